This design comes from an exercise in tuning for small area on the open sky130 flow, not from production work.
Where RTL was checked, it was by simulation tests only, not by an equivalence proof against the original.
The runs stand in the order in which they began. Some may have run side by side, so a run need not build on the results above it, and the first need not be the original design.
The series may have gaps, and a smaller design here may also do less where the tests do not look.
No functional check of the RTL was part of runs 1 to 4.
The flow treats the clock pin as an ideal source. Dropping or thinning the clock tree relies on that and would not hold on a real chip.

==> design.v <==
module uart_tx #(
    parameter BAUD_DIV = 434
) (
    input logic clk,
    input logic rst_n,
    input logic tx_start,
    input logic [7:0] data_in,
    output logic tx_busy,
    output logic tx
);
    logic [9:0] tx_shift;   
    logic [3:0] bit_count;
    logic [11:0] baud_counter;
    logic tx_active;
    always_ff @(posedge clk or negedge rst_n) begin
        if (!rst_n) begin
            tx_active <= 0;
            baud_counter <= 0;
            tx_busy <= 0;
            tx <= 1;   
        end else begin
            if (tx_start && !tx_active) begin
                tx_active <= 1;
                tx_shift <= {1'b1, data_in, 1'b0};   
                baud_counter <= BAUD_DIV;
                bit_count <= 0;
                tx_busy <= 1;
            end else if (tx_active) begin
                if (baud_counter == 0) begin
                    baud_counter <= BAUD_DIV;
                    tx <= tx_shift[0];   
                    tx_shift <= {1'b1, tx_shift[9:1]};   
                    bit_count <= bit_count + 1;
                    if (bit_count == 9) begin   
                        tx_active <= 0;
                        tx_busy <= 0;
                    end
                end else begin
                    baud_counter <= baud_counter - 1;
                end
            end
        end
    end
endmodule
module uart_rx #(
    parameter BAUD_DIV = 434   
) (
    input logic clk,
    input logic rst_n,
    input logic rx,
    output logic [7:0] data_out,
    output logic data_valid,
	 	output logic [7:0] leds
);
    logic [11:0] baud_counter;
    logic [3:0] bit_count;
    logic [7:0] rx_shift;
    logic rx_active;
    always_ff @(posedge clk or negedge rst_n) begin
        if (!rst_n) begin
            baud_counter <= 0;
            bit_count <= 0;
            rx_active <= 0;
            data_valid <= 0;
            rx_shift <= 8'b0;   
        end else begin
            if (!rx_active && !rx) begin
                rx_active <= 1;
                baud_counter <= BAUD_DIV / 2;
                bit_count <= 0;
                rx_shift <= 8'b0;   
            end else if (rx_active) begin
                if (baud_counter == 0) begin
                    baud_counter <= BAUD_DIV;
                    if (bit_count < 9) begin
                        rx_shift <= {rx, rx_shift[7:1]};   
                        bit_count <= bit_count + 1;
                    end else begin
                        rx_active <= 0;
                        data_out <= rx_shift;  
								leds <= rx_shift;
                        data_valid <= 1;
                    end
                end else begin
                    baud_counter <= baud_counter - 1;
                end
            end else begin
                data_valid <= 0;
            end
        end
    end
endmodule
module uart_edge_detection (
    input logic clk,           
    input logic rst_n,         
    input logic uart_rx,       
    output logic uart_tx,      
    output logic led_rx,       
    output logic led_tx,       
    output logic data_ready    
);
    parameter CLOCK_FREQ = 50000000;    
    parameter BAUD_RATE  = 115200;
    parameter BAUD_DIV   = CLOCK_FREQ / BAUD_RATE;
    parameter THRESHOLD  = 4;           
    logic [7:0] rx_data;
    logic rx_done;
    logic [7:0] processed_data;
    logic tx_start;
    logic tx_busy;
    logic [7:0] image_data [0:63];     
    logic [7:0] conv_result [0:35];    
    logic [5:0] rx_counter;            
    logic [5:0] tx_counter;            
    typedef enum logic [1:0] {IDLE, RECEIVE, PROCESS, SEND} state_t;
    state_t state, next_state;
    uart_rx #(
        .BAUD_DIV(BAUD_DIV)
    ) uart_receiver (
        .clk(clk),
        .rst_n(rst_n),
        .rx(uart_rx),
        .data_out(rx_data),
        .data_valid(rx_done)
    );
    uart_tx #(
        .BAUD_DIV(BAUD_DIV)
    ) uart_transmitter (
        .clk(clk),
        .rst_n(rst_n),
        .tx_start(tx_start),
        .data_in(processed_data),
        .tx_busy(tx_busy),
        .tx(uart_tx)
    );
    always_ff @(posedge clk or negedge rst_n) begin
        if (!rst_n)
            state <= IDLE;
        else
            state <= next_state;
    end
    always_comb begin
        case (state)
            IDLE:      next_state = (rx_done) ? RECEIVE : IDLE;
            RECEIVE:   next_state = (rx_counter == 6'd63 && rx_done) ? PROCESS : RECEIVE;
            PROCESS:   next_state = SEND;
            SEND:      next_state = (tx_counter == 6'd36 && !tx_busy) ? IDLE : SEND;
            default:   next_state = IDLE;
        endcase
    end
    always_ff @(posedge clk or negedge rst_n) begin
        if (!rst_n) begin
            rx_counter <= 6'd0;
        end else if ((state == IDLE || state == RECEIVE) && rx_done) begin
            image_data[rx_counter] <= rx_data;
            rx_counter <= rx_counter + 1;
        end else if (state == IDLE) begin
            rx_counter <= 6'd0;
        end
    end
    integer i, j, k, l;
    reg [3:0] sum;
    always_ff @(posedge clk or negedge rst_n) begin
        if (!rst_n) begin
            for (i = 0; i < 36; i = i + 1)
                conv_result[i] <= 8'd0;
        end else if (state == PROCESS) begin
            for (i = 0; i < 6; i = i + 1) begin
                for (j = 0; j < 6; j = j + 1) begin
                    sum = 0;
                    for (k = 0; k < 3; k = k + 1) begin
                        for (l = 0; l < 3; l = l + 1) begin
                            sum = sum + image_data[(i + k) * 8 + (j + l)][0];
                        end
                    end
                    conv_result[i * 6 + j] <= (sum >= THRESHOLD) ? 8'b1 : 8'b0;
                end
            end
        end
    end
    always_ff @(posedge clk or negedge rst_n) begin
        if (!rst_n) begin
            tx_counter <= 6'd0;
            tx_start <= 1'b0;
            processed_data <= 8'd0;
        end else if (state == SEND) begin
            if (!tx_busy && !tx_start) begin
                tx_start <= 1'b1;
                processed_data <= conv_result[tx_counter];
                tx_counter <= tx_counter + 1;
            end else if (tx_start && tx_busy) begin
                tx_start <= 1'b0;
            end
        end else begin
            tx_counter <= 6'd0;
            tx_start <= 1'b0;
        end
    end
    always_ff @(posedge clk or negedge rst_n) begin
        if (!rst_n) begin
            led_rx <= 1'b0;
            led_tx <= 1'b0;
            data_ready <= 1'b0;
        end else begin
            led_rx <= (state == RECEIVE) ? rx_done : 1'b0;
            led_tx <= (state == SEND) ? ~tx_busy : 1'b0;
            data_ready <= (state == SEND);  
        end
    end
endmodule
==> run.sh <==
#!/bin/bash
# synth_recipe.tcl (not shown) runs the flow's synth.tcl, then flattens the netlist and writes it again
# the make line also repeats each setting of config.mk as NAME=value (left out here)
make -C /OpenROAD-flow-scripts/flow DESIGN_CONFIG=/design/flow/config.mk WORK_HOME=/design/flow/orfs CLKGATE_MAP_FILE= SYNTH_SCRIPT=/design/flow/synth_recipe.tcl finish
==> config.mk <==
export PLATFORM = sky130hd
export DESIGN_NAME = uart_edge_detection
export DESIGN_NICKNAME = uart_edge_detection
export VERILOG_FILES = /design/flow/design.v
export SDC_FILE = /design/flow/constraint.sdc
export NUM_CORES = 4
export LEC_CHECK = 0
export CAP_MARGIN = 20
export CORE_MARGIN = 2
export CORE_UTILIZATION = 40
export SLEW_MARGIN = 20
==> constraint.sdc <==
create_clock -name core_clock -period 20.0 [get_ports {clk}]
set_input_delay 4.0000 -clock core_clock [delete_from_list [all_inputs] [get_ports {clk}]]
set_output_delay 4.0000 -clock core_clock [all_outputs]
set_load 0.01 [all_outputs]
==> summary.md, run 1 <==
| Metric | Value |
|---|---|
| Syn Area/Cell | 10.4 µm² |
| Vias in the first global route | 8278 |
| Port bufs | 6 |
| Synth warn | 5 |
| Iteration-0 DRC Markers | 533 |
| Status | complete, no violations |
| Netlist Area Pre-Place | 0.0125 mm² |
| Final Hold Fails | 0 |
| Yosys top cell area share | 19.1% |
| Final net count | 1422 |
| Critical Path End Type | register |
| Max_slew headroom | 45.3% |
| Min cycle time layout | 5800 ps |
| Ys flop type | dfrtp_1 |
| Remaining global-route overflow | 0 |
| Routed length per instance | 16.9 µm |
| Inserted Diodes | 0 |
| Worst Path Max Fanout | 65 |
| Vias per std cell | 5.09 |
| Final period util | 29.0% |
| Post-CTS resize count | 0 |
| Sequential-to-total area share from yosys stat | 38.1% |
| GRT Overall Usage | 17.7% |
| Setup TNS | 0 ps |
| TritonCTS clock tree | done |
| Syn nets | 1430 |
| Critical path class | input pin to register |
| Clock Skews | 13.8 ps |
| Die Ht | 181 µm |
| CTS Buffer Depth | 2 |
| Crit path DAT | 5860 ps |
| Netlist cell types | 61 |
| Via Count | 8116 |
| Die ar. | 0.0326 mm² |
| Area contributors post-synth | dfrtp_1 19%, edfxtp_1 19%, fa_1 17% |
| Flop2flop setup slack | 16280 ps |
| Initial antenna violation count | 4 |
| Synth Register Bits | 174 |
| Largest net degree at the start of global routing | 73 |
| First-pass GRT wire length | 45100 µm |
| Tightest Hold Check Type | register to register |
| Final setup vio count | 0 |
| RSZ-0062 raised after global routing | false |
| P&R area growth vs syn | 7.96% |
| Post-synth EDFFs | 78 |
| Total wire length | 27000 µm |
| Worst endpoint required time | 20070 ps |
| Die width | 181 µm |
| Yosys top cell by area | dfrtp_1 |
| Worst Tran Pin Value | 820 ps |
| Max Cap Violations | 0 |
| Root buffer cell | clkbuf_16 |
| Worst-path clk slew | 60 ps |
| 1st-pass router iterations | 5 |
| Row count | 64 |
| Hold bufs inserted after CTS | 0 |
| Core Region | 0.0307 mm² |
| H-tree levels | 4 |
| Initial Utilization | 40.6% |
| Asr flop ratio synth | 55.2% |
| Post-CTS Setup Inserts | 0 |
| F_max | 173 MHz |
| Ratio of cells with drive above 1 in the final layout | 4.17% |
| Post-route ant nets | 0 |
| Crit path launch type | input pin |
| GPL Wtd Cong | 0.798 |
| Syn Inst Count | 1194 |
| Drt drc | 0 |
| I/O pin total | 7 |
| Skew-Pair Late Insertion Delay | 440 ps |
| Dpl hpwl | 20400 µm |
| Sink Count | 174 |
| CTS buffer count | 17 |
| Slew Limit Fails | 0 |
synthesized netlist by cell type, types with 3 or more instances:
| cell type | instances |
|---|---|
| inv_1 | 231 |
| ha_1 | 125 |
| nor2_1 | 112 |
| fa_1 | 108 |
| dfrtp_1 | 95 |
| nand2_1 | 86 |
| edfxtp_1 | 78 |
| o21ai_0 | 59 |
| a21o_1 | 39 |
| a211oi_1 | 37 |
| clkbuf_1 | 31 |
| nor3_1 | 13 |
| mux2i_1 | 11 |
| nand2b_1 | 11 |
| xnor2_1 | 11 |
| nand3_1 | 10 |
| a21oi_1 | 9 |
| and2_1 | 9 |
| nor2b_1 | 9 |
| a32o_1 | 8 |
| nand4_1 | 8 |
| nor4_1 | 6 |
| xor2_1 | 6 |
| o22ai_1 | 5 |
| or3_1 | 5 |
| or4_1 | 5 |
| a22oi_1 | 4 |
| a31oi_1 | 4 |
| and3_1 | 4 |
| buf_1 | 4 |
| a2111oi_0 | 3 |
| nand4b_1 | 3 |
| nor3b_1 | 3 |
| nor4b_1 | 3 |
| o21a_1 | 3 |
| or2_2 | 3 |
worst paths after layout:
| kind | startpoint | endpoint | cells after the start |
|---|---|---|---|
| hold reg to reg | uart_receiver.rx_shift[0] | uart_receiver.data_out[0] | 0 |
| setup reg to reg | image_data[27] | conv_result[20][0] | 9 |
| min in group asynchronous | rst_n | uart_receiver.rx_shift[6] | 1 |
| max in group asynchronous | rst_n | conv_result[1][0] | 2 |
| setup / recovery | rst_n | uart_transmitter.tx_shift[0] | 3 |
| hold / removal | uart_receiver.rx_shift[0] | uart_receiver.data_out[0] | 0 |
logic make-up (layout without fill, tap and decap cells):
group / Yosys count / after routing / synth area share (%)
AOI/OAI and AO/OA: 194 / 194 / 10.7
xor gates and xnor gates: 17 / 17 / 1.19
adders and majority gates: 233 / 233 / 29.9
buffers and inverters: 268 / 273 / 8.14
DFF: 174 / 174 / 38.1
muxes: 13 / 13 / 1.06
and+or+nand+nor: 295 / 295 / 10.9
layer usage:
metal	GRT usage, %	up-vias	share of wire (%)
met2	28.1	128	47
met4	4.65	0	1.8
met1	24.9	4028	47
met5	0	-	0
li1	-	3929	-
met3	3.25	31	3.9
per-stage QoR:
| step | std cells | setup slack, ps | area (µm²) | hold slack [ps] | utilization [%] |
|---|---|---|---|---|---|
| floorplan | 1194 | 14890 | 12500 | 415 | - |
| global placement | 1563 | 13420 | 12900 | 437 | 42.1 |
| detailed placement | 1563 | 13340 | 12900 | 448 | 42.1 |
| CTS | 1595 | 13820 | 13500 | 463 | 43.9 |
| global route | 1595 | 13940 | 13500 | 468 | 43.9 |
| finish | 1595 | 14200 | 13500 | 461 | 43.9 |
state kept, by name, indices dropped and copies added (netlist names), 2 cells and up:
register and flops:
uart_transmitter.bit_count 4, uart_transmitter.tx_shift 9, uart_receiver.baud_counter 12, state 2, tx_counter 6, conv_result 36
uart_receiver.bit_count 4, uart_transmitter.baud_counter 12, image_data 64, rx_counter 6, uart_receiver.rx_shift 8
layout make-up:
type | count | area, µm²
Inverter | 231 | 867
Clock buffer | 21 | 473
Timing Repair Buffer | 10 | 87.6
Fill cell | 2926 | 17200
Sequential cell | 174 | 4750
Clock inverter | 11 | 78.8
Tap cell | 396 | 495
Multi-Input combinational cell | 752 | 6710
critical path: stages:
cell	delay, ps
buf_4	390
buf_4	720
nor2b_2	690
cell usage in the layout (no fill, tap or decap), types with 8 or more instances in the layout:
cell type  netlist  layout
nor2_1         112     112
clkbuf_16        0      18
fa_1           108     108
a211oi_1        37      37
inv_1          231     231
nand2b_1        11      10
o21ai_0         59      59
nor2b_1          9       8
nor3_1          13      13
a21o_1          39      39
xnor2_1         11      11
edfxtp_1        78      78
ha_1           125     125
a21oi_1          9       9
and2_1           9       9
nand4_1          8       8
nand2_1         86      86
dfrtp_1         95      95
a32o_1           8       8
nand3_1         10      10
mux2i_1         11      11
Power of run 1 is not shown: the default activity estimate is doubtful for this run.
==> inputs of run 2 (changes only) <==
==> design.v (replaced) <==
module uart_tx (
    input  logic clk,
    input  logic rst_n,
    input  logic tx_start,
    input  logic data_in,
    output logic tx_busy,
    output logic tx
);
    localparam logic [8:0] BAUD_TICK = 9'b001101000;
    localparam logic [8:0] BAUD_FULL = 9'b011010001;
    logic [8:0] baud;
    logic [3:0] bit_count;
    wire        tick = baud == BAUD_TICK;
    always_ff @(posedge clk or negedge rst_n) begin
        if (!rst_n)
            tx_busy <= 1'b0;
        else if (tx_start && !tx_busy)
            tx_busy <= 1'b1;
        else if (tx_busy && tick && bit_count == 4'd9)
            tx_busy <= 1'b0;
    end
    always_ff @(posedge clk) begin
        if (!tx_busy) begin
            baud      <= BAUD_FULL;
            bit_count <= 4'd0;
        end else begin
            baud <= {baud[7:0], baud[8] ^ baud[4] ^ tick};
            if (tick)
                bit_count <= bit_count + 4'd1;
        end
    end
    assign tx = !tx_busy || bit_count == 4'd0 || (bit_count == 4'd2 && data_in);
endmodule
module uart_rx (
    input  logic clk,
    input  logic rst_n,
    input  logic rx,
    output logic data_out,
    output logic data_valid
);
    localparam logic [8:0] BAUD_TICK = 9'b001101000;
    localparam logic [8:0] BAUD_HALF = 9'b110010100;
    logic [8:0] baud;
    logic [3:0] bit_count;
    logic       rx_active;
    logic       bit0;
    wire        tick = baud == BAUD_TICK;
    always_ff @(posedge clk or negedge rst_n) begin
        if (!rst_n) begin
            rx_active  <= 1'b0;
            data_valid <= 1'b0;
        end else begin
            if (!rx_active && !rx) begin
                rx_active <= 1'b1;
            end else if (rx_active) begin
                if (tick && bit_count == 4'd9) begin
                    rx_active  <= 1'b0;
                    data_valid <= 1'b1;
                end
            end else begin
                data_valid <= 1'b0;
            end
        end
    end
    always_ff @(posedge clk) begin
        if (!rx_active) begin
            baud      <= BAUD_HALF;
            bit_count <= 4'd0;
        end else begin
            baud <= {baud[7:0], baud[8] ^ baud[4] ^ tick};
            if (tick) begin
                bit_count <= bit_count + 4'd1;
                if (bit_count == 4'd1)
                    bit0 <= rx;
                if (bit_count == 4'd9)
                    data_out <= bit0;
            end
        end
    end
endmodule
module uart_edge_detection (
    input logic clk,           
    input logic rst_n,         
    input logic uart_rx,       
    output logic uart_tx,      
    output logic led_rx,       
    output logic led_tx,       
    output logic data_ready    
);
    parameter CLOCK_FREQ = 50000000;    
    parameter BAUD_RATE  = 115200;
    parameter BAUD_DIV   = CLOCK_FREQ / BAUD_RATE;
    parameter THRESHOLD  = 4;           
    logic rx_data;             
    logic rx_done;
    logic tx_start;
    logic tx_busy;
    logic tx_data;             
    logic [17:0] line_buf;     
    logic [35:0] results;
    logic [5:0]  counter;      
    localparam logic [1:0] IDLE = 2'd0, RECEIVE = 2'd1, PROCESS = 2'd2, SEND = 2'd3;
    logic [1:0] state, next_state;
    uart_rx uart_receiver (
        .clk(clk),
        .rst_n(rst_n),
        .rx(uart_rx),
        .data_out(rx_data),
        .data_valid(rx_done)
    );
    uart_tx uart_transmitter (
        .clk(clk),
        .rst_n(rst_n),
        .tx_start(tx_start),
        .data_in(tx_data),
        .tx_busy(tx_busy),
        .tx(uart_tx)
    );
    always_ff @(posedge clk or negedge rst_n) begin
        if (!rst_n)
            state <= IDLE;
        else
            state <= next_state;
    end
    always_comb begin
        case (state)
            IDLE:      next_state = (rx_done) ? RECEIVE : IDLE;
            RECEIVE:   next_state = (counter == 6'd63 && rx_done) ? PROCESS : RECEIVE;
            PROCESS:   next_state = SEND;
            SEND:      next_state = (counter == 6'd36 && !tx_busy) ? IDLE : SEND;
            default:   next_state = IDLE;
        endcase
    end
    wire take_pixel = (state == IDLE || state == RECEIVE) && rx_done;
    wire load_byte  = (state == SEND) && !tx_busy && !tx_start;
    logic [2:0] s, c;
    assign {c[0], s[0]} = rx_data + line_buf[0] + line_buf[1];
    assign {c[1], s[1]} = line_buf[7] + line_buf[8] + line_buf[9];
    assign {c[2], s[2]} = line_buf[15] + line_buf[16] + line_buf[17];
    wire window_set = (c[0] & c[1]) | (c[0] & c[2]) | (c[1] & c[2])
                    | ((c[0] | c[1] | c[2]) & ((s[0] & s[1]) | (s[0] & s[2]) | (s[1] & s[2])));
    wire window_done = (state == RECEIVE) && rx_done && counter[2:1] != 2'b00;
    always_ff @(posedge clk) begin
        if (state == IDLE)
            counter <= {5'd0, rx_done};
        else if ((state == RECEIVE && rx_done) || load_byte)
            counter <= counter + 6'd1;
    end
    always_ff @(posedge clk) begin
        if (take_pixel)
            line_buf <= {line_buf[16:0], rx_data};
        if (window_done || load_byte)
            results <= {results[34:0], window_set};
        if (load_byte)
            tx_data <= results[35];
    end
    always_ff @(posedge clk or negedge rst_n) begin
        if (!rst_n)
            tx_start <= 1'b0;
        else
            tx_start <= load_byte || (tx_start && !tx_busy);
    end
    assign led_tx = tx_start;
    always_ff @(posedge clk or negedge rst_n) begin
        if (!rst_n) begin
            led_rx <= 1'b0;
            data_ready <= 1'b0;
        end else begin
            led_rx <= (state == RECEIVE) ? rx_done : 1'b0;
            data_ready <= (state == SEND);
        end
    end
endmodule
--- a/config.mk
+++ b/config.mk
@@ -8,4 +8,6 @@
 export CAP_MARGIN = 20
 export CORE_MARGIN = 2
 export CORE_UTILIZATION = 40
+export CTS_CLUSTER_DIAMETER = 200
+export CTS_CLUSTER_SIZE = 40
 export SLEW_MARGIN = 20
==> summary.md, run 2 <==
| Metric | Value |
|---|---|
| Skew-Pair Late Insertion Delay | 350 ps |
| Crit path DAT | 1810 ps |
| Final net count | 262 |
| Asr flop ratio synth | 8.25% |
| Vias per std cell | 4.89 |
| Setup TNS | 0 ps |
| Final worst slack | 14190 ps |
| Crit-path slowest cell | clkdlybuf4s50_1 |
| Post-route ant nets | 0 |
| F_max | 172 MHz |
| Top cells by count, synth | 58 x edfxtp_1, 31 x dfxtp_1, 16 x nand2_1, 12 x nand2b_1, 12 x nor2_1 |
| Worst endpoint required time | 16000 ps |
| Clock Skews | 7.48 ps |
| Initial Utilization | 41.2% |
| Commonest non-fill, non-tap cell in the layout | edfxtp_1 |
| Synth Register Bits | 97 |
| Crit path max-delay family | buffers and inverters |
| Remaining global-route overflow | 0 |
| Most frequent cells in the layout | 58 x edfxtp_1, 31 x dfxtp_1, 16 x nand2_1, 12 x nor2_1, 12 x nand2b_1 |
| Initial antenna violation count | 0 |
| P&R area growth vs syn | 9.99% |
| CTS Buffer Depth | 2 |
| Ratio of cells with drive above 1 in the final layout | 10.7% |
| Post-CTS Setup Inserts | 0 |
| GRT Overall Usage | 11.0% |
| Post-CTS resize count | 0 |
| Synth warn | 3 |
| Area contributors post-synth | edfxtp_1 48%, dfxtp_1 17%, dfrtp_1 5.6% |
| Sink Count | 97 |
| Netlist Area Pre-Place | 0.00359 mm² |
| Hold bufs inserted after CTS | 0 |
| Die ar. | 0.00976 mm² |
| Syn nets | 252 |
| Port bufs | 6 |
| Worst path max stage delay | 570 ps |
| Final setup vio count | 0 |
| Final Util | 45.3% |
| Largest reg by FF count | results |
| Sequential-to-total area share from yosys stat | 71.3% |
| Core Region | 0.00872 mm² |
| Crit path buf inv count | 2 |
| Via Count | 1764 |
| Syn Inst Count | 238 |
| Inserted Diodes | 0 |
| Die Ht | 98.8 µm |
| Finished Layout Cells | 361 |
| H-tree levels | 3 |
| Max Cap Violations | 0 |
| Drt drc | 0 |
| First-pass GRT wire length | 8370 µm |
| I/O pin total | 7 |
| Worst-path clk slew | 90 ps |
| Crit path launch type | register |
| Iteration-0 DRC Markers | 68 |
| Min cycle time layout | 5810 ps |
| CP cell instances | inv_1, ha_1, a21oi_1, o31ai_1, clkdlybuf4s50_1 |
| Vias in the first global route | 1770 |
| Largest net degree at the start of global routing | 37 |
| Max reg flops | 36 |
| Status | complete, no violations |
| Worst Tran Pin Value | 762 ps |
| Worst Path Max Fanout | 5 |
| Worst slack, placed | 14570 ps |
| Syn Area/Cell | 15.1 µm² |
| Max_slew headroom | 49.2% |
| Final period util | 29.1% |
| Placed instance count | 344 |
| Routed length per instance | 13.2 µm |
| Final Hold Fails | 0 |
| Yosys top cell by area | edfxtp_1 |
| Critical Path End Type | output port |
| Top flop regs | results (36), line_buf (18) |
| CTS buffer count | 9 |
| GPL Wtd Cong | 0.731 |
| Total wire length | 4770 µm |
| Post-synth EDFFs | 58 |
| Ys flop type | edfxtp_1 |
| Count leader, synth | edfxtp_1 |
| Root buffer cell | clkbuf_8 |
| Slew Limit Fails | 0 |
| Yosys top cell area share | 48.5% |
| Tightest Hold Check Type | register to register |
| TritonCTS clock tree | done |
| Die width | 98.8 µm |
| RSZ-0062 raised after global routing | false |
| Critical path class | register to output port |
| Row count | 34 |
| Dpl hpwl | 2870 µm |
| Netlist cell types | 46 |
| 1st-pass router iterations | 4 |
[run 2: cell count changes after synthesis, moves of 55 or more]
cell / change
inv_1: -223
o21ai_0: -55
fa_1: -105
dfrtp_1: -87
ha_1: -117
nor2_1: -100
nand2_1: -70
[run 2: metrics by stage]
step	cell area (µm²)	hold WS, ps
6_report	3950	424
5_1_grt	3950	438
4_1_cts	3930	427
3_5_place_dp	3750	405
3_3_place_gp	3750	404
2_1_floorplan	3590	400
[run 2: final timing paths]
check                                              startpoint                  endpoint  slack (ps)  depth (start not counted)
worst max register to register                       state[1]               results[17]       17370                          4
worst min-delay path                              results[21]               results[22]         420                          0
max in group asynchronous                               rst_n                  state[0]       15780                          1
worst max-delay path            uart_transmitter.bit_count[0]                   uart_tx       14190                          5
min in group asynchronous                               rst_n  uart_transmitter.tx_busy        3930                          1
worst min register to register                    results[21]               results[22]         420                          0
[run 2: worst reg2reg max path, cell delays in order, from the launching register on]
cell	delay [ps]
dfrtp_1	480
and2b_1	730
o21ai_0	330
a21boi_4	560
buf_16	230
[run 2: final cells by class]
type	instances	area (µm²)
Inverter	8	30.0
Tap cell	108	135
Clock buffer	11	141
Multi-Input combinational cell	125	965
Fill cell	764	4770
Timing Repair Buffer	7	87.6
Clock inverter	5	31.3
Sequential cell	97	2560
[run 2: metal layers]
layer  track usage (%)  vias up  part of all wire (%)
li1                  -      876                     -
met1              15.7      857                    53
met2              15.2       23                    42
met3              3.90        8                   3.6
met4              4.74        0                   1.6
met5                 0        -                     0
[run 2: kinds of logic (layout without fill, tap and decap cells)]
| family | after synthesis | in the layout | share of synthesized area (%) |
|---|---|---|---|
| muxes | 11 | 11 | 3.06 |
| and+or+nand+nor | 80 | 80 | 14.3 |
| DFF | 97 | 97 | 71.3 |
| adders and majority gates | 13 | 13 | 5.01 |
| AOI/OAI and AO/OA | 21 | 21 | 4.14 |
| buffers and inverters | 16 | 31 | 2.16 |
Power of run 2 is not shown: the default activity estimate is doubtful for this run.
==> inputs of run 3 (changes only) <==
--- a/config.mk
+++ b/config.mk
@@ -8,6 +8,7 @@
 export CAP_MARGIN = 20
 export CORE_MARGIN = 2
 export CORE_UTILIZATION = 40
-export CTS_CLUSTER_DIAMETER = 200
-export CTS_CLUSTER_SIZE = 40
+export CTS_BUF_LIST = sky130_fd_sc_hd__clkbuf_16
+export CTS_CLUSTER_DIAMETER = 300
+export CTS_CLUSTER_SIZE = 50
 export SLEW_MARGIN = 20
==> summary.md, run 3 <==
| Metric | Value |
|---|---|
| P&R area growth vs syn | 12.5% |
| Row count | 34 |
| Commonest non-fill, non-tap cell in the layout | edfxtp_1 |
| Post-route ant nets | 0 |
| TritonCTS clock tree | done |
| Worst Path Max Fanout | 5 |
| Crit path buf inv count | 2 |
| Die width | 98.8 µm |
| Skew-Pair Late Insertion Delay | 330 ps |
| Routed length per instance | 13.1 µm |
| Die ar. | 0.00976 mm² |
| Max_slew headroom | 50.0% |
| Largest reg by FF count | results |
| GPL Wtd Cong | 0.731 |
| Crit path DAT | 1780 ps |
| Worst-path clk slew | 60 ps |
| Crit path max-delay family | buffers and inverters |
| Vias in the first global route | 1796 |
| Initial Utilization | 41.2% |
| Post-CTS resize count | 0 |
| Syn Inst Count | 238 |
| Area contributors post-synth | edfxtp_1 48%, dfxtp_1 17%, dfrtp_1 5.6% |
| Total wire length | 4740 µm |
| Sink Count | 97 |
| Dpl hpwl | 2870 µm |
| Most frequent cells in the layout | 58 x edfxtp_1, 31 x dfxtp_1, 16 x nand2_1, 12 x nor2_1, 12 x nand2b_1 |
| F_max | 173 MHz |
| Setup TNS | 0 ps |
| Crit path launch type | register |
| Final net count | 262 |
| Netlist cell types | 46 |
| Post-CTS Setup Inserts | 0 |
| I/O pin total | 7 |
| Syn nets | 252 |
| Core Region | 0.00872 mm² |
| Asr flop ratio synth | 8.25% |
| Netlist Area Pre-Place | 0.00359 mm² |
| Critical Path End Type | output port |
| Inserted Diodes | 0 |
| GRT Overall Usage | 11.0% |
| Max Cap Violations | 0 |
| Top cells by count, synth | 58 x edfxtp_1, 31 x dfxtp_1, 16 x nand2_1, 12 x nand2b_1, 12 x nor2_1 |
| Count leader, synth | edfxtp_1 |
| Final period util | 28.9% |
| Root buffer cell | clkbuf_16 |
| Synth Register Bits | 97 |
| Ratio of cells with drive above 1 in the final layout | 10.3% |
| Worst path max stage delay | 570 ps |
| Tightest Hold Check Type | register to register |
| Crit-path slowest cell | clkdlybuf4s50_1 |
| 1st-pass router iterations | 4 |
| Worst Tran Pin Value | 750 ps |
| Slew Limit Fails | 0 |
| Min cycle time layout | 5780 ps |
| RSZ-0062 raised after global routing | false |
| Iteration-0 DRC Markers | 71 |
| H-tree levels | 3 |
| CP cell instances | inv_1, ha_1, a21oi_1, o31ai_1, clkdlybuf4s50_1 |
| Max reg flops | 36 |
| Yosys top cell by area | edfxtp_1 |
| CTS Buffer Depth | 2 |
| Drt drc | 0 |
| Critical path class | register to output port |
| Final Hold Fails | 0 |
| Worst endpoint required time | 16000 ps |
| Initial antenna violation count | 0 |
| Status | complete, no violations |
| Hold bufs inserted after CTS | 0 |
| First-pass GRT wire length | 8420 µm |
| Remaining global-route overflow | 0 |
| Sequential-to-total area share from yosys stat | 71.3% |
| Synth warn | 3 |
| Yosys top cell area share | 48.5% |
| Clock Skews | 7.72 ps |
| Top flop regs | results (36), line_buf (18) |
| CTS buffer count | 9 |
| Largest net degree at the start of global routing | 37 |
| Final setup vio count | 0 |
| Post-synth EDFFs | 58 |
| Ys flop type | edfxtp_1 |
| Port bufs | 6 |
| Via Count | 1757 |
| Syn Area/Cell | 15.1 µm² |
| Vias per std cell | 4.87 |
| Fillcell total | 750 |
| Die Ht | 98.8 µm |
==> run 3: cell count changes in the layout (fill, tap and decap cells not counted) <==
cell / change
clkbuf_8: -10
clkbuf_16: +9
clkinv_1: +1
clkbuf_1: -1
inv_1: +1
==> run 3: logic make-up (layout without fill, tap and decap cells) <==
family	after synthesis	count (layout)	share of synthesized area, %
and+or+nand+nor	80	80	14.3
AOI/OAI and AO/OA	21	21	4.14
muxes	11	11	3.06
buffers and inverters	16	31	2.16
DFF	97	97	71.3
adders and majority gates	13	13	5.01
==> run 3: area by class of cell <==
cell class	instances	area, µm²	share of cell area, %
clock buffer	9	225	5.57
clock inverter	7	38.8	0.959
inverter	8	30.0	0.743
multi-input combinational	125	965	23.9
sequential	97	2560	63.4
tap	108	135	3.34
timing repair buffer	7	87.6	2.17
==> run 3: layer usage <==
metal	wire length, µm	GRT usage, %	up-vias	part of all wire, %
met2	2000	14.9	24	42
met3	186	4.33	4	3.9
li1	-	-	876	-
met4	34	4.85	0	0.72
met5	0	0	-	0
met1	2530	15.6	853	53
==> run 3: per-stage QoR <==
stage	hold WS [ps]	utilization, %	instance area (µm²)	setup slack (ps)	cells
floorplan	400	-	3590	15060	238
global placement	404	43.0	3750	14610	344
detailed placement	405	43.0	3750	14570	344
CTS	421	46.1	4020	14200	360
global route	426	46.4	4040	14090	361
finish	420	46.4	4040	14220	361
==> run 3: final timing paths <==
check	from	endpoint	slack, ps	cells past startpoint
worst max-delay path	uart_transmitter.bit_count[0]	uart_tx	14220	5
worst min-delay path	line_buf[10]	line_buf[11]	420	0
worst max register to register	state[1]	results[19]	17380	4
worst min register to register	line_buf[10]	line_buf[11]	420	0
max in group asynchronous	rst_n	state[1]	15750	1
min in group asynchronous	rst_n	uart_receiver.data_valid	3960	1
Power of run 3 is not shown: the default activity estimate is doubtful for this run.
==> inputs of run 4 (changes only) <==
--- a/config.mk
+++ b/config.mk
@@ -8,7 +8,5 @@
 export CAP_MARGIN = 20
 export CORE_MARGIN = 2
 export CORE_UTILIZATION = 40
-export CTS_BUF_LIST = sky130_fd_sc_hd__clkbuf_16
-export CTS_CLUSTER_DIAMETER = 300
-export CTS_CLUSTER_SIZE = 50
+export CTS_BUF_LIST = sky130_fd_sc_hd__clkbuf_4 sky130_fd_sc_hd__clkbuf_8
 export SLEW_MARGIN = 20
==> summary.md, run 4 <==
| Metric | Value |
|---|---|
| Status | complete, no violations |
| GRT Overall Usage | 11.0% |
| RSZ-0062 raised after global routing | false |
| Worst Path Max Fanout | 5 |
| F_max | 172 MHz |
| Hold bufs inserted after CTS | 0 |
| Worst-path clk slew | 90 ps |
| Port bufs | 6 |
| Initial antenna violation count | 0 |
| Count leader, synth | edfxtp_1 |
| Crit-path slowest cell | clkdlybuf4s50_1 |
| CTS Buffer Depth | 2 |
| P&R area growth vs syn | 10.1% |
| First-pass GRT wire length | 8370 µm |
| Crit path launch type | register |
| Remaining global-route overflow | 0 |
| Crit path buf inv count | 2 |
| Cells on worst reg2reg path | 4 |
| FF-to-FF End | results[17] |
| Sink Count | 97 |
| WP depth | 5 |
| I/O pin total | 7 |
| Top cells by count, synth | 58 x edfxtp_1, 31 x dfxtp_1, 16 x nand2_1, 12 x nand2b_1, 12 x nor2_1 |
| Ratio of cells with drive above 1 in the final layout | 11.1% |
| Max_slew headroom | 49.2% |
| Max reg flops | 36 |
| Syn Area/Cell | 15.1 µm² |
| Final setup vio count | 0 |
| Met1 Usage GRT | 15.7% |
| H-tree levels | 3 |
| Inserted Diodes | 0 |
| Crit path DAT | 1810 ps |
| Min cycle time layout | 5810 ps |
| Post-synth EDFFs | 58 |
| Vias per std cell | 4.89 |
| CTS buffer count | 9 |
| Largest reg by FF count | results |
| GR met3 Demand/Resource | 3.90% |
| GPL Wtd Cong | 0.731 |
| Top flop regs | results (36), line_buf (18) |
| Netlist Area Pre-Place | 0.00359 mm² |
| Sequential-to-total area share from yosys stat | 71.3% |
| Area contributors post-synth | edfxtp_1 48%, dfxtp_1 17%, dfrtp_1 5.6% |
| Drt drc | 0 |
| Initial Utilization | 41.2% |
| Routed length per instance | 13.2 µm |
| Footprint of the multi-input gates | 965 µm² |
| TritonCTS clock tree | done |
| Synth Register Bits | 97 |
| Syn nets | 252 |
| Flop2flop setup slack | 17370 ps |
| Worst setup path end | uart_tx |
| Critical Path End Type | output port |
| Row count | 34 |
| Root buffer cell | clkbuf_8 |
| R2R Path Start | state[1] |
| Worst path max stage delay | 570 ps |
| Setup TNS | 0 ps |
| GRT busiest layer | met1 |
| Asr flop ratio synth | 8.25% |
| Netlist cell types | 46 |
| Syn Inst Count | 238 |
| Ys flop type | edfxtp_1 |
| CP cell instances | inv_1, ha_1, a21oi_1, o31ai_1, clkdlybuf4s50_1 |
| Slew Limit Fails | 0 |
| Final period util | 29.1% |
| Post-CTS Setup Inserts | 0 |
| Die Ht | 98.8 µm |
| Synth warn | 3 |
| Fillcell total | 764 |
| Total wire length | 4770 µm |
| Post-route ant nets | 0 |
| Met2 usage | 15.2% |
| Commonest non-fill, non-tap cell in the layout | edfxtp_1 |
| Die ar. | 0.00976 mm² |
| Worst endpoint required time | 16000 ps |
| Final net count | 262 |
| CP startpoint | uart_transmitter.bit_count[0] |
| 1st-pass router iterations | 4 |
| Max Cap Violations | 0 |
| Yosys top cell area share | 48.5% |
| Tightest Hold Check Type | register to register |
| Clock Skews | 7.48 ps |
| Final Hold Fails | 0 |
| Largest net degree at the start of global routing | 37 |
| Via Count | 1764 |
| Worst Tran Pin Value | 762 ps |
| Crit path max-delay family | buffers and inverters |
| Most frequent cells in the layout | 58 x edfxtp_1, 31 x dfxtp_1, 16 x nand2_1, 12 x nor2_1, 12 x nand2b_1 |
| Yosys top cell by area | edfxtp_1 |
| Iteration-0 DRC Markers | 68 |
| Die width | 98.8 µm |
| Dpl hpwl | 2870 µm |
| Critical path class | register to output port |
| Vias in the first global route | 1770 |
| Core Region | 0.00872 mm² |
| Skew-Pair Late Insertion Delay | 350 ps |
| Reg area | 0.00256 mm² |
| Post-CTS resize count | 0 |
## run 4: cell counts after synthesis
No cell type changed its count.
## run 4: stage by stage
| step | utilization, % | instance area, µm² | hold WS, ps | setup WS [ps] | std cells |
|---|---|---|---|---|---|
| 6_report | 45.4 | 3960 | 424 | 14190 | 361 |
| 5_1_grt | 45.4 | 3960 | 438 | 14050 | 361 |
| 4_1_cts | 45.1 | 3930 | 427 | 14160 | 360 |
| 3_5_place_dp | 43.0 | 3750 | 405 | 14570 | 344 |
| 3_3_place_gp | 43.0 | 3750 | 404 | 14610 | 344 |
| 2_1_floorplan | - | 3590 | 400 | 15060 | 238 |
## run 4: kinds of logic (layout without fill, tap and decap cells)
logic type | after synthesis | count (layout) | synth area share [%]
compound gates | 21 | 21 | 4.14
fa+ha+maj | 13 | 13 | 5.01
buf+inv | 16 | 31 | 2.16
flops | 97 | 97 | 71.3
mux | 11 | 11 | 3.06
simple gates | 80 | 80 | 14.3
## run 4: metal layers
| layer | vias up | part of all wire [%] |
|---|---|---|
| met5 | - | 0 |
| met4 | 0 | 1.6 |
| met3 | 8 | 3.6 |
| met2 | 23 | 42 |
| met1 | 857 | 53 |
| li1 | 876 | - |
## run 4: worst min-delay path by stage
stage | from | end | slack [ps] | depth (start not counted)
detailed placement | uart_receiver.bit0 | uart_receiver.data_out | 410 | 0
global placement | results[25] | results[26] | 400 | 0
floorplan | line_buf[10] | line_buf[11] | 400 | 0
finish | results[21] | results[22] | 420 | 0
CTS | line_buf[14] | line_buf[15] | 430 | 0
global route | results[25] | results[26] | 440 | 0
## run 4: final cells by class
type	instances	share of cell area, %
clock buffers	11	3.67
clock inverters	5	0.791
inverters	8	0.759
multi-input cells	125	24.4
flip-flops and latches	97	64.8
well taps	108	3.42
repair buffers	7	2.21
## run 4: worst reg2reg max path: stages, from the launching register on
cell and delay [ps]:
dfrtp_1 480, and2b_1 730, o21ai_0 330, a21boi_4 560
buf_16 230
Power of run 4 is not shown: the default activity estimate is doubtful for this run.
==> inputs of run 5 (changes only) <==
--- a/design.v
+++ b/design.v
@@ -12,12 +12,16 @@
     logic [3:0] bit_count;
     wire        tick = baud == BAUD_TICK;
     always_ff @(posedge clk or negedge rst_n) begin
-        if (!rst_n)
+        if (!rst_n) begin
             tx_busy <= 1'b0;
-        else if (tx_start && !tx_busy)
+            tx      <= 1'b1;
+        end else if (tx_start && !tx_busy) begin
             tx_busy <= 1'b1;
-        else if (tx_busy && tick && bit_count == 4'd9)
-            tx_busy <= 1'b0;
+        end else if (tx_busy && tick) begin
+            tx <= (bit_count == 4'd1 && data_in) || bit_count == 4'd9;
+            if (bit_count == 4'd9)
+                tx_busy <= 1'b0;
+        end
     end
     always_ff @(posedge clk) begin
         if (!tx_busy) begin
@@ -29,7 +33,6 @@
                 bit_count <= bit_count + 4'd1;
         end
     end
-    assign tx = !tx_busy || bit_count == 4'd0 || (bit_count == 4'd2 && data_in);
 endmodule
 module uart_rx (
     input  logic clk,
--- a/config.mk
+++ b/config.mk
@@ -8,5 +8,4 @@
 export CAP_MARGIN = 20
 export CORE_MARGIN = 2
 export CORE_UTILIZATION = 40
-export CTS_BUF_LIST = sky130_fd_sc_hd__clkbuf_4 sky130_fd_sc_hd__clkbuf_8
 export SLEW_MARGIN = 20
==> summary.md, run 5 <==
| Metric | Value |
|---|---|
| Largest reg by FF count | results |
| Worst Tran Pin Value | 563 ps |
| I/O pin total | 7 |
| Vias in the first global route | 1769 |
| Remaining global-route overflow | 0 |
| H-tree levels | 3 |
| Syn Inst Count | 254 |
| Slew Limit Fails | 0 |
| Post-CTS resize count | 0 |
| Crit path max-delay family | flip-flops |
| Initial Utilization | 40.6% |
| Largest net degree at the start of global routing | 37 |
| Post-synth EDFFs | 58 |
| Top cells by count, synth | 58 x edfxtp_1, 31 x dfxtp_1, 16 x nand2_1, 15 x nand2b_1, 11 x and2_1 |
| Post-CTS Setup Inserts | 0 |
| Netlist Area Pre-Place | 0.00370 mm² |
| Sink Count | 98 |
| Synth Register Bits | 98 |
| Asr flop ratio synth | 9.18% |
| Skew-Pair Late Insertion Delay | 350 ps |
| Drt drc | 0 |
| Die Ht | 100 µm |
| Yosys top cell by area | edfxtp_1 |
| Adder-Cell Fraction of Synth Area | 4.20% |
| Tightest Hold Check Type | register to register |
| CTS Buffer Depth | 2 |
| Commonest non-fill, non-tap cell in the layout | edfxtp_1 |
| Routed length per instance | 14.0 µm |
| CP cell instances | clkdlybuf4s50_1 |
| Hold bufs inserted after CTS | 0 |
| Sequential-to-total area share from yosys stat | 70.0% |
| Synth Area in Compound Gates | 5.48% |
| Cells on worst reg2reg path | 3 |
| GPL Wtd Cong | 0.740 |
| Most frequent cells in the layout | 58 x edfxtp_1, 31 x dfxtp_1, 16 x nand2_1, 15 x nand2b_1, 11 x and2_1 |
| 1st-pass router iterations | 4 |
| Max Used Layer | met4 |
| Final period util | 27.1% |
| Setup TNS | 0 ps |
| WL met1 | 2730 µm |
| Dpl hpwl | 3340 µm |
| Post-synthesis share of cell area spent on xor and xnor gates | 0% |
| Worst Path Max Fanout | 2 |
| Core Region | 0.00911 mm² |
| Worst-path clk slew | 100 ps |
| Max_slew headroom | 62.5% |
| P&R area growth vs syn | 10.5% |
| Root buffer cell | clkbuf_8 |
| Crit path DAT | 1420 ps |
| Syn nets | 266 |
| Critical path class | register to output port |
| Vias per std cell | 5.00 |
| Crit path launch type | register |
| Proportion of synthesized area in mux cells | 2.44% |
| Count leader, synth | edfxtp_1 |
| Final setup vio count | 0 |
| TritonCTS clock tree | done |
| Max Cap Violations | 0 |
| Hold depth | 0 |
| Final Hold Fails | 0 |
| Syn Area/Cell | 14.6 µm² |
| F_max | 184 MHz |
| Total wire length | 5320 µm |
| Inserted Diodes | 0 |
| Min cycle time layout | 5420 ps |
| Status | complete, no violations |
| Row count | 35 |
| GRT Overall Usage | 11.9% |
| Ys flop type | edfxtp_1 |
| Top flop regs | results (36), line_buf (18) |
| Netlist cell types | 55 |
| RSZ-0062 raised after global routing | false |
| Crit path buf inv count | 1 |
| Largest family of logic cells by synthesized area | simple AND/OR/NAND/NOR gates |
| Critical Path End Type | output port |
| Worst endpoint required time | 16000 ps |
| First-pass GRT wire length | 9110 µm |
| Worst path max stage delay | 540 ps |
| Max reg flops | 36 |
| Area contributors post-synth | edfxtp_1 47%, dfxtp_1 17%, dfrtp_1 5.4% |
| Final net count | 276 |
| Synth Area in Simple Gates | 15.7% |
| Port bufs | 6 |
| Via Count | 1901 |
| Crit-path slowest cell | dfstp_2 |
| Yosys top cell area share | 47.1% |
| Iteration-0 DRC Markers | 173 |
| CTS buffer count | 9 |
| WP depth | 1 |
| Clock Skews | 8.56 ps |
| Post-route ant nets | 0 |
| Die ar. | 0.0100 mm² |
| Met2 wire len | 2360 µm |
| Met3 wire len | 168 µm |
| Die width | 100 µm |
| Initial antenna violation count | 0 |
| Ratio of cells with drive above 1 in the final layout | 10.4% |
| Synth warn | 3 |
## run 5: worst paths after layout
check / from / to / slack [ps]
min in group asynchronous: rst_n / uart_transmitter.tx_busy / 3950
setup / recovery: uart_transmitter.tx / uart_tx / 14580
hold reg to reg: results[1] / results[2] / 420
setup reg to reg: uart_transmitter.tx_busy / results[1] / 17930
max in group asynchronous: rst_n / uart_transmitter.tx / 15700
hold / removal: results[1] / results[2] / 420
## run 5: cell type report
type,count,area (µm²)
Fill cell,845,5020
Tap cell,111,139
Sequential cell,98,2590
Timing Repair Buffer,8,95.1
Multi-Input combinational cell,137,1040
Inverter,10,37.5
Clock buffer,9,124
Clock inverter,7,60.1
## run 5: kinds of logic (layout without fill, tap and decap cells)
kind of cell    after synthesis  after routing
mux                           9              9
flops                        98             98
fa+ha+maj                    11             11
simple gates                 89             89
compound gates               28             28
buf+inv                      19             34
## run 5: stage by stage
| stage | util, % | cells | setup WS [ps] | hold slack, ps | instance area, µm² |
|---|---|---|---|---|---|
| final | 44.8 | 380 | 14580 | 422 | 4080 |
| after global routing | 44.8 | 380 | 14520 | 427 | 4080 |
| after CTS | 44.5 | 379 | 14540 | 428 | 4060 |
| after detailed placement | 42.5 | 363 | 14960 | 405 | 3870 |
| after global placement | 42.5 | 363 | 14970 | 402 | 3870 |
| after floorplan | - | 254 | 15040 | 400 | 3700 |
## run 5: metal layers
metal | global-route usage (%) | up-vias
li1 | - | 945
met1 | 17.4 | 923
met2 | 16.4 | 27
met3 | 3.76 | 6
met4 | 4.74 | 0
met5 | 0 | -
Power of run 5 is not shown: the default activity estimate is doubtful for this run.
==> inputs of run 6 (changes only) <==
--- a/config.mk
+++ b/config.mk
@@ -8,4 +8,6 @@
 export CAP_MARGIN = 20
 export CORE_MARGIN = 2
 export CORE_UTILIZATION = 40
+export CTS_CLUSTER_DIAMETER = 200
+export CTS_CLUSTER_SIZE = 40
 export SLEW_MARGIN = 20
==> summary.md, run 6 <==
| Metric | Value |
|---|---|
| Max Cap Violations | 0 |
| Post-synth EDFFs | 58 |
| I/O pin total | 7 |
| Count leader, synth | edfxtp_1 |
| Post-synthesis share of cell area spent on xor and xnor gates | 0% |
| Footprint of the multi-input gates | 0.00104 mm² |
| Commonest non-fill, non-tap cell in the layout | edfxtp_1 |
| Initial Utilization | 40.6% |
| Sequential-to-total area share from yosys stat | 70.0% |
| H-tree levels | 3 |
| Synth Register Bits | 98 |
| Largest reg by FF count | results |
| Via Count | 1901 |
| CTS Buffer Depth | 2 |
| Syn Inst Count | 254 |
| Worst-path clk slew | 100 ps |
| Post-route ant nets | 0 |
| Initial antenna violation count | 0 |
| Final period util | 27.1% |
| Root buffer cell | clkbuf_8 |
| Final setup vio count | 0 |
| Yosys top cell by area | edfxtp_1 |
| CP cell instances | clkdlybuf4s50_1 |
| Largest net degree at the start of global routing | 37 |
| Vias in the first global route | 1769 |
| Crit path max-delay family | flip-flops |
| Area contributors post-synth | edfxtp_1 47%, dfxtp_1 17%, dfrtp_1 5.4% |
| Hold depth | 0 |
| Post-CTS resize count | 0 |
| Vias per std cell | 5.00 |
| Port bufs | 6 |
| First-pass GRT wire length | 9110 µm |
| Inserted Diodes | 0 |
| Die Ht | 100 µm |
| Drt drc | 0 |
| Hold bufs inserted after CTS | 0 |
| 1st-pass router iterations | 4 |
| Yosys top cell area share | 47.1% |
| Iteration-0 DRC Markers | 173 |
| Die ar. | 0.0100 mm² |
| Proportion of synthesized area in mux cells | 2.44% |
| Netlist Area Pre-Place | 0.00370 mm² |
| Die width | 100 µm |
| Routed length per instance | 14.0 µm |
| Cells on worst reg2reg path | 3 |
| Adder-Cell Fraction of Synth Area | 4.20% |
| Synth Area in Compound Gates | 5.48% |
| GRT Overall Usage | 11.9% |
| Max_slew headroom | 62.5% |
| Most frequent cells in the layout | 58 x edfxtp_1, 31 x dfxtp_1, 16 x nand2_1, 15 x nand2b_1, 11 x and2_1 |
| Worst endpoint required time | 16000 ps |
| Worst Tran Pin Value | 563 ps |
| Crit path buf inv count | 1 |
| Synth warn | 3 |
| Finished Layout Cells | 380 |
| RSZ-0062 raised after global routing | false |
| Largest family of logic cells by synthesized area | simple AND/OR/NAND/NOR gates |
| Top cells by count, synth | 58 x edfxtp_1, 31 x dfxtp_1, 16 x nand2_1, 15 x nand2b_1, 11 x and2_1 |
| Min cycle time layout | 5420 ps |
| Post-CTS Setup Inserts | 0 |
| Worst path max stage delay | 540 ps |
| Skew-Pair Late Insertion Delay | 350 ps |
| Row count | 35 |
| Max reg flops | 36 |
| Remaining global-route overflow | 0 |
| GPL Wtd Cong | 0.740 |
| Ys flop type | edfxtp_1 |
| Clock Skews | 8.56 ps |
| Asr flop ratio synth | 9.18% |
| Crit path launch type | register |
| Worst Path Max Fanout | 2 |
| Sink Count | 98 |
| Dpl hpwl | 3340 µm |
| TritonCTS clock tree | done |
| CTS buffer count | 9 |
| Total wire length | 5320 µm |
| F_max | 184 MHz |
| Top flop regs | results (36), line_buf (18) |
| Setup TNS | 0 ps |
| Tightest Hold Check Type | register to register |
| Synth Area in Simple Gates | 15.7% |
| Crit-path slowest cell | dfstp_2 |
| Core Region | 0.00911 mm² |
| Critical path class | register to output port |
| Final Hold Fails | 0 |
| Syn nets | 266 |
| Final net count | 276 |
| Fillcell total | 845 |
| P&R area growth vs syn | 10.5% |
| Syn Area/Cell | 14.6 µm² |
| Critical Path End Type | output port |
| Netlist cell types | 55 |
| Reg area | 0.00259 mm² |
| Status | complete, no violations |
| Slew Limit Fails | 0 |
| Ratio of cells with drive above 1 in the final layout | 10.4% |
| Crit path DAT | 1420 ps |
| WP depth | 1 |
| Placed instance count | 363 |
run 6: per-stage QoR:
stage	hold WS, ps	utilization [%]	worst slack [ps]	area (µm²)
global route	427	44.8	14520	4080
CTS	428	44.5	14540	4060
global placement	402	42.5	14970	3870
finish	422	44.8	14580	4080
floorplan	400	-	15040	3700
detailed placement	405	42.5	14960	3870
run 6: metal layers:
metal	up-vias	GRT usage, %	part of all wire [%]
met3	6	3.76	3.2
met5	-	0	0
met1	923	17.4	51
met4	0	4.74	1.2
li1	945	-	-
met2	27	16.4	44
run 6: logic make-up (layout without fill, tap and decap cells):
group	after synthesis	count (layout)
DFF	98	98
AOI/OAI and AO/OA	28	28
buffers and inverters	19	34
adders and majority gates	11	11
and+or+nand+nor	89	89
muxes	9	9
run 6: worst paths after layout:
| kind | startpoint | endpoint | slack (ps) |
|---|---|---|---|
| max | uart_transmitter.tx | uart_tx | 14580 |
| max reg2reg | uart_transmitter.tx_busy | results[1] | 17930 |
| min | results[1] | results[2] | 420 |
| max in group asynchronous | rst_n | uart_transmitter.tx | 15700 |
| min in group asynchronous | rst_n | uart_transmitter.tx_busy | 3950 |
| min reg2reg | results[1] | results[2] | 420 |
run 6: cell type report:
| type | count | share of cell area, % |
|---|---|---|
| inverter | 10 | 0.919 |
| sequential | 98 | 63.4 |
| timing repair buffer | 8 | 2.33 |
| multi-input combinational | 137 | 25.5 |
| tap | 111 | 3.40 |
| clock buffer | 9 | 3.03 |
| clock inverter | 7 | 1.47 |
Power of run 6 is not shown: the default activity estimate is doubtful for this run.
==> inputs of run 7 (changes only) <==
==> flow/run.sh (new file) <==
#!/bin/bash
# Layout flow: standard.sh (standard synthesis unchanged), with
#  - the combinational logic of that synthesis re-mapped by ABC's area
#    mapper (flow/reopt.tcl); flip-flops are kept as synthesis made them;
#  - port buffers of buf_1 instead of the resizer's default pick;
#  - clock tree synthesis without dummy loads.
# Each tool's output goes to a log file here: synth_make.log, reopt_yosys.log,
# flow_make.log (ORFS also keeps per-step logs under orfs/logs).
set -euo pipefail
RES=orfs/results/$FLOW_PLATFORM/uart_edge_detection/base

bash standard.sh synth > synth_make.log 2>&1

cp $RES/1_2_yosys.v std_synth.v
export REOPT_DONT_USE="sky130_fd_sc_hd__probe_p_8 sky130_fd_sc_hd__probec_p_8 sky130_fd_sc_hd__lpflow_* sky130_fd_sc_hd__fill_*"
yosys -c flow/reopt.tcl > reopt_yosys.log 2>&1
cp reopt.v $RES/1_2_yosys.v
rm -f $RES/1_synth.odb

bash standard.sh \
  "BUFFER_PORTS_ARGS=-buffer_cell sky130_fd_sc_hd__buf_1" \
  "CTS_ARGS=-sink_clustering_enable -repair_clock_nets -dont_use_dummy_load" \
  finish > flow_make.log 2>&1
==> flow/area.abc (new file) <==
strash; dc2; dc2; dch; amap; topo; stime -c
==> flow/reopt.tcl (new file) <==
# Re-map the combinational logic of the standard synthesis for area.
# Reads std_synth.v (the standard synthesis netlist), keeps every flip-flop
# instance as it is (same name, same cell), turns the other cells back into
# logic and maps that logic again with ABC's area mapper. Writes reopt.v.
set lib $::env(FLOW_HOME)/platforms/sky130hd/lib/sky130_fd_sc_hd__tt_025C_1v80.lib
set dont_use {}
foreach c $::env(REOPT_DONT_USE) { lappend dont_use -dont_use $c }
yosys read_liberty -ignore_miss_func -ignore_miss_dir $lib
# flip-flops keep their hierarchy so that flatten and ABC leave them untouched
set flops {}
foreach m [split [exec grep -o {sky130_fd_sc_hd__e\?df[a-z0-9_]*} std_synth.v] "\n"] {
  if {[lsearch $flops $m] < 0} { lappend flops $m }
}
yosys setattr -mod -set keep_hierarchy 1 {*}$flops
yosys read_verilog std_synth.v
yosys hierarchy -top $::env(FLOW_TOP)
yosys flatten
yosys opt_clean -purge
yosys abc -liberty $lib {*}$dont_use -script flow/area.abc $::env(FLOW_TOP)
yosys opt_clean -purge
yosys hilomap -singleton -hicell sky130_fd_sc_hd__conb_1 HI -locell sky130_fd_sc_hd__conb_1 LO $::env(FLOW_TOP)
yosys insbuf -buf sky130_fd_sc_hd__buf_4 A X $::env(FLOW_TOP)
yosys opt_clean -purge
yosys stat -liberty $lib $::env(FLOW_TOP)
yosys select $::env(FLOW_TOP)
yosys write_verilog -noattr -nohex -nodec -selected reopt.v
==> standard.sh (new file) <==
#!/bin/bash
# synth_recipe.tcl (not shown) runs the flow's synth.tcl, then flattens the netlist and writes it again
# the make line also repeats each setting of config.mk as NAME=value (left out here)
make -C /OpenROAD-flow-scripts/flow DESIGN_CONFIG=/design/flow/config.mk WORK_HOME=/design/flow/orfs CLKGATE_MAP_FILE= SYNTH_SCRIPT=/design/flow/synth_recipe.tcl "${@:-finish}"
--- a/config.mk
+++ b/config.mk
@@ -8,6 +8,4 @@
 export CAP_MARGIN = 20
 export CORE_MARGIN = 2
 export CORE_UTILIZATION = 40
-export CTS_CLUSTER_DIAMETER = 200
-export CTS_CLUSTER_SIZE = 40
 export SLEW_MARGIN = 20
removed: run.sh
==> summary.md, run 7 <==
| Metric | Value |
|---|---|
| Status | complete, no violations |
| Skew-Pair Late Insertion Delay | 350 ps |
| Row count | 33 |
| Ratio of cells with drive above 1 in the final layout | 5.00% |
| Largest reg by FF count | results |
| Worst Tran Pin Value | 491 ps |
| Min cycle time layout | 5020 ps |
| Post-CTS Setup Inserts | 0 |
| Clock Skews | 17.0 ps |
| Synth warn | 3 |
| Max_slew headroom | 67.0% |
| Worst Path Max Fanout | 2 |
| Routed length per instance | 12.2 µm |
| Initial Utilization | 40.8% |
| First-pass GRT wire length | 7250 µm |
| Die Ht | 95.1 µm |
| Final period util | 25.1% |
| Worst slack, placed | 15350 ps |
| Critical Path End Type | output port |
| TritonCTS clock tree | done |
| Sink Count | 98 |
| Root buffer cell | clkbuf_8 |
| Fillcell total | 732 |
| Flop2flop setup slack | 17750 ps |
| Cells on worst reg2reg path | 8 |
| Max Cap Violations | 0 |
| Critical path class | register to output port |
| Most frequent cells in the layout | 58 x edfxtp_1, 35 x nor2_1, 31 x dfxtp_1, 27 x clkinv_1, 14 x nand2_1 |
| Final Hold Fails | 0 |
| Vias in the first global route | 1562 |
| Largest net degree at the start of global routing | 37 |
| Initial antenna violation count | 0 |
| Slew Limit Fails | 0 |
| Netlist Area Pre-Place | 0.00332 mm² |
| Worst path max stage delay | 530 ps |
| Syn Area/Cell | 13.7 µm² |
| FF-to-FF End | uart_transmitter.bit_count[3] |
| Hold depth | 2 |
| F_max | 199 MHz |
| Port bufs | 6 |
| Final setup vio count | 0 |
| CTS buffer count | 9 |
| Inserted Diodes | 0 |
| Tightest Hold Check Type | register to register |
| Iteration-0 DRC Markers | 89 |
| Hold bufs inserted after CTS | 0 |
| Final net count | 265 |
| Syn Inst Count | 243 |
| Max reg flops | 36 |
| Final worst slack | 14980 ps |
| Crit path launch type | register |
| Top flop regs | results (36), line_buf (18) |
| CTS Buffer Depth | 2 |
| Crit path DAT | 1020 ps |
| Total wire length | 4440 µm |
| Syn nets | 246 |
| Crit path max-delay family | flip-flops |
| Worst endpoint required time | 16000 ps |
| Crit path buf inv count | 1 |
| 1st-pass router iterations | 4 |
| Core Region | 0.00813 mm² |
| Drt drc | 0 |
| Hold path start | uart_transmitter.baud[2] |
| Post-CTS resize count | 0 |
| Commonest non-fill, non-tap cell in the layout | edfxtp_1 |
| Worst-path clk slew | 80 ps |
| Dpl hpwl | 2780 µm |
| Die ar. | 0.00904 mm² |
| Post-route ant nets | 0 |
| CP cell instances | buf_1 |
| H-tree levels | 3 |
| RSZ-0062 raised after global routing | false |
| R2R Path Start | uart_transmitter.baud[5] |
| Worst Hold End | uart_transmitter.baud[3] |
| Setup TNS | 0 ps |
| Crit-path slowest cell | dfstp_2 |
| I/O pin total | 7 |
| P&R area growth vs syn | 8.90% |
| GRT Overall Usage | 10.7% |
| Die width | 95.1 µm |
| Remaining global-route overflow | 0 |
| Vias per std cell | 4.77 |
| Via Count | 1740 |
| GPL Wtd Cong | 0.784 |
[run 7: stage by stage]
stage	instance area, µm²	std cells	util, %	hold WS, ps
6_report	3610	365	44.4	404
5_1_grt	3610	365	44.4	420
4_1_cts	3610	365	44.4	405
3_5_place_dp	3490	356	42.9	405
3_3_place_gp	3490	356	42.9	403
2_1_floorplan	3320	243	-	398
[run 7: area by class of cell]
cell class	count	area (µm²)	area share, %
multi-input combinational	118	632	17.5
tap	105	131	3.63
clock buffer	9	124	3.43
inverter	27	101	2.80
sequential	98	2590	71.6
timing repair buffer	8	37.5	1.04
[run 7: routing by layer]
metal	up-vias	track usage [%]	share of wire, %
li1	898	-	-
met1	812	15.3	54
met2	21	14.1	41
met3	9	4.35	3.7
met4	0	5.07	1.8
met5	-	0	0
[run 7: worst max-delay path by stage]
stage | end | cells after the start | from
floorplan | uart_tx | 0 | uart_transmitter.tx
global placement | uart_tx | 1 | uart_transmitter.tx
detailed placement | uart_tx | 1 | uart_transmitter.tx
CTS | uart_tx | 1 | uart_transmitter.tx
global route | uart_tx | 1 | uart_transmitter.tx
finish | uart_tx | 1 | uart_transmitter.tx
Power of run 7 is not shown: the default activity estimate is doubtful for this run.
==> inputs of run 8 (changes only) <==
==> design.v (replaced) <==
module uart_tx (
    input  logic clk,
    input  logic rst_n,
    input  logic tx_start,
    input  logic data_in,
    output logic tx_busy,
    output logic tx
);
    localparam logic [8:0] BAUD_TICK = 9'b001101000;
    localparam logic [8:0] BAUD_FULL = 9'b011010001;
    logic [8:0] baud;
    logic [3:0] bit_count;
    wire        tick      = baud == BAUD_TICK;
    wire        line_high = bit_count[2] && bit_count[1];
    wire        last_bit  = line_high && bit_count[0];
    always_ff @(posedge clk or negedge rst_n) begin
        if (!rst_n) begin
            tx_busy <= 1'b0;
            tx      <= 1'b1;
        end else if (tx_start && !tx_busy) begin
            tx_busy <= 1'b1;
        end else if (tx_busy && tick) begin
            tx <= line_high;
            if (last_bit)
                tx_busy <= 1'b0;
        end
    end
    always_ff @(posedge clk) begin
        if (!tx_busy) begin
            baud      <= BAUD_FULL;
            bit_count <= {2'b10, data_in, 1'b1};
        end else begin
            baud <= {baud[7:0], baud[8] ^ baud[4] ^ tick};
            if (tick)
                bit_count <= {bit_count[2:0], !bit_count[3] && (bit_count[1] || !bit_count[2])};
        end
    end
endmodule
module uart_rx (
    input  logic clk,
    input  logic rst_n,
    input  logic rx,
    output logic data_out,
    output logic data_valid
);
    localparam logic [8:0] BAUD_TICK = 9'b001101000;
    localparam logic [8:0] BAUD_HALF = 9'b110010100;
    logic [8:0] baud;
    logic [3:0] bit_count;
    logic       rx_active;
    logic       bit0;
    wire        tick      = baud == BAUD_TICK;
    wire        first_bit = !bit_count[3] && !bit_count[0];
    wire        last_slot = !bit_count[1] && !bit_count[0];
    always_ff @(posedge clk or negedge rst_n) begin
        if (!rst_n) begin
            rx_active  <= 1'b0;
            data_valid <= 1'b0;
        end else begin
            if (!rx_active && !rx) begin
                rx_active <= 1'b1;
            end else if (rx_active) begin
                if (tick && last_slot) begin
                    rx_active  <= 1'b0;
                    data_valid <= 1'b1;
                end
            end else begin
                data_valid <= 1'b0;
            end
        end
    end
    always_ff @(posedge clk) begin
        if (!rx_active) begin
            baud      <= BAUD_HALF;
            bit_count <= 4'b0011;
        end else begin
            baud <= {baud[7:0], baud[8] ^ baud[4] ^ tick};
            if (tick) begin
                bit_count <= {bit_count[2:0], bit_count[3] ^ bit_count[2]};
                if (first_bit)
                    bit0 <= rx;
                if (last_slot)
                    data_out <= bit0;
            end
        end
    end
endmodule
module uart_edge_detection (
    input logic clk,           
    input logic rst_n,         
    input logic uart_rx,       
    output logic uart_tx,      
    output logic led_rx,       
    output logic led_tx,       
    output logic data_ready    
);
    logic rx_data;             
    logic rx_done;
    logic tx_start;
    logic tx_busy;
    logic [17:0] line_buf;     
    logic [35:0] results;
    logic [5:0]  counter;      
    localparam logic [1:0] IDLE = 2'd0, RECEIVE = 2'd1, FIRST = 2'd2, SEND = 2'd3;
    logic [1:0] state, next_state;
    wire sending = state == SEND || (state == FIRST && !led_rx);
    uart_rx uart_receiver (
        .clk(clk),
        .rst_n(rst_n),
        .rx(uart_rx),
        .data_out(rx_data),
        .data_valid(rx_done)
    );
    uart_tx uart_transmitter (
        .clk(clk),
        .rst_n(rst_n),
        .tx_start(tx_start),
        .data_in(results[35]),
        .tx_busy(tx_busy),
        .tx(uart_tx)
    );
    always_ff @(posedge clk or negedge rst_n) begin
        if (!rst_n)
            state <= IDLE;
        else
            state <= next_state;
    end
    always_comb begin
        case (state)
            IDLE:      next_state = (rx_done) ? RECEIVE : IDLE;
            RECEIVE:   next_state = (counter == 6'd63 && rx_done) ? FIRST : RECEIVE;
            FIRST:     next_state = led_rx ? FIRST : SEND;
            SEND:      next_state = (counter == 6'd36 && !tx_busy) ? IDLE : SEND;
            default:   next_state = IDLE;
        endcase
    end
    wire take_pixel = (state == IDLE || state == RECEIVE) && rx_done;
    wire load_byte  = sending && !tx_busy && !tx_start;
    wire tx_takes   = tx_start && !tx_busy;
    logic [2:0] s, c;
    assign {c[0], s[0]} = rx_data + line_buf[0] + line_buf[1];
    assign {c[1], s[1]} = line_buf[7] + line_buf[8] + line_buf[9];
    assign {c[2], s[2]} = line_buf[15] + line_buf[16] + line_buf[17];
    wire window_set = (c[0] & c[1]) | (c[0] & c[2]) | (c[1] & c[2])
                    | ((c[0] | c[1] | c[2]) & ((s[0] & s[1]) | (s[0] & s[2]) | (s[1] & s[2])));
    wire window_done = (state == RECEIVE) && rx_done && counter[2:1] != 2'b00;
    always_ff @(posedge clk) begin
        if (state == IDLE)
            counter <= {5'd0, rx_done};
        else if ((state == RECEIVE && rx_done) || load_byte)
            counter <= counter + 6'd1;
    end
    always_ff @(posedge clk) begin
        if (take_pixel)
            line_buf <= {line_buf[16:0], rx_data};
        if (window_done || tx_takes)
            results <= {results[34:0], window_set};
    end
    always_ff @(posedge clk or negedge rst_n) begin
        if (!rst_n)
            tx_start <= 1'b0;
        else
            tx_start <= load_byte || (tx_start && !tx_busy);
    end
    always_ff @(posedge clk or negedge rst_n) begin
        if (!rst_n)
            led_rx <= 1'b0;
        else
            led_rx <= (state == RECEIVE) ? rx_done : 1'b0;
    end
    assign led_tx = tx_start;
    assign data_ready = state == SEND || (state == IDLE && tx_start);
endmodule
==> summary.md, run 8 <==
| Metric | Value |
|---|---|
| RSZ-0062 raised after global routing | false |
| Syn nets | 236 |
| FF-to-FF End | counter[5] |
| Worst-path clk slew | 80 ps |
| Critical path class | register to output port |
| Via Count | 1707 |
| Sink Count | 96 |
| Largest net degree at the start of global routing | 37 |
| Slew Limit Fails | 0 |
| GPL Wtd Cong | 0.750 |
| Vias in the first global route | 1682 |
| GRT Overall Usage | 12.0% |
| Most frequent cells in the layout | 58 x edfxtp_1, 30 x nor2_1, 30 x dfxtp_1, 26 x clkinv_1, 13 x nand2_1 |
| TritonCTS clock tree | done |
| Worst Tran Pin Value | 491 ps |
| Synth warn | 3 |
| H-tree levels | 3 |
| Initial Utilization | 41.4% |
| Ratio of cells with drive above 1 in the final layout | 5.20% |
| Final period util | 28.0% |
| Fillcell total | 717 |
| CTS buffer count | 9 |
| Port bufs | 6 |
| Root buffer cell | clkbuf_8 |
| Clock Skews | 11.3 ps |
| CTS Buffer Depth | 2 |
| Worst Hold End | results[26] |
| Iteration-0 DRC Markers | 61 |
| F_max | 178 MHz |
| CP cell instances | nor2_1, clkinv_1, o21ai_0, buf_1 |
| Crit-path slowest cell | dfrtp_1 |
| Status | complete, no violations |
| Die ar. | 0.00878 mm² |
| P&R area growth vs syn | 9.10% |
| Core Region | 0.00777 mm² |
| Drt drc | 0 |
| First-pass GRT wire length | 7830 µm |
| Syn Area/Cell | 13.8 µm² |
| Max Cap Violations | 0 |
| Die Ht | 93.7 µm |
| Worst path max stage delay | 420 ps |
| Min cycle time layout | 5610 ps |
| Hold bufs inserted after CTS | 0 |
| Row count | 32 |
| Largest reg by FF count | results |
| Setup TNS | 0 ps |
| Worst Path Max Fanout | 8 |
| Max_slew headroom | 67.2% |
| Post-CTS resize count | 0 |
| Vias per std cell | 4.85 |
| R2R Path Start | state[1] |
| Dpl hpwl | 2890 µm |
| Routed length per instance | 12.8 µm |
| Flop2flop setup slack | 17950 ps |
| Hold depth | 0 |
| Crit path launch type | register |
| Die width | 93.7 µm |
| Critical Path End Type | output port |
| Final net count | 255 |
| Final setup vio count | 0 |
| Crit path DAT | 1610 ps |
| Tightest Hold Check Type | register to register |
| 1st-pass router iterations | 4 |
| Post-CTS Setup Inserts | 0 |
| Final Hold Fails | 0 |
| Initial antenna violation count | 0 |
| Commonest non-fill, non-tap cell in the layout | edfxtp_1 |
| Cells on worst reg2reg path | 8 |
| Post-route ant nets | 0 |
| Remaining global-route overflow | 0 |
| Worst endpoint required time | 16000 ps |
| Inserted Diodes | 0 |
| I/O pin total | 7 |
| Netlist Area Pre-Place | 0.00322 mm² |
| Syn Inst Count | 233 |
| Total wire length | 4500 µm |
| Hold path start | results[25] |
| Max reg flops | 36 |
| Top flop regs | results (36), line_buf (18) |
| Skew-Pair Late Insertion Delay | 360 ps |
## run 8: worst max-delay path by stage
stage          startpoint    endpoint  slack (ps)  cells after the start
6_report         state[1]  data_ready       14390                      4
3_5_place_dp     state[1]  data_ready       14720                      4
4_1_cts          state[1]  data_ready       14330                      4
3_3_place_gp     state[1]  data_ready       14780                      4
5_1_grt          state[1]  data_ready       14260                      4
2_1_floorplan    state[1]  data_ready       14970                      3
## run 8: routing by layer
layer / GRT usage [%] / wire, µm / part of all wire (%) / vias up
met5: 0 / 0 / 0 / -
met4: 6.88 / 100 / 2.2 / 0
li1: - / - / - / 868
met1: 16.2 / 2320 / 51 / 811
met3: 4.09 / 159 / 3.5 / 10
met2: 16.7 / 1920 / 43 / 18
## run 8: stage by stage
stage | hold slack [ps] | utilization [%] | setup WS [ps] | area [µm²] | cells
6_report | 410 | 45.2 | 14390 | 3510 | 352
5_1_grt | 418 | 45.2 | 14260 | 3510 | 352
3_5_place_dp | 405 | 43.6 | 14720 | 3390 | 343
4_1_cts | 417 | 45.2 | 14330 | 3510 | 352
2_1_floorplan | 397 | - | 14970 | 3220 | 233
3_3_place_gp | 402 | 43.6 | 14780 | 3390 | 343
## run 8: cell type report
type	count	area (µm²)	share of cell area, %
tap	102	128	3.64
timing repair buffer	8	37.5	1.07
multi-input combinational	111	579	16.5
sequential	96	2540	72.5
clock buffer	9	124	3.53
inverter	26	97.6	2.78
## run 8: critical path, delay by kind of cell, from the launching register on
family          cells  cell delay, ps
compound gates      1             250
buf+inv             2             400
flops               1             420
simple gates        1             190
Power of run 8 is not shown: the default activity estimate is doubtful for this run.
==> inputs of run 9 (changes only) <==
--- a/flow/run.sh
+++ b/flow/run.sh
@@ -1,9 +1,12 @@
 #!/bin/bash
 # Layout flow: standard.sh (standard synthesis unchanged), with
-#  - the combinational logic of that synthesis re-mapped by ABC's area
-#    mapper (flow/reopt.tcl); flip-flops are kept as synthesis made them;
+#  - the combinational logic of that synthesis re-mapped by ABC for area
+#    (flow/reopt.tcl, flow/area.abc); flip-flops are kept as synthesis made
+#    them, same instances, names and cells;
 #  - port buffers of buf_1 instead of the resizer's default pick;
-#  - clock tree synthesis without dummy loads.
+#  - clock tree synthesis without dummy loads; afterwards leaf clusters are
+#    merged up to 20 registers and the root buffer is a clkbuf_2
+#    (flow/post_cts.tcl).
 # Each tool's output goes to a log file here: synth_make.log, reopt_yosys.log,
 # flow_make.log (ORFS also keeps per-step logs under orfs/logs).
 set -euo pipefail
@@ -20,4 +23,6 @@
 bash standard.sh \
   "BUFFER_PORTS_ARGS=-buffer_cell sky130_fd_sc_hd__buf_1" \
   "CTS_ARGS=-sink_clustering_enable -repair_clock_nets -dont_use_dummy_load" \
+  "POST_CTS_TCL=$PWD/flow/post_cts.tcl" CLK_LEAF_MAX=20 CLK_LEAF_SPAN=120 \
+  CLK_ROOT_CELL=sky130_fd_sc_hd__clkbuf_2 \
   finish > flow_make.log 2>&1
==> flow/area.abc (replaced) <==
strash; &get -n; &st; &dc2; &syn3; &put; dc2; dch; if -K 6 -a; mfs2; strash; dch; amap; topo; stime -c
==> flow/post_cts.tcl (new file) <==
# Runs after TritonCTS (POST_CTS_TCL). TritonCTS splits the registers into
# leaf clusters of at most 15 sinks, each driven by its own clkbuf_8. Here
# clusters are merged, smallest pair of neighbours first, while a merged
# cluster stays at most $max_sinks registers: the clock then reaches the
# registers through fewer leaf buffers. The merged buffer moves to the middle
# of its registers, and the placement is legalized again.
set max_sinks [expr {[info exists ::env(CLK_LEAF_MAX)] ? $::env(CLK_LEAF_MAX) : 20}]
set max_span [expr {[info exists ::env(CLK_LEAF_SPAN)] ? $::env(CLK_LEAF_SPAN) : 120.0}]
set block [ord::get_db_block]
set dbu [$block getDbUnitsPerMicron]

proc is_reg_clk {iterm} {
  set m [[$iterm getInst] getMaster]
  return [expr {[string match "*__*df*" [$m getName]] && [[$iterm getMTerm] getName] eq "CLK"}]
}

# leaf buffer -> list of register clock iterms it drives
proc leaves {} {
  set out {}
  foreach inst [[ord::get_db_block] getInsts] {
    if {![string match "sky130_fd_sc_hd__clkbuf_*" [[$inst getMaster] getName]]} { continue }
    set onet [[$inst findITerm X] getNet]
    if {$onet eq "NULL"} { continue }
    set sinks {}
    set other 0
    foreach it [$onet getITerms] {
      if {[$it isOutputSignal]} { continue }
      if {[is_reg_clk $it]} { lappend sinks $it } else { incr other }
    }
    if {[llength $sinks] > 0 && $other == 0} { lappend out [list $inst $sinks] }
  }
  return $out
}

proc centroid {sinks} {
  set x 0; set y 0
  foreach it $sinks {
    set bb [[$it getInst] getBBox]
    set x [expr {$x + ([$bb xMin] + [$bb xMax]) / 2.0}]
    set y [expr {$y + ([$bb yMin] + [$bb yMax]) / 2.0}]
  }
  set n [llength $sinks]
  return [list [expr {$x / $n}] [expr {$y / $n}]]
}

while {1} {
  set ls [leaves]
  set best {}
  set best_cost 1e18
  for {set i 0} {$i < [llength $ls]} {incr i} {
    for {set j [expr {$i + 1}]} {$j < [llength $ls]} {incr j} {
      set a [lindex $ls $i]; set b [lindex $ls $j]
      set n [expr {[llength [lindex $a 1]] + [llength [lindex $b 1]]}]
      if {$n > $max_sinks} { continue }
      set all [concat [lindex $a 1] [lindex $b 1]]
      # span of the merged cluster, in um
      set xs {}; set ys {}
      foreach it $all {
        set bb [[$it getInst] getBBox]
        lappend xs [$bb xMin]; lappend ys [$bb yMin]
      }
      set span [expr {(([tcl::mathfunc::max {*}$xs] - [tcl::mathfunc::min {*}$xs]) + ([tcl::mathfunc::max {*}$ys] - [tcl::mathfunc::min {*}$ys])) / double($dbu)}]
      if {$span > $max_span} { continue }
      set cost [expr {$n * 1000 + $span}]
      if {$cost < $best_cost} { set best_cost $cost; set best [list $a $b] }
    }
  }
  if {$best eq {}} { break }
  lassign $best a b
  set keep [lindex $a 0]; set drop [lindex $b 0]
  set knet [[$keep findITerm X] getNet]
  set dnet [[$drop findITerm X] getNet]
  set inet [[$drop findITerm A] getNet]
  puts "post_cts: merging [$drop getName] ([llength [lindex $b 1]] sinks) into [$keep getName] ([llength [lindex $a 1]] sinks)"
  foreach it [lindex $b 1] {
    set pin "[[$it getInst] getName]/CLK"
    disconnect_pin [$dnet getName] $pin
    connect_pin [$knet getName] $pin
  }
  disconnect_pin [$inet getName] "[$drop getName]/A"
  disconnect_pin [$dnet getName] "[$drop getName]/X"
  delete_instance [$drop getName]
  delete_net [$dnet getName]
  lassign [centroid [concat [lindex $a 1] [lindex $b 1]]] cx cy
  $keep setLocation [expr {int($cx)}] [expr {int($cy)}]
  $keep setPlacementStatus PLACED
}
detailed_placement
check_placement -verbose

# The root buffer drives only the leaf buffers' inputs; a smaller cell
# is enough for that load.
if {[info exists ::env(CLK_ROOT_CELL)]} {
  foreach inst [[ord::get_db_block] getInsts] {
    if {![string match "sky130_fd_sc_hd__clkbuf_*" [[$inst getMaster] getName]]} { continue }
    set onet [[$inst findITerm X] getNet]
    if {$onet eq "NULL"} { continue }
    set only_bufs 1
    foreach it [$onet getITerms] {
      if {[$it isOutputSignal]} { continue }
      if {![string match "sky130_fd_sc_hd__clkbuf_*" [[[$it getInst] getMaster] getName]]} { set only_bufs 0 }
    }
    if {$only_bufs} {
      puts "post_cts: root [$inst getName] -> $::env(CLK_ROOT_CELL)"
      replace_cell [$inst getName] $::env(CLK_ROOT_CELL)
    }
  }
  detailed_placement
  check_placement -verbose
}
==> summary.md, run 9 <==
| Metric | Value |
|---|---|
| Synth warn | 3 |
| Slew Limit Fails | 0 |
| Most frequent cells in the layout | 58 x edfxtp_1, 30 x dfxtp_1, 27 x nor2_1, 22 x clkinv_1, 16 x nand2_1 |
| Final net count | 252 |
| Final period util | 29.4% |
| GPL Wtd Cong | 0.809 |
| Die width | 93.6 µm |
| P&R area growth vs syn | 8.00% |
| Dpl hpwl | 2830 µm |
| Syn nets | 235 |
| Final setup vio count | 0 |
| Initial Utilization | 41.3% |
| Crit-path slowest cell | dfrtp_1 |
| CP cell instances | nor2_1, clkinv_1, o21ai_0, buf_1 |
| Tightest Hold Check Type | register to register |
| Row count | 32 |
| First-pass GRT wire length | 7340 µm |
| Drt drc | 0 |
| Via Count | 1662 |
| Die ar. | 0.00875 mm² |
| Reg area | 0.00254 mm² |
| Flop2flop setup slack | 18090 ps |
| Worst endpoint required time | 16000 ps |
| Skew-Pair Late Insertion Delay | 500 ps |
| Iteration-0 DRC Markers | 62 |
| Sink Count | 96 |
| Top flop regs | results (36), line_buf (18) |
| Remaining global-route overflow | 0 |
| Crit path launch type | register |
| Largest net degree at the start of global routing | 37 |
| Max Cap Violations | 0 |
| Min cycle time layout | 5880 ps |
| Status | complete, no violations |
| 1st-pass router iterations | 6 |
| Die Ht | 93.6 µm |
| Post-route ant nets | 0 |
| Core Region | 0.00777 mm² |
| Port bufs | 6 |
| Inserted Diodes | 0 |
| Clock Skews | 26.6 ps |
| Crit path DAT | 1880 ps |
| Total wire length | 4420 µm |
| Footprint of the multi-input gates | 586 µm² |
| Critical Path End Type | output port |
| Vias per std cell | 4.76 |
| Commonest non-fill, non-tap cell in the layout | edfxtp_1 |
| Worst Path Max Fanout | 8 |
| Worst Tran Pin Value | 514 ps |
| Setup TNS | 0 ps |
| GRT Overall Usage | 11.2% |
| F_max | 170 MHz |
| Vias in the first global route | 1547 |
| Fillcell total | 702 |
| Final Hold Fails | 0 |
| Largest reg by FF count | results |
| Initial antenna violation count | 0 |
| Ratio of cells with drive above 1 in the final layout | 4.45% |
| Critical path class | register to output port |
| Worst-path clk slew | 100 ps |
| Worst path max stage delay | 440 ps |
| Syn Inst Count | 232 |
| RSZ-0062 raised after global routing | false |
| Syn Area/Cell | 13.8 µm² |
| Routed length per instance | 12.7 µm |
| Max reg flops | 36 |
| Netlist Area Pre-Place | 0.00321 mm² |
| Max_slew headroom | 65.7% |
| I/O pin total | 7 |
-- run 9: routing by layer --
layer  vias up  routed length (µm)  global-route usage (%)
li1        856                   -                       -
met1       782                2380                    16.0
met2        15                1780                    15.0
met3         9                 169                    3.87
met4         0                  93                    5.80
met5         -                   0                       0
-- run 9: critical path, delay by kind of cell, from the launching register on --
kind	cells	cell delay, ps
flip-flops	1	440
AO/OA/AOI/OAI	1	280
AND/OR/NAND/NOR	1	250
buffers and inverters	2	420
-- run 9: layout make-up --
class,instances,share of cell area (%)
clock buffer,7,2.53
inverter,22,2.38
multi-input combinational,114,16.9
sequential,96,73.4
tap,102,3.68
timing repair buffer,8,1.08
-- run 9: metrics by stage --
step | hold slack, ps | util, % | cell area (µm²) | worst slack (ps) | std cells
final | 421 | 44.6 | 3460 | 14120 | 349
after floorplan | 397 | - | 3210 | 14900 | 232
after global placement | 402 | 43.5 | 3380 | 14660 | 342
after detailed placement | 405 | 43.5 | 3380 | 14630 | 342
after global routing | 425 | 44.6 | 3460 | 13960 | 349
-- run 9: path summary, 6_finish.rpt --
path / startpoint / endpoint / cells past startpoint
setup / recovery: state[1] / data_ready / 4
hold / removal: results[29] / results[30] / 0
setup reg to reg: uart_receiver.data_valid / results[1] / 5
hold reg to reg: results[29] / results[30] / 0
max in group asynchronous: rst_n / uart_transmitter.tx / 1
min in group asynchronous: rst_n / uart_receiver.rx_active / 1
Power of run 9 is not shown: the default activity estimate is doubtful for this run.
==> inputs of run 10 (changes only) <==
--- a/design.v
+++ b/design.v
@@ -99,7 +99,7 @@
     logic tx_start;
     logic tx_busy;
     logic [17:0] line_buf;     
-    logic [35:0] results;
+    logic [29:0] results;
     logic [5:0]  counter;      
     localparam logic [1:0] IDLE = 2'd0, RECEIVE = 2'd1, FIRST = 2'd2, SEND = 2'd3;
     logic [1:0] state, next_state;
@@ -115,7 +115,7 @@
         .clk(clk),
         .rst_n(rst_n),
         .tx_start(tx_start),
-        .data_in(results[35]),
+        .data_in(results[29]),
         .tx_busy(tx_busy),
         .tx(uart_tx)
     );
@@ -143,7 +143,10 @@
     assign {c[2], s[2]} = line_buf[15] + line_buf[16] + line_buf[17];
     wire window_set = (c[0] & c[1]) | (c[0] & c[2]) | (c[1] & c[2])
                     | ((c[0] | c[1] | c[2]) & ((s[0] & s[1]) | (s[0] & s[2]) | (s[1] & s[2])));
-    wire window_done = (state == RECEIVE) && rx_done && counter[2:1] != 2'b00;
+    wire window = (state == RECEIVE) && rx_done && counter[2:1] != 2'b00;
+    wire last_row = counter[5:3] == 3'd7;
+    wire window_done = window && !last_row;
+    wire window_last = window && last_row;
     always_ff @(posedge clk) begin
         if (state == IDLE)
             counter <= {5'd0, rx_done};
@@ -151,10 +154,11 @@
             counter <= counter + 6'd1;
     end
     always_ff @(posedge clk) begin
-        if (take_pixel)
-            line_buf <= {line_buf[16:0], rx_data};
+        if (take_pixel || tx_takes)
+            line_buf <= {line_buf[16:2], window_last ? window_set : line_buf[1],
+                         line_buf[0], rx_data};
         if (window_done || tx_takes)
-            results <= {results[34:0], window_set};
+            results <= {results[28:0], tx_takes ? line_buf[7] : window_set};
     end
     always_ff @(posedge clk or negedge rst_n) begin
         if (!rst_n)
==> summary.md, run 10 <==
| Metric | Value |
|---|---|
| Netlist Area Pre-Place | 0.00308 mm² |
| Placed instance count | 349 |
| Die width | 91.8 µm |
| Critical Path End Type | output port |
| Setup TNS | 0 ps |
| Iteration-0 DRC Markers | 47 |
| Drt drc | 0 |
| Fillcell total | 724 |
| Crit path launch type | register |
| Initial Utilization | 40.5% |
| Syn Area/Cell | 12.9 µm² |
| Crit path DAT | 1880 ps |
| Core Region | 0.00761 mm² |
| Vias per std cell | 4.89 |
| Worst endpoint required time | 16000 ps |
| Largest reg by FF count | results |
| Die ar. | 0.00843 mm² |
| WL met1 | 2330 µm |
| Worst Path Max Fanout | 6 |
| I/O pin total | 7 |
| Post-route ant nets | 0 |
| Final net count | 259 |
| Die Ht | 91.8 µm |
| Max Cap Violations | 0 |
| Dpl hpwl | 2890 µm |
| Max_slew headroom | 66.3% |
| Port bufs | 6 |
| Commonest non-fill, non-tap cell in the layout | edfxtp_1 |
| Skew-Pair Late Insertion Delay | 480 ps |
| Met2 wire len | 1840 µm |
| Largest net degree at the start of global routing | 31 |
| Worst Tran Pin Value | 505 ps |
| Min cycle time layout | 5880 ps |
| Status | complete, no violations |
| Tightest Hold Check Type | register to register |
| Critical path class | register to output port |
| CP cell instances | nor2_1, clkinv_1, o22ai_1, buf_1 |
| WHS | 399 ps |
| Synth warn | 3 |
| Initial antenna violation count | 0 |
| Finished Layout Cells | 356 |
| Worst-path clk slew | 100 ps |
| P&R area growth vs syn | 8.32% |
| Via Count | 1741 |
| Top flop regs | results (30), line_buf (18) |
| First-pass GRT wire length | 7530 µm |
| Inserted Diodes | 0 |
| Total wire length | 4440 µm |
| RSZ-0062 raised after global routing | false |
| Sink Count | 90 |
| F_max | 170 MHz |
| GRT Overall Usage | 11.6% |
| Remaining global-route overflow | 0 |
| Worst path max stage delay | 430 ps |
| Vias in the first global route | 1612 |
| Max Used Layer | met4 |
| Final period util | 29.4% |
| Flop2flop setup slack | 17990 ps |
| Clock Skews | 28.9 ps |
| Met3 wire len | 203 µm |
| Routed length per instance | 12.5 µm |
| Max reg flops | 30 |
| Slew Limit Fails | 0 |
| Final setup vio count | 0 |
| Row count | 32 |
| Syn nets | 242 |
| Syn Inst Count | 239 |
| Crit-path slowest cell | dfrtp_1 |
| Most frequent cells in the layout | 52 x edfxtp_1, 30 x nor2_1, 30 x dfxtp_1, 29 x clkinv_1, 15 x a21oi_1 |
| Ratio of cells with drive above 1 in the final layout | 4.33% |
| GPL Wtd Cong | 0.812 |
| 1st-pass router iterations | 4 |
| Final Hold Fails | 0 |
-- run 10: changes by cell type in the layout (fill, tap and decap cells not counted), sizes merged, moves of 2 or more --
cell,change
a21oi,+2
a22oi,-2
clkinv,+7
edfxtp,-6
nand2,-2
nor2,+3
nor3,+6
o21ai,-2
o22ai,+3
o32ai,+2
-- run 10: path summary, 6_finish.rpt --
check | startpoint | depth (start not counted) | endpoint
min in group asynchronous | rst_n | 1 | uart_receiver.rx_active
worst max-delay path | state[1] | 4 | data_ready
max in group asynchronous | rst_n | 1 | uart_transmitter.tx
worst min register to register | results[3] | 0 | results[4]
worst min-delay path | results[3] | 0 | results[4]
worst max register to register | uart_receiver.data_valid | 5 | results[10]
-- run 10: layout make-up --
class | count | area, µm² | share of cell area (%)
Sequential cell | 90 | 2360 | 70.7
Multi-Input combinational cell | 120 | 616 | 18.4
Tap cell | 102 | 128 | 3.82
Inverter | 29 | 109 | 3.26
Clock buffer | 7 | 87.6 | 2.62
Timing Repair Buffer | 8 | 37.5 | 1.12
-- run 10: critical path: cells and delay by family (launching register included) --
| family | cells | cell delay, ps |
|---|---|---|
| and+or+nand+nor | 1 | 340 |
| buffers and inverters | 2 | 430 |
| AOI/OAI and AO/OA | 1 | 210 |
| DFF | 1 | 430 |
-- run 10: routing by layer --
metal	track usage, %	up-vias
li1	-	876
met1	16.5	829
met2	15.6	29
met3	4.11	7
met4	5.60	0
met5	0	-
-- run 10: metrics by stage --
stage	cell area [µm²]	setup slack [ps]	util [%]
2_1_floorplan	3080	14910	-
3_3_place_gp	3250	14660	42.8
3_5_place_dp	3250	14620	42.8
5_1_grt	3340	13920	43.9
6_report	3340	14120	43.9
Power of run 10 is not shown: the default activity estimate is doubtful for this run.
==> inputs of run 11 (changes only) <==
--- a/design.v
+++ b/design.v
@@ -8,8 +8,10 @@
 );
     localparam logic [8:0] BAUD_TICK = 9'b001101000;
     localparam logic [8:0] BAUD_FULL = 9'b011010001;
-    logic [8:0] baud;
-    logic [3:0] bit_count;
+    logic [8:0] baud_q;
+    wire  [8:0] baud = baud_q ^ BAUD_FULL;
+    logic [3:0] bit_count_q;   
+    wire  [3:0] bit_count = bit_count_q ^ 4'b1001;
     wire        tick      = baud == BAUD_TICK;
     wire        line_high = bit_count[2] && bit_count[1];
     wire        last_bit  = line_high && bit_count[0];
@@ -27,12 +29,12 @@
     end
     always_ff @(posedge clk) begin
         if (!tx_busy) begin
-            baud      <= BAUD_FULL;
-            bit_count <= {2'b10, data_in, 1'b1};
+            baud_q    <= 9'd0;
+            bit_count_q <= {2'b00, data_in, 1'b0};
         end else begin
-            baud <= {baud[7:0], baud[8] ^ baud[4] ^ tick};
+            baud_q <= {baud[7:0], baud[8] ^ baud[4] ^ tick} ^ BAUD_FULL;
             if (tick)
-                bit_count <= {bit_count[2:0], !bit_count[3] && (bit_count[1] || !bit_count[2])};
+                bit_count_q <= {bit_count[2:0], !bit_count[3] && (bit_count[1] || !bit_count[2])} ^ 4'b1001;
         end
     end
 endmodule
@@ -45,8 +47,10 @@
 );
     localparam logic [8:0] BAUD_TICK = 9'b001101000;
     localparam logic [8:0] BAUD_HALF = 9'b110010100;
-    logic [8:0] baud;
-    logic [3:0] bit_count;
+    logic [8:0] baud_q;
+    wire  [8:0] baud = baud_q ^ BAUD_HALF;
+    logic [3:0] bit_count_q;   
+    wire  [3:0] bit_count = bit_count_q ^ 4'b0011;
     logic       rx_active;
     logic       bit0;
     wire        tick      = baud == BAUD_TICK;
@@ -71,12 +75,12 @@
     end
     always_ff @(posedge clk) begin
         if (!rx_active) begin
-            baud      <= BAUD_HALF;
-            bit_count <= 4'b0011;
+            baud_q    <= 9'd0;
+            bit_count_q <= 4'd0;
         end else begin
-            baud <= {baud[7:0], baud[8] ^ baud[4] ^ tick};
+            baud_q <= {baud[7:0], baud[8] ^ baud[4] ^ tick} ^ BAUD_HALF;
             if (tick) begin
-                bit_count <= {bit_count[2:0], bit_count[3] ^ bit_count[2]};
+                bit_count_q <= {bit_count[2:0], bit_count[3] ^ bit_count[2]} ^ 4'b0011;
                 if (first_bit)
                     bit0 <= rx;
                 if (last_slot)
--- a/flow/run.sh
+++ b/flow/run.sh
@@ -4,9 +4,9 @@
 #    (flow/reopt.tcl, flow/area.abc); flip-flops are kept as synthesis made
 #    them, same instances, names and cells;
 #  - port buffers of buf_1 instead of the resizer's default pick;
-#  - clock tree synthesis without dummy loads; afterwards leaf clusters are
-#    merged up to 20 registers and the root buffer is a clkbuf_2
-#    (flow/post_cts.tcl).
+#  - clock tree synthesis without dummy loads; afterwards the registers are
+#    split again into 5 even groups by x, each driven by one leaf buffer,
+#    and the root buffer is a clkbuf_2 (flow/post_cts.tcl).
 # Each tool's output goes to a log file here: synth_make.log, reopt_yosys.log,
 # flow_make.log (ORFS also keeps per-step logs under orfs/logs).
 set -euo pipefail
@@ -23,6 +23,6 @@
 bash standard.sh \
   "BUFFER_PORTS_ARGS=-buffer_cell sky130_fd_sc_hd__buf_1" \
   "CTS_ARGS=-sink_clustering_enable -repair_clock_nets -dont_use_dummy_load" \
-  "POST_CTS_TCL=$PWD/flow/post_cts.tcl" CLK_LEAF_MAX=20 CLK_LEAF_SPAN=120 \
+  "POST_CTS_TCL=$PWD/flow/post_cts.tcl" CLK_LEAF_NX=5 CLK_LEAF_NY=1 \
   CLK_ROOT_CELL=sky130_fd_sc_hd__clkbuf_2 \
   finish > flow_make.log 2>&1
==> flow/area.abc (replaced) <==
strash; &get -n; &st; &syn2; &put; dc2; dch; if -K 4 -a; mfs2; strash; dch; amap; topo; stime -c
==> flow/post_cts.tcl (replaced) <==
# Runs after TritonCTS (POST_CTS_TCL). TritonCTS drives the registers from
# leaf buffers of at most 15 registers each, placed on an H-tree, and the
# clusters come out uneven. Here the registers are split again into
# CLK_LEAF_NX x CLK_LEAF_NY groups of (nearly) equal size, by x and then by
# y, each driven by one of the existing leaf buffers, moved to the middle of
# its group; leaf buffers left over are removed. The root buffer, which
# then drives only the leaf buffers' inputs, becomes CLK_ROOT_CELL.
# The placement is legalized afterwards.
set nx $::env(CLK_LEAF_NX)
set ny $::env(CLK_LEAF_NY)
set block [ord::get_db_block]

proc is_reg_clk {iterm} {
  set m [[$iterm getInst] getMaster]
  return [expr {[string match "*__*df*" [$m getName]] && [[$iterm getMTerm] getName] eq "CLK"}]
}

proc pin_xy {iterm} {
  set bb [[$iterm getInst] getBBox]
  return [list [expr {([$bb xMin] + [$bb xMax]) / 2}] [expr {([$bb yMin] + [$bb yMax]) / 2}]]
}

# leaf buffers and the register clock pins they drive; the root
set leaves {}
set sinks {}
set root ""
foreach inst [$block getInsts] {
  if {![string match "sky130_fd_sc_hd__clkbuf_*" [[$inst getMaster] getName]]} { continue }
  set onet [[$inst findITerm X] getNet]
  if {$onet eq "NULL"} { continue }
  set regs {}
  set other 0
  foreach it [$onet getITerms] {
    if {[$it isOutputSignal]} { continue }
    if {[is_reg_clk $it]} { lappend regs $it } else { incr other }
  }
  if {[llength $regs] > 0 && $other == 0} {
    lappend leaves $inst
    foreach it $regs { lappend sinks [list $it {*}[pin_xy $it]] }
  } elseif {[llength $regs] == 0 && $other > 0} {
    set root $inst
  }
}
set k [expr {$nx * $ny}]
puts "post_cts: [llength $leaves] leaf buffers, [llength $sinks] registers, root [expr {$root eq "" ? "none" : [$root getName]}]"
if {$root ne "" && [llength $leaves] > $k} {
  # split into nx columns of equal size by x, each into ny groups by y
  set groups {}
  set byx [lsort -integer -index 1 $sinks]
  set n [llength $byx]
  for {set i 0} {$i < $nx} {incr i} {
    set a [expr {($n * $i) / $nx}]
    set b [expr {($n * ($i + 1)) / $nx - 1}]
    set col [lsort -integer -index 2 [lrange $byx $a $b]]
    set m [llength $col]
    for {set j 0} {$j < $ny} {incr j} {
      set c [expr {($m * $j) / $ny}]
      set d [expr {($m * ($j + 1)) / $ny - 1}]
      lappend groups [lrange $col $c $d]
    }
  }
  # rewire: group g is driven by leaf buffer g
  for {set g 0} {$g < $k} {incr g} {
    set buf [lindex $leaves $g]
    set net [[$buf findITerm X] getNet]
    set sx 0; set sy 0
    foreach s [lindex $groups $g] {
      lassign $s it x y
      set sx [expr {$sx + $x}]; set sy [expr {$sy + $y}]
      set cur [$it getNet]
      if {$cur ne $net} {
        set pin "[[$it getInst] getName]/CLK"
        disconnect_pin [$cur getName] $pin
        connect_pin [$net getName] $pin
      }
    }
    set cnt [llength [lindex $groups $g]]
    $buf setLocation [expr {$sx / $cnt}] [expr {$sy / $cnt}]
    $buf setPlacementStatus PLACED
    puts "post_cts: [$buf getName] drives $cnt registers"
  }
  # remove the leaf buffers left over
  set rnet [[$root findITerm X] getNet]
  foreach buf [lrange $leaves $k end] {
    set net [[$buf findITerm X] getNet]
    puts "post_cts: removing [$buf getName]"
    disconnect_pin [$rnet getName] "[$buf getName]/A"
    disconnect_pin [$net getName] "[$buf getName]/X"
    delete_instance [$buf getName]
    delete_net [$net getName]
  }
  if {[info exists ::env(CLK_ROOT_CELL)]} {
    puts "post_cts: root [$root getName] -> $::env(CLK_ROOT_CELL)"
    replace_cell [$root getName] $::env(CLK_ROOT_CELL)
  }
  detailed_placement
  check_placement -verbose
}
==> summary.md, run 11 <==
| Metric | Value |
|---|---|
| Top flop regs | results (30), line_buf (18) |
| Drt drc | 0 |
| Inserted Diodes | 0 |
| Hold path start | uart_transmitter.baud_q[3] |
| Placed cell area | 0.00321 mm² |
| Skew-Pair Late Insertion Delay | 400 ps |
| FF-to-FF End | uart_receiver.data_out |
| Vias in the first global route | 1553 |
| Ratio of cells with drive above 1 in the final layout | 4.05% |
| Status | complete, no violations |
| Final design instance area without fill | 0.00328 mm² |
| Initial antenna violation count | 0 |
| Die Ht | 91.2 µm |
| Total wire length | 4180 µm |
| Sink Count | 90 |
| Dpl hpwl | 2700 µm |
| Clock Skews | 8.25 ps |
| Routed length per instance | 12.1 µm |
| Critical Path End Type | output port |
| Final setup vio count | 0 |
| Largest reg by FF count | results |
| Max_slew headroom | 70.4% |
| Row count | 31 |
| Crit-path slowest cell | dfrtp_1 |
| Most frequent cells in the layout | 52 x edfxtp_1, 41 x nor2_1, 30 x dfxtp_1, 23 x clkinv_1, 15 x o21ai_0 |
| Syn nets | 236 |
| Netlist Area Pre-Place | 0.00304 mm² |
| Flop2flop setup slack | 17940 ps |
| Max reg flops | 30 |
| First-pass GRT wire length | 7090 µm |
| I/O pin total | 7 |
| RSZ-0062 raised after global routing | false |
| Syn Area/Cell | 13.0 µm² |
| Slew Limit Fails | 0 |
| Final Hold Fails | 0 |
| 1st-pass router iterations | 4 |
| Worst path max stage delay | 430 ps |
| Crit path DAT | 1800 ps |
| Largest net degree at the start of global routing | 31 |
| Hold depth | 1 |
| Synth warn | 3 |
| Setup TNS | 0 ps |
| Worst-path clk slew | 110 ps |
| F_max | 173 MHz |
| Final period util | 29.0% |
| GPL Wtd Cong | 0.884 |
| Cells on worst reg2reg path | 6 |
| Critical path class | register to output port |
| Min cycle time layout | 5800 ps |
| Tightest Hold Check Type | register to register |
| Worst endpoint required time | 16000 ps |
| Port bufs | 6 |
| Syn Inst Count | 233 |
| Iteration-0 DRC Markers | 50 |
| Die ar. | 0.00831 mm² |
| Worst Path Max Fanout | 6 |
| Crit path launch type | register |
| Commonest non-fill, non-tap cell in the layout | edfxtp_1 |
| Worst Hold End | uart_transmitter.baud_q[4] |
| Post-route ant nets | 0 |
| Remaining global-route overflow | 0 |
| Vias per std cell | 4.82 |
| Worst slack, placed | 14660 ps |
| Final net count | 252 |
| Core Region | 0.00729 mm² |
| P&R area growth vs syn | 7.94% |
| R2R Path Start | uart_receiver.baud_q[0] |
| Worst Tran Pin Value | 443 ps |
| WHS | 405 ps |
| GRT Overall Usage | 10.6% |
| CP cell instances | nor2_1, clkinv_1, o21ai_0, buf_1 |
| Via Count | 1668 |
| Initial Utilization | 41.7% |
| Die width | 91.2 µm |
| Final worst slack | 14210 ps |
| Max Cap Violations | 0 |
==> run 11: worst max path at each step <==
| stage | startpoint | end | slack (ps) | cells past startpoint |
|---|---|---|---|---|
| floorplan | state[1] | data_ready | 14850 | 3 |
| global placement | state[1] | data_ready | 14680 | 4 |
| detailed placement | state[1] | data_ready | 14660 | 4 |
| global route | state[1] | data_ready | 13990 | 4 |
| finish | state[1] | data_ready | 14210 | 4 |
==> run 11: area by class of cell <==
| type | count | area (µm²) |
|---|---|---|
| inverter | 23 | 86.3 |
| clock buffer | 6 | 73.8 |
| sequential | 90 | 2360 |
| timing repair buffer | 8 | 37.5 |
| multi-input combinational | 120 | 597 |
| fill | 686 | 4010 |
| tap | 99 | 124 |
==> run 11: per-stage QoR <==
stage	utilization, %	instances
3_3_place_gp	44.0	340
2_1_floorplan	-	233
5_1_grt	45.0	346
3_5_place_dp	44.0	340
6_report	45.0	346
==> run 11: critical path, delay by kind of cell, from the launching register on <==
family | cells | cell delay [ps]
and+or+nand+nor | 1 | 340
DFF | 1 | 430
AOI/OAI and AO/OA | 1 | 200
buffers and inverters | 2 | 430
==> run 11: layer usage <==
metal / GRT usage (%) / wire [µm]
met5: 0 / 0
met4: 2.78 / 31
met3: 3.73 / 161
met2: 16.5 / 1820
met1: 14.4 / 2170
Power of run 11 is not shown: the default activity estimate is doubtful for this run.
==> inputs of run 12 (changes only) <==
--- a/flow/run.sh
+++ b/flow/run.sh
@@ -2,7 +2,8 @@
 # Layout flow: standard.sh (standard synthesis unchanged), with
 #  - the combinational logic of that synthesis re-mapped by ABC for area
 #    (flow/reopt.tcl, flow/area.abc); flip-flops are kept as synthesis made
-#    them, same instances, names and cells;
+#    them, same instances, names and cells, and so are its full adders and
+#    majority gates;
 #  - port buffers of buf_1 instead of the resizer's default pick;
 #  - clock tree synthesis without dummy loads; afterwards the registers are
 #    split again into 5 even groups by x, each driven by one leaf buffer,
==> flow/area.abc (replaced) <==
strash; dc2; dc2; dch; amap; topo; stime -c
--- a/flow/reopt.tcl
+++ b/flow/reopt.tcl
@@ -1,14 +1,16 @@
 # Re-map the combinational logic of the standard synthesis for area.
 # Reads std_synth.v (the standard synthesis netlist), keeps every flip-flop
-# instance as it is (same name, same cell), turns the other cells back into
+# instance as it is (same name, same cell), and the full adders and majority
+# gates synthesis made for the window count, turns the other cells back into
 # logic and maps that logic again with ABC's area mapper. Writes reopt.v.
 set lib $::env(FLOW_HOME)/platforms/sky130hd/lib/sky130_fd_sc_hd__tt_025C_1v80.lib
 set dont_use {}
 foreach c $::env(REOPT_DONT_USE) { lappend dont_use -dont_use $c }
 yosys read_liberty -ignore_miss_func -ignore_miss_dir $lib
-# flip-flops keep their hierarchy so that flatten and ABC leave them untouched
+# flip-flops, full adders and majority gates keep their hierarchy so that
+# flatten and ABC leave them untouched
 set flops {}
-foreach m [split [exec grep -o {sky130_fd_sc_hd__e\?df[a-z0-9_]*} std_synth.v] "\n"] {
+foreach m [split [exec grep -o {sky130_fd_sc_hd__\(e\?df\|fa_\|maj3_\)[a-z0-9_]*} std_synth.v] "\n"] {
   if {[lsearch $flops $m] < 0} { lappend flops $m }
 }
 yosys setattr -mod -set keep_hierarchy 1 {*}$flops
==> summary.md, run 12 <==
| Metric | Value |
|---|---|
| Critical path class | register to output port |
| Top flop regs | results (30), line_buf (18) |
| Placed instance count | 321 |
| GPL Wtd Cong | 0.804 |
| Worst Tran Pin Value | 438 ps |
| Routed length per instance | 12.5 µm |
| Initial Utilization | 41.4% |
| Ratio of cells with drive above 1 in the final layout | 4.39% |
| Min cycle time layout | 5680 ps |
| Status | complete, no violations |
| P&R area growth vs syn | 7.92% |
| Via Count | 1556 |
| Inserted Diodes | 0 |
| Skew-Pair Late Insertion Delay | 410 ps |
| Crit path launch type | register |
| Most frequent cells in the layout | 52 x edfxtp_1, 31 x nor2_1, 30 x dfxtp_1, 21 x clkinv_1, 12 x o21ai_0 |
| Vias per std cell | 4.76 |
| Die Ht | 90.9 µm |
| Final Hold Fails | 0 |
| WL met1 | 2220 µm |
| 1st-pass router iterations | 5 |
| Total wire length | 4100 µm |
| Syn Area/Cell | 14.1 µm² |
| Max Used Layer | met4 |
| Met2 wire len | 1740 µm |
| Crit path DAT | 1680 ps |
| Netlist Area Pre-Place | 0.00302 mm² |
| Fillcell total | 696 |
| I/O pin total | 7 |
| Critical Path End Type | output port |
| Final setup vio count | 0 |
| Sink Count | 90 |
| Syn Inst Count | 214 |
| Dpl hpwl | 2720 µm |
| Core Region | 0.00729 mm² |
| Port bufs | 6 |
| Synth warn | 3 |
| Post-route ant nets | 0 |
| RSZ-0062 raised after global routing | false |
| Final Util | 44.7% |
| Row count | 31 |
| Finished Layout Cells | 327 |
| Worst-path clk slew | 110 ps |
| Tightest Hold Check Type | register to register |
| Die ar. | 0.00826 mm² |
| Max_slew headroom | 70.8% |
| Clock Skews | 8.98 ps |
| Initial antenna violation count | 0 |
| Remaining global-route overflow | 0 |
| Syn nets | 220 |
| Slew Limit Fails | 0 |
| GRT Overall Usage | 10.6% |
| F_max | 176 MHz |
| Max reg flops | 30 |
| Met3 wire len | 123 µm |
| Largest net degree at the start of global routing | 31 |
| Largest reg by FF count | results |
| First-pass GRT wire length | 6950 µm |
| Commonest non-fill, non-tap cell in the layout | edfxtp_1 |
| Worst Path Max Fanout | 9 |
| Max Cap Violations | 0 |
| Drt drc | 0 |
| Final net count | 236 |
| Setup TNS | 0 ps |
| Iteration-0 DRC Markers | 106 |
| Final period util | 28.4% |
| Worst endpoint required time | 16000 ps |
| Die width | 90.9 µm |
| Vias in the first global route | 1453 |
## run 12: metrics by stage
step / setup WS (ps) / hold WS, ps / area [µm²]
floorplan: 14980 / 378 / 3020
global placement: 14780 / 387 / 3180
detailed placement: 14780 / 390 / 3180
global route: 14200 / 433 / 3260
finish: 14320 / 405 / 3260
## run 12: metal layers
layer  vias to the layer above  track usage (%)
met2                        21             15.5
li1                        785                -
met5                         -                0
met1                       748             15.4
met3                         2             3.76
met4                         0             1.89
## run 12: cell type report
class / count / area, µm² / area share [%]
Clock buffer: 6 / 73.8 / 2.27
Multi-Input combinational cell: 103 / 579 / 17.8
Inverter: 21 / 78.8 / 2.42
Sequential cell: 90 / 2360 / 72.6
Timing Repair Buffer: 8 / 37.5 / 1.15
Tap cell: 99 / 124 / 3.80
## run 12: final timing paths
kind / from / endpoint / slack (ps) / cells past startpoint
worst max-delay path: state[1] / data_ready / 14320 / 4
worst min-delay path: uart_receiver.baud_q[1] / uart_receiver.baud_q[2] / 410 / 1
worst max register to register: uart_receiver.baud_q[4] / uart_receiver.bit0 / 18000 / 5
worst min register to register: uart_receiver.baud_q[1] / uart_receiver.baud_q[2] / 410 / 1
max in group asynchronous: rst_n / uart_transmitter.tx / 16180 / 1
min in group asynchronous: rst_n / state[1] / 3480 / 1
## run 12: critical path, cell delays in order, from the launching register on
cell      delay, ps
dfrtp_1         440
nor2_1          150
clkinv_1        230
o21ai_0         270
buf_1           180
Power of run 12 is not shown: the default activity estimate is doubtful for this run.
==> inputs of run 13 (changes only) <==
--- a/design.v
+++ b/design.v
@@ -105,9 +105,20 @@
     logic [17:0] line_buf;     
     logic [29:0] results;
     logic [5:0]  counter;      
-    localparam logic [1:0] IDLE = 2'd0, RECEIVE = 2'd1, FIRST = 2'd2, SEND = 2'd3;
-    logic [1:0] state, next_state;
-    wire sending = state == SEND || (state == FIRST && !led_rx);
+    localparam logic [2:0]
+        IDLE      = 3'b000,
+        RECEIVE   = 3'b001,    
+        PROCESS   = 3'b010,    
+        RECEIVE_L = 3'b011,    
+        FIRST     = 3'b100,    
+        SEND      = 3'b101,    
+        IDLE_T    = 3'b110,    
+        SEND_T    = 3'b111;    
+    logic [2:0] state, next_state;
+    wire idle      = state == IDLE || state == IDLE_T;
+    wire receiving = !state[2] && state[0];
+    wire sending   = state[2] && (!state[1] || state[0]);
+    assign tx_start = state[2] && state[1];
     uart_rx uart_receiver (
         .clk(clk),
         .rst_n(rst_n),
@@ -129,17 +140,21 @@
         else
             state <= next_state;
     end
+    wire load_byte  = sending && !tx_busy && !tx_start;
+    wire tx_start_next = load_byte || (tx_start && !tx_busy);
     always_comb begin
-        case (state)
-            IDLE:      next_state = (rx_done) ? RECEIVE : IDLE;
-            RECEIVE:   next_state = (counter == 6'd63 && rx_done) ? FIRST : RECEIVE;
-            FIRST:     next_state = led_rx ? FIRST : SEND;
-            SEND:      next_state = (counter == 6'd36 && !tx_busy) ? IDLE : SEND;
-            default:   next_state = IDLE;
-        endcase
+        if (idle)
+            next_state = rx_done ? RECEIVE : IDLE;
+        else if (receiving)
+            next_state = !rx_done ? RECEIVE : counter == 6'd63 ? PROCESS : RECEIVE_L;
+        else if (state == PROCESS)
+            next_state = FIRST;
+        else if (counter == 6'd36 && !tx_busy)
+            next_state = tx_start_next ? IDLE_T : IDLE;
+        else
+            next_state = tx_start_next ? SEND_T : SEND;
     end
-    wire take_pixel = (state == IDLE || state == RECEIVE) && rx_done;
-    wire load_byte  = sending && !tx_busy && !tx_start;
+    wire take_pixel = (idle || receiving) && rx_done;
     wire tx_takes   = tx_start && !tx_busy;
     logic [2:0] s, c;
     assign {c[0], s[0]} = rx_data + line_buf[0] + line_buf[1];
@@ -147,14 +162,14 @@
     assign {c[2], s[2]} = line_buf[15] + line_buf[16] + line_buf[17];
     wire window_set = (c[0] & c[1]) | (c[0] & c[2]) | (c[1] & c[2])
                     | ((c[0] | c[1] | c[2]) & ((s[0] & s[1]) | (s[0] & s[2]) | (s[1] & s[2])));
-    wire window = (state == RECEIVE) && rx_done && counter[2:1] != 2'b00;
+    wire window = receiving && rx_done && counter[2:1] != 2'b00;
     wire last_row = counter[5:3] == 3'd7;
     wire window_done = window && !last_row;
     wire window_last = window && last_row;
     always_ff @(posedge clk) begin
-        if (state == IDLE)
+        if (idle)
             counter <= {5'd0, rx_done};
-        else if ((state == RECEIVE && rx_done) || load_byte)
+        else if ((receiving && rx_done) || load_byte)
             counter <= counter + 6'd1;
     end
     always_ff @(posedge clk) begin
@@ -164,18 +179,7 @@
         if (window_done || tx_takes)
             results <= {results[28:0], tx_takes ? line_buf[7] : window_set};
     end
-    always_ff @(posedge clk or negedge rst_n) begin
-        if (!rst_n)
-            tx_start <= 1'b0;
-        else
-            tx_start <= load_byte || (tx_start && !tx_busy);
-    end
-    always_ff @(posedge clk or negedge rst_n) begin
-        if (!rst_n)
-            led_rx <= 1'b0;
-        else
-            led_rx <= (state == RECEIVE) ? rx_done : 1'b0;
-    end
-    assign led_tx = tx_start;
-    assign data_ready = state == SEND || (state == IDLE && tx_start);
+    assign led_rx     = !state[2] && state[1];
+    assign led_tx     = tx_start;
+    assign data_ready = state[2] && (state[1] || state[0]);
 endmodule
==> summary.md, run 13 <==
| Metric | Value |
|---|---|
| F_max | 180 MHz |
| Final period util | 27.7% |
| Max_slew headroom | 48.3% |
| Remaining global-route overflow | 0 |
| Min cycle time layout | 5550 ps |
| Worst Path Max Fanout | 5 |
| Syn nets | 222 |
| Finished Layout Cells | 328 |
| Placed instance count | 322 |
| Post-route ant nets | 0 |
| Status | complete, no violations |
| Worst path most repeated cell | clkinv_1 |
| Flop2flop setup slack | 17540 ps |
| Inserted Diodes | 0 |
| Initial antenna violation count | 0 |
| Vias in the first global route | 1483 |
| Die ar. | 0.00822 mm² |
| I/O pin total | 7 |
| Worst path max stage delay | 390 ps |
| Commonest non-fill, non-tap cell in the layout | edfxtp_1 |
| Crit path buf inv count | 3 |
| Total wire length | 4090 µm |
| Crit-path slowest cell | dfrtp_1 |
| Largest reg by FF count | results |
| Drt drc | 0 |
| Worst endpoint required time | 16000 ps |
| Netlist Area Pre-Place | 0.00300 mm² |
| Worst Tran Pin Value | 776 ps |
| Crit path max-delay family | buffers and inverters |
| Via Count | 1553 |
| Die Ht | 90.6 µm |
| 1st-pass router iterations | 4 |
| Routed length per instance | 12.5 µm |
| Top flop regs | results (30), line_buf (18) |
| Crit path launch type | register |
| Final Hold Fails | 0 |
| Tightest Hold Check Type | register to register |
| Synth warn | 3 |
| Syn Area/Cell | 13.9 µm² |
| Worst setup path end | data_ready |
| Port bufs | 6 |
| Row count | 31 |
| Syn Inst Count | 216 |
| Core Region | 0.00725 mm² |
| Critical Path End Type | output port |
| CP startpoint | state[2] |
| FF-to-FF End | line_buf[12] |
| WP depth | 5 |
| Fillcell total | 668 |
| Max reg flops | 30 |
| Slew Limit Fails | 0 |
| Dpl hpwl | 2630 µm |
| CP cell instances | clkinv_1, nor2_1, clkinv_1, o21ai_0, buf_1 |
| Initial Utilization | 41.4% |
| Setup TNS | 0 ps |
| GPL Wtd Cong | 0.779 |
| Clock Skews | 9.19 ps |
| Most frequent cells in the layout | 52 x edfxtp_1, 33 x nor2_1, 30 x dfxtp_1, 23 x clkinv_1, 14 x nand2_1 |
| P&R area growth vs syn | 7.79% |
| Cells on worst reg2reg path | 6 |
| Worst-path clk slew | 100 ps |
| Crit path DAT | 1550 ps |
| Ratio of cells with drive above 1 in the final layout | 3.93% |
| Sink Count | 89 |
| Final setup vio count | 0 |
| RSZ-0062 raised after global routing | false |
| Vias per std cell | 4.73 |
| R2R Path Start | state[2] |
| Largest net degree at the start of global routing | 31 |
| Critical path class | register to output port |
| Max Cap Violations | 0 |
| Iteration-0 DRC Markers | 103 |
| Skew-Pair Late Insertion Delay | 410 ps |
| GRT Overall Usage | 10.8% |
| Final net count | 237 |
| Die width | 90.6 µm |
| First-pass GRT wire length | 6980 µm |
[run 13: worst reg2reg max path, delay by kind of cell, from the launching register on]
family          cells  cell delay (ps)
buf+inv             2              350
flops               1              410
simple gates        3             1210
compound gates      1              130
[run 13: worst min-delay path by stage]
| stage | from | endpoint | slack (ps) | cells after the start |
|---|---|---|---|---|
| detailed placement | uart_receiver.baud_q[3] | uart_receiver.baud_q[4] | 400 | 1 |
| global placement | uart_receiver.baud_q[3] | uart_receiver.baud_q[4] | 390 | 1 |
| global route | uart_receiver.baud_q[2] | uart_receiver.baud_q[3] | 430 | 1 |
| floorplan | uart_receiver.baud_q[1] | uart_receiver.baud_q[2] | 380 | 1 |
| finish | uart_receiver.baud_q[2] | uart_receiver.baud_q[3] | 410 | 1 |
[run 13: routing by layer]
layer	GRT usage, %	vias up	part of all wire, %
met5	0	-	0
met3	4.01	4	3.1
met2	15.4	19	44
met4	3.85	0	1.1
met1	15.4	742	52
li1	-	788	-
[run 13: per-stage QoR]
step	util (%)	cell area (µm²)	hold slack, ps	setup WS, ps
after floorplan	-	3000	381	14990
after global routing	44.6	3240	427	14250
final	44.6	3240	407	14450
after detailed placement	43.6	3160	398	14880
after global placement	43.6	3160	391	14960
[run 13: final cells by class]
class	instances	area, µm²	area share [%]
Clock buffer	6	73.8	2.28
Timing Repair Buffer	7	30.0	0.928
Inverter	23	86.3	2.67
Tap cell	99	124	3.83
Sequential cell	89	2340	72.2
Multi-Input combinational cell	104	584	18.1
Power of run 13 is not shown: the default activity estimate is doubtful for this run.

## static timing again, ports no longer ideal
The results above use ideal ports. As a check the final layouts listed here were re-extracted and re-timed, cells and wires unchanged.
Step 1, drivers: a clkbuf_16 drives clk and a buf_2 each remaining input, both assumed.
Step 2 adds t to the input delays and takes it off the output delays; t is the mean of the earliest and latest rising clock arrival at the registers after step 1. Input paths then give back, and output paths get back, about the clock's delay inside the block.
Three values: ideal, step 1, step 2; two values: the first two.
run	t (ns)	setup WS [ns]	worst hold slack (ns)	slew at the worst register clock pin (ns)	pins driven straight from the clock port
run 1	0.481	14.204 / 14.231 / 13.750	0.461 / 0.461 / 0.461	0.08 / 0.08	1
run 2	0.376	14.188 / 14.160 / 14.536	0.424 / 0.424 / 0.424	0.09 / 0.09	1
run 3	0.362	14.220 / 14.185 / 14.548	0.420 / 0.420 / 0.420	0.07 / 0.07	1
run 4	0.376	14.188 / 14.160 / 14.536	0.424 / 0.424 / 0.424	0.09 / 0.09	1
run 5	0.378	14.578 / 14.549 / 14.926	0.422 / 0.422 / 0.422	0.10 / 0.10	1
run 6	0.378	14.578 / 14.549 / 14.926	0.422 / 0.422 / 0.422	0.10 / 0.10	1
run 7	0.369	14.979 / 14.952 / 15.321	0.404 / 0.404 / 0.404	0.09 / 0.09	1
run 8	0.379	14.391 / 14.362 / 14.741	0.410 / 0.410 / 0.410	0.08 / 0.08	1
run 9	0.518	14.121 / 14.095 / 14.612	0.421 / 0.421 / 0.421	0.11 / 0.11	1
run 10	0.487	14.118 / 14.093 / 14.581	0.399 / 0.399 / 0.399	0.10 / 0.10	1
run 11	0.424	14.205 / 14.177 / 14.601	0.405 / 0.405 / 0.405	0.11 / 0.11	1
run 12	0.430	14.324 / 14.301 / 14.731	0.405 / 0.405 / 0.405	0.11 / 0.11	1
run 13	0.438	14.455 / 14.427 / 14.864	0.407 / 0.407 / 0.407	0.10 / 0.10	1
After both steps every run listed still meets setup and hold. The setup slack of run 1, which loses most, moves by +0.027 ns with the drivers and by -0.454 ns with both steps.
